This is an optimization exercise on Yosys and OpenROAD, whose aim is small area, a short achievable clock period and few clock cycles per item, not a production implementation. At most, simulation tests tie the RTL to the original design; equivalence was not proved. Runs are listed by start time; runs that overlapped did not see each other's results, and the first one shown may already differ from the original design. Not every run is shown, and edits may drop behaviour that the tests do not exercise. The RTL of run 4 was laid out without a check of its function. No activity file was given, so power comes from the tool's default toggle rates.

===== flow/constraint.sdc =====
create_clock -name core_clock -period 10.0 [get_ports {clk}]
set_input_delay 2.0000 -clock core_clock [delete_from_list [all_inputs] [get_ports {clk}]]
set_output_delay 2.0000 -clock core_clock [all_outputs]
set_load 0.01 [all_outputs]

===== flow/run.sh =====
#!/bin/bash
# synth_recipe.tcl (not shown) runs the flow's synth.tcl, then flattens the netlist and writes it again
# the make line also repeats each setting of config.mk as NAME=value (left out here)
make -C /OpenROAD-flow-scripts/flow DESIGN_CONFIG=/design/flow/config.mk WORK_HOME=/design/flow/orfs CLKGATE_MAP_FILE= SYNTH_SCRIPT=/design/flow/synth_recipe.tcl finish

===== flow/config.mk =====
export PLATFORM = sky130hd
export DESIGN_NAME = core
export DESIGN_NICKNAME = core
export VERILOG_FILES = /design/flow/design.v
export SDC_FILE = /design/flow/constraint.sdc
export NUM_CORES = 4
export LEC_CHECK = 0
export CAP_MARGIN = 20
export CORE_MARGIN = 2
export CORE_UTILIZATION = 25
export PLACE_DENSITY = 0.45
export SLEW_MARGIN = 20

===== flow/design.v =====
module registers (
    input rst,
    input clk,
    input [4:0] r1_addr,
    input [4:0] r2_addr,
    input [4:0] rd1_addr,  
    input [4:0] rd2_addr,  
    input [31:0] rd1_data,
    input [31:0] rd2_data,
    output reg [31:0]  r1_data,
    output reg [31:0]  r2_data
);
reg [31:0] r [0:31];
always @ (*)
    if (r1_addr == 0) r1_data = 0;
    else if (r1_addr == rd2_addr) r1_data = rd2_data;
    else if (r1_addr == rd1_addr) r1_data = rd1_data;
    else r1_data = r[r1_addr];
always @ (*)
    if (r2_addr == 0) r2_data = 0;
    else if (r2_addr == rd2_addr) r2_data = rd2_data;
    else if (r2_addr == rd1_addr) r2_data = rd1_data;
    else r2_data = r[r2_addr];
integer i;
always @ (posedge clk, posedge rst)
if (rst)
    for (i = 0; i < 32; i = i + 1) r[i] <= 0;
else begin
    if (rd1_addr != 0) r[rd1_addr] <= rd1_data;
    if (rd2_addr != 0) r[rd2_addr] <= rd2_data;
end
endmodule
module instr_fetch(
    input rst,
    input clk,
    input en,
    input pc_set,
    input [31:0] pc_data,
    input [31:0] mem_data,
    output reg [31:0] mem_addr,
    output wire [31:0] ir,
    output reg [31:0] pc
);
assign ir = mem_data;
always @ (posedge clk, posedge rst)
begin
    if (rst) pc <= 0;
    else if (en)
    begin
        if (pc_set)
        begin
            mem_addr <= pc_data;
            pc <= pc_data + 4;
        end
        else
        begin
            mem_addr <= pc;
            pc <= pc + 4;
        end
    end
end
endmodule
module instr_decode(
    input rst,
    input clk,
    input en,
    input [31:0] ir_in,
    input [31:0] r1_data,
    input [31:0] r2_data,
    output reg [4:0] r1_addr,
    output reg [4:0] r2_addr,
    output wire [4:0] rd,
    output reg [31:0] op1,
    output reg [31:0] op2,
    output reg [12:0] offset,
    output wire [6:0] opcode,
    output wire [2:0] funct3,
    output wire [6:0] funct7
);
reg [31:0] ir;
wire [4:0] rs1, rs2;
assign opcode = ir[6:0];
assign rs1 = ir[19:15];
assign rs2 = ir[24:20];
assign rd = ir[11:7];
assign funct3 = ir[14:12];
assign funct7 = ir[31:25];
always @ (posedge clk, posedge rst)
if (rst) ir <= 0;
else if (en) ir <= ir_in;
always @ (*)
begin
    r1_addr = 0;
    r2_addr = 0;
    op1 = 0;
    op2 = 0;
    offset = 0;
    case (opcode)
    7'b0110011: begin
        r1_addr = rs1;
        op1 = r1_data;
        r2_addr = rs2;
        op2 = r2_data;
    end
    7'b0010011: begin
        r1_addr = rs1;
        op1 = r1_data;
        if (funct3 == 3'b001 || funct3 == 3'b101)
            op2 = ir[24:20];
        else
            op2 = { {20{ir[31]}}, ir[31:20] };
    end
    7'b1100011: begin
        r1_addr = rs1;
        op1 = r1_data;
        r2_addr = rs2;
        op2 = r2_data;
        offset = { ir[31], ir[7], ir[30:25], ir[11:8], 1'b0 };
    end
    default: ;
    endcase
end
endmodule
module instr_exec(
    input clk,
    input rst,
    input en,
    input [6:0] opcode,
    input [2:0] funct3,
    input [6:0] funct7,
    input [31:0] op1,
    input [31:0] op2,
    input [12:0] offset,
    input [31:0] pc,
    input [4:0] rd,
    output reg [4:0] reg_addr,
    output reg [31:0] reg_data,
    output reg [31:0] pc_data,
    output reg pc_set
);
wire alt = (opcode == 7'b0110011 || funct3 == 3'b101) && funct7 != 0;
always @ (posedge clk, posedge rst)
if (rst) begin
    reg_addr <= 0;
    pc_set <= 0;
end
else if (en) begin
    case (opcode)
    0: begin
        reg_addr <= 0;
        pc_set <= 0;
    end
    7'b0110011, 7'b0010011: begin
        reg_addr <= rd;
        pc_set <= 0;
        case (funct3)
        3'b000:
            if (!alt) reg_data <= op1 + op2;  
            else reg_data <= op1 + ~op2 + 1'b1;  
        3'b001: reg_data <= op1 << op2[4:0];
        3'b010: reg_data <= ($signed(op1) < $signed(op2)) ? 1 : 0;
        3'b011: reg_data <= (op1 < op2) ? 1 : 0;
        3'b100: reg_data <= op1 ^ op2;
        3'b101:
            if (!alt) reg_data <= op1 >> op2[4:0];  
            else reg_data <= $signed(op1) >>> op2[4:0];  
        3'b110: reg_data <= op1 | op2;
        3'b111: reg_data <= op1 & op2;
        endcase
    end
    7'b1100011: begin
        reg_addr <= 0;
        pc_data <= pc + { {19{offset[12]}}, offset[12:0] };
        case (funct3)
        3'b000: pc_set <= op1 == op2;
        3'b001: pc_set <= op1 != op2;
        3'b100: pc_set <= $signed(op1) < $signed(op2);
        3'b101: pc_set <= $signed(op1) >= $signed(op2);
        3'b110: pc_set <= op1 < op2;
        3'b111: pc_set <= op1 >= op2;
        default: pc_set <= 0;
        endcase
    end
    default: ;
    endcase
end
endmodule
module core (
    input [31:0] data_in,
    input rst,
    input clk,
    output wire [31:0] addr,
    output wire [31:0] data_out,
    output wire mem_ren,
    output wire mem_wen
);
wire fetch;
wire decode;
wire execute;
reg [2:0] state;
reg [2:0] next_state;
wire [31:0] fetch_ir, fetch_pc;
wire [4:0] r1_addr, r2_addr, rd1_addr, rd2_addr, decode_rd;
wire [31:0] r1_data, r2_data, rd1_data, rd2_data, decode_op1, decode_op2, exec_pc;
wire [12:0] decode_offset;
wire [6:0] decode_opcode, decode_funct7;
wire [2:0] decode_funct3;
wire exec_pc_set;
assign fetch = state == 3'b001;
assign decode = state == 3'b010;
assign execute = state == 3'b011;
assign mem_ren = fetch;
assign mem_wen = 1'b0;
assign data_out = 0;
always @ (posedge clk, posedge rst)
    if (rst) state <= 3'b000;
    else state <= next_state;
always @ (*)
    case (state)
    3'b001: next_state = 3'b010;
    3'b010: next_state = 3'b011;
    3'b011: next_state = 3'b001;
    default: next_state = 3'b001;
    endcase
registers registers (
    .rst(rst),
    .clk(clk),
    .r1_addr(r1_addr),
    .r2_addr(r2_addr),
    .rd1_addr(rd1_addr),
    .rd2_addr(5'd0),
    .rd1_data(rd1_data),
    .rd2_data(32'd0),
    .r1_data(r1_data),
    .r2_data(r2_data)
);
instr_fetch instr_fetch (
    .clk(clk),
    .rst(rst),
    .en(next_state == 3'b001),
    .pc_set(exec_pc_set),
    .pc_data(exec_pc),
    .mem_data(data_in),
    .mem_addr(addr),
    .ir(fetch_ir),
    .pc(fetch_pc)
);
instr_decode instr_decode (
    .clk(clk),
    .rst(rst),
    .en(fetch),
    .ir_in(fetch_ir),
    .r1_data(r1_data),
    .r2_data(r2_data),
    .r1_addr(r1_addr),
    .r2_addr(r2_addr),
    .rd(decode_rd),
    .op1(decode_op1),
    .op2(decode_op2),
    .offset(decode_offset),
    .opcode(decode_opcode),
    .funct3(decode_funct3),
    .funct7(decode_funct7)
);
instr_exec instr_exec (
    .clk(clk),
    .rst(rst),
    .en(decode),
    .opcode(decode_opcode),
    .funct3(decode_funct3),
    .funct7(decode_funct7),
    .op1(decode_op1),
    .op2(decode_op2),
    .offset(decode_offset),
    .pc(addr),
    .rd(decode_rd),
    .reg_addr(rd1_addr),
    .reg_data(rd1_data),
    .pc_data(exec_pc),
    .pc_set(exec_pc_set)
);
endmodule

==> impl_metrics.env, run 1 <==
export IMPL_status="timing/DRC/antenna clean"
export IMPL_start_util=0.251
export IMPL_slew_headroom=0.0329
export IMPL_worst_pin_slew_ns=1.44
export IMPL_antenna_found_initial=32
export IMPL_synthArstFlopShare=0.917
export IMPL_finalSetupViolations=0
export IMPL_post_cts_buffers=0
export IMPL_cts_hold_buf=0
export IMPL_power_internal_mw=10.3
export IMPL_fmaxAchievable_mhz=112
export IMPL_cp_slowest_cell="nand2b_4"
export IMPL_fin_crit_ns=8.89
export IMPL_vdd_drop_max_mv=0.125
export IMPL_min_path_type="register to register"
export IMPL_powerDensity_nw_per_um2=192
export IMPL_coreArea_um2=277000
export IMPL_die_area_um2=283000
export IMPL_synth_edf_count=96
export IMPL_cts_resized=0
export IMPL_rsz0062_at_grt="false"
export IMPL_crit_required_ns=10.54
export IMPL_clock_latency_ns=0.87
export IMPL_reg2reg_to="instr_exec.reg_data[31]"
export IMPL_grt_use_total=0.290
export IMPL_fin_nets=6615
export IMPL_final_cell_mix="1,081 x mux2_2, 1,053 x dfrtp_1, 470 x a22oi_1"
export IMPL_numCtsBuffers=144
export IMPL_clkPwrFrac=0.366
export IMPL_vias_per_cell=6.44
export IMPL_cp_start_kind="register"
export IMPL_place_hpwl_mm=278
export IMPL_cts_tree="yes"
export IMPL_path_cells="nand2b_4 -> buf_4 -> a2111oi_4 -> buf_4 -> a22oi_1 -> nand4_1 -> nor4_1 -> a21oi_2 -> ha_1 -> nand2b_1 -> a221oi_1 -> o21bai_1 -> o311a_1 -> o311a_1 -> o21ai_0 -> nand4_1 -> a31oi_1 -> a2111oi_0 -> a211oi_1 -> xor2_1 -> o211ai_1"
export IMPL_drtIter0Drc=12800
export IMPL_synth_seq_area_share=0.424
export IMPL_critical_path_class="register to register"
export IMPL_final_hold_violation_count=0
export IMPL_area_growth_pct=16.4
export IMPL_syn_inst=6490
export IMPL_hp_start="instr_fetch.mem_addr[0]"
export IMPL_regToRegSetupSlack_ns=1.11
export IMPL_cp_top_family="compound AO/OA/AOI/OAI gates"
export IMPL_vias=66300
export IMPL_drt_pass1_iter_count=11
export IMPL_grt_overflow=0
export IMPL_crit_start="instr_decode.ir[6]"
export IMPL_clk_pin_slew_ns=0.07
export IMPL_p_seq_frac=0.442
export IMPL_stdcell_count=10300
export IMPL_num_rows=193
export IMPL_synth_distinct_cells=112
export IMPL_period_share=0.889
export IMPL_final_util=0.293
export IMPL_synthFlopType="dfrtp_1"
export IMPL_holdPathEnd="instr_exec.pc_data[0]"
export IMPL_whs_path_depth=0
export IMPL_final_common_cell="mux2_2"
export IMPL_fillers=28600
export IMPL_die_w_um=532
export IMPL_clock_root_buffer="clkbuf_16"
export IMPL_grt_pass1_wl_mm=568
export IMPL_syn_area_per_cell_um2=10.7
export IMPL_grt_max_degree=162
export IMPL_cp_max_fo=50
export IMPL_p_switching_mw=5.19
export IMPL_ant_nets=0
export IMPL_routedWlPerCell_um=41.4
export IMPL_fin_skew_ns=0.0465
export IMPL_reg2regPathDepth=21
export IMPL_design_area_um2=81000
export IMPL_post_dp_cell_area_um2=75800
export IMPL_ys_ff_latch=1160
export IMPL_yosysWarnings=6
export IMPL_power_switching_fraction=0.335
export IMPL_end_kind="register"
export IMPL_routed_wl_mm=427
export IMPL_first_global_vias=62300
export IMPL_slowest_delay_ns=0.86
export IMPL_p_leak_nw=33.6
export IMPL_maxSlewViolCount=0
export IMPL_arrival_ns=9.43
export IMPL_pwr_share_comb=0.192
export IMPL_dp_cells=10000
export IMPL_crit_buf_inv=2
export IMPL_io_pins=100
export IMPL_drc=0
export IMPL_cts_max_level=4
export IMPL_synth_area_um2=69600
export IMPL_r2r_start="instr_decode.ir[6]"
export IMPL_maxCapViolCount=0
export IMPL_place_gp_congestion=1.02
export IMPL_io_buffers=66
export IMPL_clkSinkCount=1160
export IMPL_final_layout_size_suffix_gt1_frac=0.283
export IMPL_clockBufferDepth=3
export IMPL_chipHeight_um=532
## power groups by stage
stage / Sequential [mW] / Clock (mW) / Combinational, mW
final: 6.86 / 5.69 / 2.98
after global routing: 6.88 / 5.92 / 3.08
after CTS: 6.77 / 5.73 / 2.89
after detailed placement: 6.84 / 0 / 2.88
after global placement: 6.84 / 0 / 2.83
after floorplan: 6.30 / 0 / 1.85
## through the flow
stage / hold WS (ns) / TNS [ns] / setup slack [ns] / power, mW
after global routing: 0.494 / 0 / 1.23 / 15.9
after global placement: 0.446 / 0 / 1.60 / 9.67
final: 0.463 / 0 / 1.11 / 15.5
after floorplan: 0.446 / -7704.86 / -9.29 / 8.15
after detailed placement: 0.458 / 0 / 1.68 / 9.72
after CTS: 0.474 / 0 / 1.65 / 15.4
## worst max path at each step
stage,to,cells after the start
global route,instr_exec.reg_data[31],21
detailed placement,instr_exec.reg_data[31],21
global placement,instr_exec.reg_data[31],24
CTS,instr_exec.reg_data[31],21
finish,instr_exec.reg_data[31],21
floorplan,instr_exec.pc_data[0],3
## routing by layer
metal,routed length (um),global-route usage
met5,314,0.00422
met3,53000,0.0984
met1,168000,0.375
met2,171000,0.404
met4,33900,0.194
## state kept, by name (all words and copies together) (netlist names)
register	count
instr_decode.ir	32
instr_exec.pc_data	32
instr_exec.pc_set	1
instr_exec.reg_addr	5
instr_exec.reg_data	32
instr_fetch.mem_addr	32
instr_fetch.pc	32
registers.r	992
state	2
## cell usage after synthesis (all sizes together), types with 119 or more instances
master / n / area share
nand3: 202 / 0.015
ha: 131 / 0.024
a22o: 134 / 0.017
nand2: 339 / 0.018
inv: 133 / 0.0072
a22oi: 470 / 0.051
buf: 264 / 0.022
nor2: 243 / 0.013
mux2i: 127 / 0.018
mux2: 1081 / 0.17
nand4: 148 / 0.013
clkbuf: 356 / 0.019
a21oi: 169 / 0.013
dfrtp: 1064 / 0.38
nor3: 119 / 0.0087
o21ai: 229 / 0.017
## cell type report
cell class                      instances  area, um2  share of cell area
Antenna cell                           28       70.1            0.000865
Clock buffer                          210       4230              0.0522
Clock inverter                         50        806             0.00995
Inverter                              136        514             0.00635
Multi-Input combinational cell       4606      37700               0.466
Sequential cell                      1160      29500               0.364
Tap cell                             3705       4640              0.0572
Timing Repair Buffer                  399       3520              0.0435
## logic make-up (layout without fill, tap and decap cells)
group	count (synthesis)	in the layout	synth area share
other cells	1	61	0.0000539
compound gates	1725	1725	0.192
mux	1208	1208	0.193
fa+ha+maj	134	134	0.0244
buf+inv	756	795	0.0482
xor+xnor	87	87	0.0112
flops	1160	1160	0.424
simple gates	1419	1419	0.106
Testbench counts, summed over its fixed seeds: cycles 154,959, instrs 51,525.
==> run 2: changes to the inputs <==
==> flow/design.v (replaced) <==
module core (
    input [31:0] data_in,
    input rst,
    input clk,
    output wire [31:0] addr,
    output wire [31:0] data_out,
    output wire mem_ren,
    output wire mem_wen
);
assign data_out = 32'd0;
assign mem_wen = 1'b0;
reg run;
always @(posedge clk, posedge rst)
    if (rst) run <= 1'b0;
    else run <= 1'b1;
assign mem_ren = run;
reg [31:0] ea, eb;       
reg [2:0]  ef3;          
reg        ealt;         
reg [4:0]  erd;          
reg        ebr;          
reg [29:0] epc;          
reg [10:0] eoff;         
wire [31:0] sum = ealt ? ea - eb : ea + eb;
wire        ltu = ea < eb;
wire        lts = $signed(ea) < $signed(eb);
wire        eq  = ea == eb;
wire [31:0] sra = $signed(ea) >>> eb[4:0];
wire [31:0] srl = ea >> eb[4:0];
reg [31:0] res;
always @(*)
    case (ef3)
    3'b000: res = sum;
    3'b001: res = ea << eb[4:0];
    3'b010: res = {31'd0, lts};
    3'b011: res = {31'd0, ltu};
    3'b100: res = ea ^ eb;
    3'b101: res = ealt ? sra : srl;
    3'b110: res = ea | eb;
    default: res = ea & eb;
    endcase
wire cond  = ef3[2] ? (ef3[1] ? ltu : lts) : eq;
wire taken = ebr & (cond ^ ef3[0]);
wire [29:0] pc_seq = epc + 30'd1;
wire [29:0] pc_tgt = epc + {{19{eoff[10]}}, eoff};
wire [29:0] fpc = taken ? pc_tgt : pc_seq;
assign addr = {fpc, 2'b00};
reg [31:0] r [1:31];
reg [31:1] v;
integer i;
always @(posedge clk)
    for (i = 1; i < 32; i = i + 1)
        if (erd == i) r[i] <= res;
always @(posedge clk, posedge rst)
    if (rst) v <= 31'd0;
    else
        for (i = 1; i < 32; i = i + 1)
            if (erd == i) v[i] <= 1'b1;
wire [31:0] ins = data_in;
wire [4:0]  rs1 = ins[19:15];
wire [4:0]  rs2 = ins[24:20];
wire [2:0]  f3  = ins[14:12];
wire        is_br  = ins[6];         
wire        is_imm = ~ins[5];        
wire fwd1 = (rs1 == erd) && (erd != 5'd0);
wire fwd2 = (rs2 == erd) && (erd != 5'd0);
reg [31:0] rd1, rd2;
always @(*) begin
    rd1 = 32'd0;
    rd2 = 32'd0;
    for (i = 1; i < 32; i = i + 1) begin
        if (rs1 == i && v[i]) rd1 = rd1 | r[i];
        if (rs2 == i && v[i]) rd2 = rd2 | r[i];
    end
end
wire [31:0] opa = fwd1 ? res : rd1;
wire [31:0] opb = is_imm ? {{20{ins[31]}}, ins[31:20]} : (fwd2 ? res : rd2);
always @(posedge clk) begin
    ea   <= opa;
    eb   <= opb;
    ef3  <= f3;
    ealt <= ins[30] & (ins[5] | f3 == 3'b101);
    eoff <= {ins[31], ins[7], ins[30:25], ins[11:9]};
end
always @(posedge clk, posedge rst)
    if (rst) begin
        erd <= 5'd0;
        ebr <= 1'b0;
        epc <= 30'h3ffffffe;     
    end else begin
        erd <= (run && !is_br) ? ins[11:7] : 5'd0;
        ebr <= run && is_br;
        epc <= fpc;
    end
endmodule
==> run 2 against run 1 <==
Compared with the run above:
- still clean
- critical path depth is 4 higher
- design area is 19% lower
- count of clock-buffer cells in the layout is 43 lower
- maximum frequency is 6.6% lower
- combinational power is 29% lower
- largest power group unchanged
==> impl_metrics.env, run 2 <==
export IMPL_status="timing/DRC/antenna clean"
export IMPL_regToRegSetupSlack_ns=3.76
export IMPL_vias_per_cell=6.44
export IMPL_reg_largest_list="r (992), ea (32), eb (32)"
export IMPL_maxSlewViolCount=0
export IMPL_reg2regPathDepth=24
export IMPL_dr_wl_met2_mm=132
export IMPL_final_layout_size_suffix_gt1_frac=0.144
export IMPL_worst_pin_slew_ns=1.30
export IMPL_die_w_um=479
export IMPL_powerDensity_nw_per_um2=193
export IMPL_synth_area_um2=56300
export IMPL_fin_skew_ns=0.0353
export IMPL_reg2reg_to="epc[22]"
export IMPL_fmaxAchievable_mhz=105
export IMPL_arrival_ns=7.52
export IMPL_synth_most_common_cell="edfxtp_1"
export IMPL_final_cell_mix="992 x edfxtp_1, 308 x a221oi_1, 307 x a22oi_1"
export IMPL_ys_top_cells_by_area="edfxtp_1 53%, a221oi_1 4.8%, a22o_1 4.7%"
export IMPL_start_util=0.251
export IMPL_final_common_cell="edfxtp_1"
export IMPL_synthTopCellsByCount="992 x edfxtp_1, 308 x a221oi_1, 307 x a22oi_1, 304 x clkbuf_1, 302 x a22o_1"
export IMPL_end_kind="output port"
export IMPL_grt_use_total=0.256
export IMPL_vdd_drop_max_mv=0.136
export IMPL_finalSetupViolations=0
export IMPL_maxCapViolCount=0
export IMPL_place_hpwl_mm=172
export IMPL_io_buffers=59
export IMPL_synthFlopType="edfxtp_1"
export IMPL_critical_path_class="register to output port"
export IMPL_clock_latency_ns=0.80
export IMPL_fin_hold_ws_ns=0.482
export IMPL_hp_start="v[22]"
export IMPL_coreArea_um2=224000
export IMPL_num_rows=174
export IMPL_drc=0
export IMPL_routed_wl_mm=306
export IMPL_clock_root_buffer="clkbuf_16"
export IMPL_die_area_um2=229000
export IMPL_ys_ff_latch=1139
export IMPL_chipHeight_um=479
export IMPL_cp_start_kind="register"
export IMPL_synthArstFlopShare=0.0597
export IMPL_stdcell_count=7601
export IMPL_finalSetupTns_ns=0
export IMPL_largest_register="r"
export IMPL_dp_cells=7352
export IMPL_drtIter0Drc=9810
export IMPL_grt_overflow=0
export IMPL_top_layer="met5"
export IMPL_io_pins=100
export IMPL_drt_met1_wl_mm=113
export IMPL_design_area_um2=65300
export IMPL_clockBufferDepth=3
export IMPL_rsz0062_at_grt="false"
export IMPL_place_gp_congestion=0.919
export IMPL_synth_seq_area_share=0.588
export IMPL_wl_met3_mm=40.6
export IMPL_cp_max_fo=10
export IMPL_clk_pin_slew_ns=0.06
export IMPL_synth_edf_count=992
export IMPL_r2r_start="ea[16]"
export IMPL_p_leak_nw=21.8
export IMPL_fin_crit_ns=9.52
export IMPL_vias=48900
export IMPL_routedWlPerCell_um=40.3
export IMPL_drt_pass1_iter_count=11
export IMPL_final_util=0.291
export IMPL_synth_top_area_cell="edfxtp_1"
export IMPL_crit_required_ns=8.00
export IMPL_fin_nets=4656
export IMPL_antenna_found_initial=20
export IMPL_synth_distinct_cells=96
export IMPL_yosysWarnings=2
export IMPL_area_growth_pct=15.9
export IMPL_holdPathEnd="v[22]"
export IMPL_cts_tree="yes"
export IMPL_first_global_vias=45600
export IMPL_largest_register_ffs=992
export IMPL_numCtsBuffers=130
export IMPL_cts_hold_buf=0
export IMPL_synth_top_area_frac=0.529
export IMPL_ant_nets=0
export IMPL_grt_max_degree=76
export IMPL_final_hold_violation_count=0
export IMPL_whs_path_depth=1
export IMPL_period_share=0.952
export IMPL_slew_headroom=0.121
export IMPL_syn_area_per_cell_um2=12.5
export IMPL_min_path_type="register to register"
export IMPL_cts_max_level=4
export IMPL_syn_inst=4496
export IMPL_grt_pass1_wl_mm=406
export IMPL_clkSinkCount=1139
export IMPL_post_dp_cell_area_um2=60900
run 2: changes by cell type after synthesis, moves of 77 or more:
cell      delta
dfxtp_1     +79
a221oi_1   +200
o21ai_0    -107
a22oi_1    -163
buf_2       -77
mux2i_1     -90
dfrtp_1   -1025
nand3_1     -87
nand2_1    -239
edfxtp_1   +896
a22o_1     +168
mux2_2    -1072
run 2: stage by stage:
| stage | setup slack, ns | power [mW] |
|---|---|---|
| global route | 0.00309 | 13.0 |
| CTS | 0.0228 | 12.6 |
| detailed placement | 0.664 | 7.72 |
| finish | 0.483 | 12.6 |
| floorplan | 2.15 | 6.80 |
| global placement | 0.608 | 7.73 |
run 2: layout make-up:
type	count	area, um2
tap	2992	3740
clock buffer	167	3470
antenna	14	35.0
fill	22600	159000
timing repair buffer	250	2040
inverter	123	462
clock inverter	67	801
sequential	1139	33100
multi-input combinational	2849	21600
run 2: cells by family (layout without fill, tap and decap cells):
logic type | after synthesis | in the layout | synth area share
buffers and inverters | 542 | 607 | 0.0397
multiplexers | 100 | 100 | 0.0302
other | 2 | 50 | 0.000133
AO/OA/AOI/OAI | 1610 | 1610 | 0.221
flip-flops | 1139 | 1139 | 0.588
adder cells (fa/ha/maj) | 129 | 129 | 0.0291
AND/OR/NAND/NOR | 921 | 921 | 0.0834
XOR/XNOR | 53 | 53 | 0.00851
run 2: routing by layer:
| metal | up-vias | track usage |
|---|---|---|
| met5 | - | 0 |
| met4 | 10 | 0.146 |
| met3 | 1207 | 0.0842 |
| met2 | 4607 | 0.387 |
| met1 | 24700 | 0.320 |
| li1 | 18400 | - |
run 2: repair_timing:
action / in CTS / in global routing
gates resized for setup: 2 / 8
setup endpoints to repair: 2 / 6
buffers inserted: 0 / 0
run 2: worst max-delay path, cell delays in order, from the launching register on:
cell and delay, ns:
dfxtp_1 0.61, inv_1 0.18, ha_1 0.55, nor4_1 0.09, buf_4 0.19, and2_1 0.22
a211oi_4 0.39, a21oi_2 0.15, o311ai_4 0.56, xnor2_4 0.24, and2_1 0.19, nand2b_1 0.06
ha_1 0.21, inv_1 0.09, fa_1 0.21, nor2b_1 0.06, o21a_1 0.19, o21ai_0 0.23
a21oi_1 0.14, nor4_2 0.38, a311oi_2 0.21, o21bai_2 0.25, a211oi_2 0.13, o21a_1 0.22
o311ai_1 0.36, clkdlybuf4s50_1 0.64
run 2: worst max-delay path by stage:
stage          endpoint  slack, ns  startpoint
2_1_floorplan  addr[30]       2.15       eb[2]
3_3_place_gp   addr[30]       0.61      ea[27]
3_5_place_dp   addr[30]       0.66      ea[27]
4_1_cts        addr[30]       0.02      ea[11]
5_1_grt        addr[30]      0.003      ea[11]
6_report       addr[30]       0.48      ea[16]
run 2: power breakdown:
part           switching, mW  internal, mW
registers             0.0982          5.47
logic                   1.40         0.715
clock network           2.13          2.78
total                   3.63          8.97
Testbench counts for the RTL of run 2, summed over its fixed seeds: cycles 51,909, instrs 51,525.
==> run 3: changes to the inputs <==
--- a/flow/design.v
+++ b/flow/design.v
@@ -22,9 +22,17 @@
 reg [29:0] epc;          
 reg [10:0] eoff;         
 wire [31:0] sum = ealt ? ea - eb : ea + eb;
-wire        ltu = ea < eb;
-wire        lts = $signed(ea) < $signed(eb);
-wire        eq  = ea == eb;
+reg  [31:0] cp, cg;
+wire        eq = &cp;
+reg         lt;
+integer k;
+always @(*) begin
+    lt = 1'b0;
+    for (k = 0; k < 32; k = k + 1)
+        lt = cg[k] | (cp[k] & lt);
+end
+wire        altu = ea < eb;
+wire        alts = $signed(ea) < $signed(eb);
 wire [31:0] sra = $signed(ea) >>> eb[4:0];
 wire [31:0] srl = ea >> eb[4:0];
 reg [31:0] res;
@@ -32,18 +40,18 @@
     case (ef3)
     3'b000: res = sum;
     3'b001: res = ea << eb[4:0];
-    3'b010: res = {31'd0, lts};
-    3'b011: res = {31'd0, ltu};
+    3'b010: res = {31'd0, alts};
+    3'b011: res = {31'd0, altu};
     3'b100: res = ea ^ eb;
     3'b101: res = ealt ? sra : srl;
     3'b110: res = ea | eb;
     default: res = ea & eb;
     endcase
-wire cond  = ef3[2] ? (ef3[1] ? ltu : lts) : eq;
+wire cond  = ef3[2] ? lt : eq;
 wire taken = ebr & (cond ^ ef3[0]);
 wire [29:0] pc_seq = epc + 30'd1;
 wire [29:0] pc_tgt = epc + {{19{eoff[10]}}, eoff};
-wire [29:0] fpc = taken ? pc_tgt : pc_seq;
+wire [29:0] fpc = ({30{taken}} & pc_tgt) | ({30{~taken}} & pc_seq);
 assign addr = {fpc, 2'b00};
 reg [31:0] r [1:31];
 reg [31:1] v;
@@ -78,6 +86,8 @@
 always @(posedge clk) begin
     ea   <= opa;
     eb   <= opb;
+    cp   <= ~(opa ^ opb);
+    cg   <= {f3[1] ? ~opa[31] & opb[31] : opa[31] & ~opb[31], ~opa[30:0] & opb[30:0]};
     ef3  <= f3;
     ealt <= ins[30] & (ins[5] | f3 == 3'b101);
     eoff <= {ins[31], ins[7], ins[30:25], ins[11:9]};
==> flow/config.mk (replaced) <==
export PLATFORM = sky130hd
export DESIGN_NAME = core
export DESIGN_NICKNAME = core
export VERILOG_FILES = /design/flow/design.v
export SDC_FILE = /design/flow/constraint.sdc
export NUM_CORES = 4
export LEC_CHECK = 0
export ABC_CLOCK_PERIOD_IN_PS = 5000
export CAP_MARGIN = 20
export CORE_MARGIN = 2
export CORE_UTILIZATION = 40
export PLACE_DENSITY = 0.6
export SETUP_SLACK_MARGIN = 4.5
export SLEW_MARGIN = 20
==> run 3 against run 2 <==
Compared with the run above:
- critical path depth is 13 lower
- power is 5.7% higher
- largest power group unchanged
- via count is 5.2% higher
- design area is 3.5% higher
- global-route usage is 10 points higher
==> impl_metrics.env, run 3 <==
export IMPL_whs_path_depth=1
export IMPL_ant_nets=0
export IMPL_crit_required_ns=8.00
export IMPL_synth_area_um2=59000
export IMPL_place_gp_congestion=0.978
export IMPL_fillers=13000
export IMPL_cp_max_fo=4
export IMPL_final_common_cell="edfxtp_1"
export IMPL_largest_register_ffs=992
export IMPL_clock_latency_ns=0.81
export IMPL_final_cell_mix="992 x edfxtp_1, 392 x a22oi_1, 267 x a221oi_1"
export IMPL_io_pins=100
export IMPL_die_area_um2=151000
export IMPL_synthFlopType="edfxtp_1"
export IMPL_numCtsBuffers=117
export IMPL_fin_skew_ns=0.0817
export IMPL_num_rows=140
export IMPL_clockBufferDepth=3
export IMPL_fin_nets=4995
export IMPL_vias_per_cell=7.55
export IMPL_area_growth_pct=14.5
export IMPL_final_hold_violation_count=0
export IMPL_cts_tree="yes"
export IMPL_synth_distinct_cells=97
export IMPL_routedWlPerCell_um=41.3
export IMPL_fin_crit_ns=5.82
export IMPL_clock_root_buffer="clkbuf_16"
export IMPL_drt_pass1_iter_count=15
export IMPL_min_path_type="register to register"
export IMPL_power_total_mw=13.3
export IMPL_drtIter0Drc=12300
export IMPL_largest_register="r"
export IMPL_maxCapViolCount=0
export IMPL_ys_ff_latch=1203
export IMPL_finalSetupViolations=0
export IMPL_clkSinkCount=1203
export IMPL_yosysWarnings=2
export IMPL_syn_inst=4768
export IMPL_antenna_found_initial=17
export IMPL_arrival_ns=3.82
export IMPL_reg2regPathDepth=16
export IMPL_multi_input_area_um2=23600
export IMPL_synth_top_area_cell="edfxtp_1"
export IMPL_start_util=0.404
export IMPL_vias=51500
export IMPL_routed_wl_mm=282
export IMPL_cts_hold_buf=0
export IMPL_drc=0
export IMPL_worst_pin_slew_ns=1.25
export IMPL_first_global_vias=48300
export IMPL_io_buffers=59
export IMPL_period_share=0.582
export IMPL_cts_max_level=3
export IMPL_die_w_um=388
export IMPL_status="timing/DRC/antenna clean"
export IMPL_powerDensity_nw_per_um2=197
export IMPL_ys_top_cells_by_area="edfxtp_1 50%, a22oi_1 5.0%, dfxtp_1 4.9%"
export IMPL_clk_pin_slew_ns=0.06
export IMPL_seqCellArea_um2=34400
export IMPL_syn_area_per_cell_um2=12.4
export IMPL_chipHeight_um=388
export IMPL_synth_seq_area_share=0.583
export IMPL_grt_max_degree=69
export IMPL_vdd_drop_max_mv=0.167
export IMPL_grt_pass1_wl_mm=381
export IMPL_grt_overflow=0
export IMPL_slew_headroom=0.166
export IMPL_maxSlewViolCount=0
export IMPL_p_leak_nw=23.6
export IMPL_synth_most_common_cell="edfxtp_1"
export IMPL_synthArstFlopShare=0.0565
export IMPL_synth_top_area_frac=0.505
export IMPL_synth_edf_count=992
export IMPL_place_hpwl_mm=161
export IMPL_coreArea_um2=146000
export IMPL_finalSetupTns_ns=0
export IMPL_end_kind="output port"
export IMPL_cp_start_kind="register"
export IMPL_synthTopCellsByCount="992 x edfxtp_1, 393 x a22oi_1, 321 x clkbuf_1, 268 x a221oi_1, 261 x a22o_1"
export IMPL_fmaxAchievable_mhz=172
export IMPL_rsz0062_at_grt="true"
export IMPL_grt_use_total=0.360
export IMPL_critical_path_class="register to output port"
export IMPL_final_layout_size_suffix_gt1_frac=0.173
run 3: changes by cell type after synthesis, moves of 20 or more:
cell	previous run	this run
nand3_1	115	162
buf_2	34	13
a22oi_1	307	393
ha_1	126	160
nor4_1	32	12
o21ai_1	5	52
or4_1	19	54
nand2_1	98	153
a22o_1	302	261
dfxtp_1	79	143
a221oi_1	308	268
a21oi_1	205	181
run 3: worst max-delay path, cell delays in order, from the launching register on:
cell,delay [ns]
dfstp_2,0.57
ha_4,0.22
a211oi_4,0.27
o21ai_2,0.11
a211oi_2,0.26
o211ai_1,0.19
a22oi_2,0.34
o311a_1,0.28
o21ai_2,0.07
a311oi_2,0.28
mux2_4,0.20
xnor2_2,0.11
buf_4,0.17
run 3: kinds of logic (layout without fill, tap and decap cells):
group	Yosys count	after routing	synth area share
flops	1203	1203	0.583
mux	118	118	0.0327
simple gates	1010	1010	0.0875
compound gates	1635	1635	0.212
fa+ha+maj	163	163	0.0349
buf+inv	567	659	0.0393
other cells	2	45	0.000127
xor+xnor	70	70	0.0104
run 3: path summary, 6_finish.rpt:
path / start / endpoint / slack, ns
max: epc[1] / addr[31] / 4.18
min: v[14] / v[14] / 0.49
min in group asynchronous: rst / erd[0] / 1.75
max reg2reg: eb[3] / cg[31] / 4.72
min reg2reg: v[14] / v[14] / 0.49
max in group asynchronous: rst / v[22] / 7.75
run 3: layer usage:
metal | global-route usage | routed length [um] | vias to the layer above
met3 | 0.164 | 50000 | 1630
met2 | 0.508 | 114000 | 5515
met1 | 0.447 | 94400 | 24900
met4 | 0.215 | 22800 | 29
met5 | 0.0134 | 410 | -
li1 | - | - | 19400
run 3: where the power goes:
part           leakage, nW  internal [mW]  switching (mW)
Clock                 1.95           2.60            2.06
Sequential            11.1           5.77           0.210
Combinational         10.5           1.05            1.63
run 3: what timing repair did:
action,in CTS,in global routing
setup buffers,31,39
gates cloned,4,3
setup endpoints to repair,84,48
resized for setup,212,137
pin swaps,30,48
run 3: cell type report:
| cell class | instances | area share |
|---|---|---|
| Sequential cell | 1203 | 0.509 |
| Multi-Input combinational cell | 3032 | 0.349 |
| Clock buffer | 144 | 0.0461 |
| Timing Repair Buffer | 301 | 0.0387 |
| Tap cell | 1917 | 0.0355 |
| Clock inverter | 71 | 0.0129 |
| Inverter | 143 | 0.00800 |
| Antenna cell | 9 | 0.000333 |
run 3: metrics by stage:
| stage | utilization | setup WS (ns) | hold slack [ns] | area (um2) | std cells |
|---|---|---|---|---|---|
| floorplan | - | 4.81 | 0.446 | 59100 | 4802 |
| global placement | 0.424 | 3.13 | 0.457 | 62000 | 6517 |
| detailed placement | 0.424 | 3.09 | 0.463 | 62000 | 6517 |
| CTS | 0.456 | 4.17 | 0.479 | 66700 | 6767 |
| global route | 0.462 | 4.00 | 0.490 | 67500 | 6811 |
| finish | 0.462 | 4.18 | 0.485 | 67600 | 6820 |
Testbench counts for the RTL of run 3, summed over its fixed seeds: cycles 51,909, instrs 51,525.
==> run 4: changes to the inputs <==
==> flow/design.v (replaced) <==
module core (
    input [31:0] data_in,
    input rst,
    input clk,
    output wire [31:0] addr,
    output wire [31:0] data_out,
    output wire mem_ren,
    output wire mem_wen
);
assign data_out = 32'd0;
assign mem_wen = 1'b0;
reg run;
always @(posedge clk, posedge rst)
    if (rst) run <= 1'b0;
    else run <= 1'b1;
assign mem_ren = run;
reg [31:0] ea, eb;       
reg [2:0]  ef3;          
reg        ealt;         
reg [4:0]  erd;          
reg        ebr;          
reg [29:0] eseq;         
reg [29:0] etgt;         
wire [32:0] sum1 = {ea, 1'b1} + {eb, ealt};
wire [31:0] sum = sum1[32:1];
reg  [31:0] cp, cg;
integer k;
reg         ccin, cinv;
reg  [31:0] tg [0:5];
reg  [31:0] tp [0:5];
integer l, j;
always @(*) begin
    tg[0] = cg;
    tp[0] = cp;
    for (l = 0; l < 5; l = l + 1) begin
        tg[l+1] = 32'd0;
        tp[l+1] = 32'd0;
        for (j = 0; j < (16 >> l); j = j + 1) begin
            tg[l+1][j] = tg[l][2*j+1] | (tp[l][2*j+1] & tg[l][2*j]);
            tp[l+1][j] = tp[l][2*j+1] & tp[l][2*j];
        end
    end
end
wire cmp = tg[5][0] | (tp[5][0] & ccin);
reg  [32:0] sa;
reg  [4:0]  sh;
wire [32:0] sr = $signed(sa) >>> sh;
reg  [31:0] sl;
always @(*)
    for (k = 0; k < 32; k = k + 1)
        sl[k] = sr[31-k];
reg [31:0] res;
always @(*)
    case (ef3)
    3'b000: res = sum;
    3'b001: res = sl;
    3'b010: res = {31'd0, cmp};
    3'b011: res = {31'd0, cmp};
    3'b100: res = ea ^ eb;
    3'b101: res = sr[31:0];
    3'b110: res = ea | eb;
    default: res = ea & eb;
    endcase
wire taken = ebr & (cmp ^ cinv);
wire [29:0] fpc = ({30{taken}} & etgt) | ({30{~taken}} & eseq);
assign addr = {fpc, 2'b00};
reg [31:0] r [1:31];
reg [31:1] v;
integer i;
always @(posedge clk)
    for (i = 1; i < 32; i = i + 1)
        if (erd == i) r[i] <= res;
always @(posedge clk, posedge rst)
    if (rst) v <= 31'd0;
    else
        for (i = 1; i < 32; i = i + 1)
            if (erd == i) v[i] <= 1'b1;
wire [31:0] ins = data_in;
wire [4:0]  rs1 = ins[19:15];
wire [4:0]  rs2 = ins[24:20];
wire [2:0]  f3  = ins[14:12];
wire        is_br  = ins[6];         
wire        is_imm = ~ins[5];        
wire is_shift   = ~is_br & (f3[1:0] == 2'b01);        
wire is_sub     = ~is_br & ~is_imm & ins[30] & (f3 == 3'b000);    
wire cmp_eq     = is_br & ~f3[2];                   
wire cmp_signed = is_br ? ~f3[1] : ~f3[0];           
wire fwd1 = (rs1 == erd) && (erd != 5'd0);
wire fwd2 = (rs2 == erd) && (erd != 5'd0);
reg [31:0] rd1, rd2;
always @(*) begin
    rd1 = 32'd0;
    rd2 = 32'd0;
    for (i = 1; i < 32; i = i + 1) begin
        if (rs1 == i && v[i]) rd1 = rd1 | r[i];
        if (rs2 == i && v[i]) rd2 = rd2 | r[i];
    end
end
wire [31:0] opa = fwd1 ? res : rd1;
reg  [31:0] opa_rev;
always @(*)
    for (k = 0; k < 32; k = k + 1)
        opa_rev[k] = opa[31-k];
wire [31:0] opb = is_imm ? {{20{ins[31]}}, ins[31:20]} : (fwd2 ? res : rd2);
always @(posedge clk) begin
    ea   <= opa;
    eb   <= opb ^ {32{is_sub}};
    sa   <= {is_shift & f3[2] & ins[30] & opa[31], (f3[2] ? opa : opa_rev) & {32{is_shift}}};
    sh   <= opb[4:0] & {5{is_shift}};
    cp   <= ~(opa ^ opb);
    cg   <= {cmp_signed ? opa[31] & ~opb[31] : ~opa[31] & opb[31], ~opa[30:0] & opb[30:0]} & {32{~cmp_eq}};
    ccin <= cmp_eq;
    cinv <= is_br & f3[0];
    ef3  <= f3;
    ealt <= is_sub;
    etgt <= fpc + {{20{ins[31]}}, ins[7], ins[30:25], ins[11:9]};
end
always @(posedge clk, posedge rst)
    if (rst) begin
        erd <= 5'd0;
        ebr <= 1'b0;
        eseq <= 30'h3fffffff;    
    end else begin
        erd <= (run && !is_br) ? ins[11:7] : 5'd0;
        ebr <= run && is_br;
        eseq <= fpc + 30'd1;
    end
endmodule
==> flow/config.mk (replaced) <==
export PLATFORM = sky130hd
export DESIGN_NAME = core
export DESIGN_NICKNAME = core
export VERILOG_FILES = /design/flow/design.v
export SDC_FILE = /design/flow/constraint.sdc
export NUM_CORES = 4
export LEC_CHECK = 0
export CAP_MARGIN = 20
export CORE_MARGIN = 2
export CORE_UTILIZATION = 40
export CTS_BUF_LIST = sky130_fd_sc_hd__clkbuf_4 sky130_fd_sc_hd__clkbuf_8
export PLACE_DENSITY = 0.6
export SETUP_SLACK_MARGIN = 5
export SLEW_MARGIN = 20
==> run 4 against run 3 <==
Compared with the run above:
- synthesized cell count fell by 1.8%
- power is 2.8% higher
- highest routed layer unchanged
- global-route usage down 0.26 points
- design area increased by 0.93%
- hold slack better by 0.0011 ns
==> impl_metrics.env, run 4 <==
export IMPL_synth_top_area_frac=0.503
export IMPL_die_w_um=389
export IMPL_ys_top_cells_by_area="edfxtp_1 50%, dfxtp_1 6.8%, a22oi_1 4.5%"
export IMPL_clock_latency_ns=0.99
export IMPL_grt_use_total=0.357
export IMPL_antenna_found_initial=16
export IMPL_largest_register_ffs=992
export IMPL_syn_inst=4681
export IMPL_vdd_drop_max_mv=0.148
export IMPL_p_seq_frac=0.455
export IMPL_worst_pin_slew_ns=1.27
export IMPL_fmaxAchievable_mhz=184
export IMPL_synth_compound_area_share=0.200
export IMPL_rsz0062_at_grt="true"
export IMPL_status="timing/DRC/antenna clean"
export IMPL_fin_nets=4973
export IMPL_place_gp_congestion=0.980
export IMPL_wl_met3_mm=47.5
export IMPL_coreArea_um2=147000
export IMPL_numCtsBuffers=201
export IMPL_synth_edf_count=992
export IMPL_synth_top_family_by_area="compound AO/OA/AOI/OAI gates"
export IMPL_finalSetupViolations=0
export IMPL_clk_pin_slew_ns=0.07
export IMPL_powerDensity_nw_per_um2=201
export IMPL_routed_wl_mm=279
export IMPL_cp_start_kind="register"
export IMPL_clock_root_buffer="clkbuf_8"
export IMPL_drc=0
export IMPL_synth_simple_area_share=0.0858
export IMPL_fillers=13100
export IMPL_first_global_vias=47400
export IMPL_critical_path_class="register to output port"
export IMPL_synth_distinct_cells=101
export IMPL_synth_top_area_cell="edfxtp_1"
export IMPL_slew_headroom=0.155
export IMPL_grt_pass1_wl_mm=377
export IMPL_final_hold_violation_count=0
export IMPL_design_area_um2=68200
export IMPL_synthTopCellsByCount="992 x edfxtp_1, 358 x a22oi_1, 295 x clkbuf_1, 280 x a221oi_1, 272 x a22o_1"
export IMPL_end_kind="output port"
export IMPL_chipHeight_um=389
export IMPL_drt_pass1_iter_count=14
export IMPL_synth_area_um2=59200
export IMPL_drtIter0Drc=11700
export IMPL_clkPwrFrac=0.359
export IMPL_drt_met1_wl_mm=93.7
export IMPL_dr_wl_met2_mm=114
export IMPL_start_util=0.402
export IMPL_fin_crit_ns=5.44
export IMPL_routedWlPerCell_um=40.4
export IMPL_ys_ff_latch=1262
export IMPL_synthAdderAreaFrac=0.0275
export IMPL_fin_skew_ns=0.0689
export IMPL_synth_area_mux_share=0.0357
export IMPL_synth_seq_area_share=0.601
export IMPL_synthFlopType="edfxtp_1"
export IMPL_power_internal_mw=9.76
export IMPL_place_hpwl_mm=157
export IMPL_synth_xor_area_share=0.0110
export IMPL_vias_per_cell=7.38
export IMPL_ant_nets=0
export IMPL_power_switching_fraction=0.287
export IMPL_io_buffers=59
export IMPL_final_common_cell="edfxtp_1"
export IMPL_syn_area_per_cell_um2=12.6
export IMPL_synthArstFlopShare=0.0539
export IMPL_num_rows=141
export IMPL_top_layer="met5"
export IMPL_period_share=0.544
export IMPL_vias=51000
export IMPL_p_switching_mw=3.94
export IMPL_reg_largest_list="r (992), sa (33)"
export IMPL_cp_max_fo=8
export IMPL_io_pins=100
export IMPL_grt_max_degree=69
export IMPL_min_path_type="register to register"
export IMPL_crit_required_ns=8.00
export IMPL_cts_tree="yes"
export IMPL_finalSetupTns_ns=0
export IMPL_largest_register="r"
export IMPL_final_cell_mix="992 x edfxtp_1, 358 x a22oi_1, 278 x a221oi_1"
export IMPL_cts_hold_buf=0
export IMPL_maxCapViolCount=0
export IMPL_synth_most_common_cell="edfxtp_1"
export IMPL_yosysWarnings=4
export IMPL_post_dp_cell_area_um2=62100
export IMPL_grt_overflow=0
export IMPL_pwr_share_comb=0.186
export IMPL_die_area_um2=151000
export IMPL_arrival_ns=3.44
export IMPL_maxSlewViolCount=0
export IMPL_clkSinkCount=1262
export IMPL_final_layout_size_suffix_gt1_frac=0.199
export IMPL_p_leak_nw=24.3
export IMPL_cts_max_level=4
export IMPL_area_growth_pct=15.2
export IMPL_clockBufferDepth=3
## run 4: cell types whose count changed in the layout (fill, tap and decap cells not counted), moves of 45 or more
| cell | previous run | this run |
|---|---|---|
| clkbuf_8 | 2 | 215 |
| clkbuf_16 | 123 | 0 |
| nor2_1 | 219 | 120 |
| dfxtp_1 | 133 | 197 |
| clkbuf_4 | 2 | 57 |
| a21oi_1 | 162 | 117 |
## run 4: repair_timing
action                     4_1_cts  5_1_grt
buffers inserted                45       33
gates cloned                     5        2
pin swaps                       17       27
gates resized for setup        294       81
setup endpoints to repair      147      121
## run 4: cells by family (layout without fill, tap and decap cells)
kind of cell | count (synthesis) | in the layout
compound gates | 1534 | 1534
flops | 1262 | 1262
simple gates | 962 | 962
buf+inv | 563 | 830
mux | 155 | 155
fa+ha+maj | 129 | 129
xor+xnor | 74 | 74
other cells | 2 | 40
## run 4: cell type report
cell class	count	area (um2)	share of cell area
antenna	4	10.0	0.000147
clock buffer	272	3390	0.0497
clock inverter	103	1010	0.0149
inverter	152	581	0.00851
multi-input combinational	2890	22500	0.330
sequential	1262	35600	0.522
tap	1930	2410	0.0354
timing repair buffer	301	2660	0.0390
timing repair inverter	2	10.0	0.000147
## run 4: path summary, 6_finish.rpt
check	slack, ns	start	to	depth (start not counted)
max in group asynchronous	7.69	rst	ebr	3
worst min-delay path	0.49	v[8]	v[8]	1
worst max register to register	4.89	cg[10]	etgt[29]	21
min in group asynchronous	1.66	rst	v[20]	3
worst max-delay path	4.56	cg[10]	addr[6]	10
worst min register to register	0.49	v[8]	v[8]	1
## run 4: power by group through the flow
stage / combinational (mW) / clock, mW / sequential, mW
final: 2.55 / 4.91 / 6.23
after global routing: 2.69 / 5.12 / 6.26
after CTS: 2.32 / 4.89 / 6.22
after detailed placement: 2.01 / 0 / 6.30
after global placement: 2.00 / 0 / 6.30
after floorplan: 1.28 / 0 / 6.25
## run 4: through the flow
step                       util  setup slack (ns)  hold WS, ns  total power [mW]  std cells
after floorplan               -              5.09        0.390              7.53       4715
after global placement    0.422              3.01        0.415              8.30       6451
after detailed placement  0.422              2.95        0.406              8.31       6451
after CTS                 0.459              4.56        0.481              13.4       6876
after global routing      0.463              4.42        0.501              14.1       6914
final                     0.463              4.56        0.486              13.7       6916
## run 4: critical path, stage by stage (launching register included)
cell and delay, ns:
dfxtp_1 0.31, a21oi_2 0.14, a21oi_2 0.07, o31ai_1 0.23, o211ai_1 0.12, buf_4 0.19, or2_4 0.26, o311a_4 0.44
buf_16 0.22, mux2_4 0.33, buf_6 0.14
## run 4: metal layers
metal,up-vias,track usage
li1,19200,-
met1,24700,0.438
met2,5574,0.508
met3,1561,0.158
met4,24,0.231
met5,-,0.00191
==> run 5: changes to the inputs <==
--- a/flow/design.v
+++ b/flow/design.v
@@ -23,25 +23,25 @@
 reg [29:0] etgt;         
 wire [32:0] sum1 = {ea, 1'b1} + {eb, ealt};
 wire [31:0] sum = sum1[32:1];
-reg  [31:0] cp, cg;
+reg  [15:0] cp, cg;       
+reg         ccin, cinv;
 integer k;
-reg         ccin, cinv;
-reg  [31:0] tg [0:5];
-reg  [31:0] tp [0:5];
+reg  [15:0] tg [0:4];
+reg  [15:0] tp [0:4];
 integer l, j;
 always @(*) begin
     tg[0] = cg;
     tp[0] = cp;
-    for (l = 0; l < 5; l = l + 1) begin
-        tg[l+1] = 32'd0;
-        tp[l+1] = 32'd0;
-        for (j = 0; j < (16 >> l); j = j + 1) begin
+    for (l = 0; l < 4; l = l + 1) begin
+        tg[l+1] = 16'd0;
+        tp[l+1] = 16'd0;
+        for (j = 0; j < (8 >> l); j = j + 1) begin
             tg[l+1][j] = tg[l][2*j+1] | (tp[l][2*j+1] & tg[l][2*j]);
             tp[l+1][j] = tp[l][2*j+1] & tp[l][2*j];
         end
     end
 end
-wire cmp = tg[5][0] | (tp[5][0] & ccin);
+wire cmp = tg[4][0] | (tp[4][0] & ccin);
 reg  [32:0] sa;
 reg  [4:0]  sh;
 wire [32:0] sr = $signed(sa) >>> sh;
@@ -97,6 +97,8 @@
     end
 end
 wire [31:0] opa = fwd1 ? res : rd1;
+wire [31:0] bp = ~(opa ^ opb);
+wire [31:0] bg = {cmp_signed ? opa[31] & ~opb[31] : ~opa[31] & opb[31], ~opa[30:0] & opb[30:0]} & {32{~cmp_eq}};
 reg  [31:0] opa_rev;
 always @(*)
     for (k = 0; k < 32; k = k + 1)
@@ -107,8 +109,10 @@
     eb   <= opb ^ {32{is_sub}};
     sa   <= {is_shift & f3[2] & ins[30] & opa[31], (f3[2] ? opa : opa_rev) & {32{is_shift}}};
     sh   <= opb[4:0] & {5{is_shift}};
-    cp   <= ~(opa ^ opb);
-    cg   <= {cmp_signed ? opa[31] & ~opb[31] : ~opa[31] & opb[31], ~opa[30:0] & opb[30:0]} & {32{~cmp_eq}};
+    for (k = 0; k < 16; k = k + 1) begin
+        cp[k] <= bp[2*k+1] & bp[2*k];
+        cg[k] <= bg[2*k+1] | (bp[2*k+1] & bg[2*k]);
+    end
     ccin <= cmp_eq;
     cinv <= is_br & f3[0];
     ef3  <= f3;
--- a/flow/config.mk
+++ b/flow/config.mk
@@ -8,7 +8,6 @@
 export CAP_MARGIN = 20
 export CORE_MARGIN = 2
 export CORE_UTILIZATION = 40
-export CTS_BUF_LIST = sky130_fd_sc_hd__clkbuf_4 sky130_fd_sc_hd__clkbuf_8
 export PLACE_DENSITY = 0.6
 export SETUP_SLACK_MARGIN = 5
 export SLEW_MARGIN = 20
==> run 5 against run 4 <==
Compared with the run above:
- final cell count fell by 3.3%
- still clean
- clock skew grew 0.054 ns
- via count decreased by 3.5%
==> impl_metrics.env, run 5 <==
export IMPL_synthArstFlopShare=0.0553
export IMPL_num_rows=139
export IMPL_fin_crit_ns=5.26
export IMPL_min_path_type="register to register"
export IMPL_place_gp_congestion=0.997
export IMPL_yosysWarnings=4
export IMPL_vias=49200
export IMPL_final_common_cell="edfxtp_1"
export IMPL_fin_hold_ws_ns=0.461
export IMPL_ant_nets=0
export IMPL_synth_top_area_frac=0.513
export IMPL_grt_max_degree=69
export IMPL_grt_pass1_wl_mm=360
export IMPL_arrival_ns=3.26
export IMPL_vias_per_cell=7.36
export IMPL_slowest_delay_ns=0.32
export IMPL_io_pins=100
export IMPL_vdd_drop_max_mv=0.163
export IMPL_final_cell_mix="992 x edfxtp_1, 405 x a22oi_1, 248 x a22o_1"
export IMPL_critical_path_class="register to output port"
export IMPL_reg_largest_list="r (992), sa (33)"
export IMPL_maxSlewViolCount=0
export IMPL_die_w_um=385
export IMPL_period_share=0.526
export IMPL_post_dp_cell_area_um2=61200
export IMPL_drt_pass1_iter_count=12
export IMPL_synth_area_um2=58100
export IMPL_grt_use_total=0.347
export IMPL_cts_max_level=3
export IMPL_crit_required_ns=8.00
export IMPL_fmaxAchievable_mhz=190
export IMPL_grt_overflow=0
export IMPL_synthFlopType="edfxtp_1"
export IMPL_antenna_found_initial=17
export IMPL_chipHeight_um=385
export IMPL_cp_top_family="compound AO/OA/AOI/OAI gates"
export IMPL_slew_headroom=0.212
export IMPL_drtIter0Drc=11000
export IMPL_largest_register="r"
export IMPL_final_hold_violation_count=0
export IMPL_ys_ff_latch=1230
export IMPL_cts_hold_buf=0
export IMPL_cp_max_fo=6
export IMPL_clock_latency_ns=0.81
export IMPL_routedWlPerCell_um=39.7
export IMPL_clock_root_buffer="clkbuf_16"
export IMPL_cp_slowest_cell="dfxtp_2"
export IMPL_regToRegSetupSlack_ns=5.00
export IMPL_finalSetupViolations=0
export IMPL_end_kind="output port"
export IMPL_largest_register_ffs=992
export IMPL_clockBufferDepth=3
export IMPL_die_area_um2=148000
export IMPL_crit_buf_inv=5
export IMPL_coreArea_um2=144000
export IMPL_synthTopCellsByCount="992 x edfxtp_1, 405 x a22oi_1, 308 x clkbuf_1, 248 x a22o_1, 247 x a221oi_1"
export IMPL_rsz0062_at_grt="true"
export IMPL_synth_edf_count=992
export IMPL_design_area_um2=67000
export IMPL_first_global_vias=45600
export IMPL_fin_skew_ns=0.123
export IMPL_ys_top_cells_by_area="edfxtp_1 51%, dfxtp_1 5.9%, a22oi_1 5.2%"
export IMPL_start_util=0.404
export IMPL_fillers=12600
export IMPL_syn_area_per_cell_um2=12.6
export IMPL_p_leak_nw=23.6
export IMPL_cp_start_kind="register"
export IMPL_finalSetupTns_ns=0
export IMPL_final_layout_size_suffix_gt1_frac=0.180
export IMPL_synth_top_area_cell="edfxtp_1"
export IMPL_place_hpwl_mm=152
export IMPL_worst_pin_slew_ns=1.18
export IMPL_syn_inst=4616
export IMPL_drc=0
export IMPL_fin_nets=4834
export IMPL_routed_wl_mm=266
export IMPL_clk_pin_slew_ns=0.06
export IMPL_synth_distinct_cells=94
export IMPL_synth_seq_area_share=0.601
export IMPL_path_cells="a211oi_2 -> o21a_1 -> o211ai_1 -> a211oi_4 -> buf_6 -> nor3_2 -> nand3b_1 -> buf_4 -> buf_12 -> clkbuf_16 -> mux2_4 -> buf_6"
export IMPL_crit_path_frequent_cell="buf_6"
export IMPL_clkSinkCount=1230
export IMPL_synth_most_common_cell="edfxtp_1"
export IMPL_area_growth_pct=15.2
export IMPL_maxCapViolCount=0
export IMPL_power_total_mw=13.2
export IMPL_status="timing/DRC/antenna clean"
export IMPL_cts_tree="yes"
export IMPL_numCtsBuffers=121
export IMPL_powerDensity_nw_per_um2=197
export IMPL_io_buffers=59
==> run 5: cell count changes after synthesis, sizes merged, moves of 26 or more <==
cell / change
a221oi: -33
a22oi: +46
dfxtp: -32
nand2: -26
nor2: +52
o21ai: +33
==> run 5: timing repair <==
action / in CTS / in global routing
setup endpoints to repair: 160 / 80
gates cloned: 3 / 1
pin swaps: 20 / 31
setup buffers: 50 / 27
gates resized for setup: 375 / 57
==> run 5: where the power goes <==
group          total (mW)  switching [mW]  internal, mW
clock                4.68            2.10          2.59
sequential           6.09           0.180          5.91
combinational        2.42            1.39          1.02
total                13.2            3.67          9.52
==> run 5: kinds of logic (layout without fill, tap and decap cells) <==
family | Yosys count | count (layout) | share of synthesized area
AOI/OAI and AO/OA | 1517 | 1517 | 0.197
buffers and inverters | 539 | 662 | 0.0380
xor gates and xnor gates | 89 | 89 | 0.0134
muxes | 150 | 150 | 0.0364
other | 2 | 51 | 0.000129
DFF | 1230 | 1230 | 0.601
and+or+nand+nor | 960 | 960 | 0.0860
adders and majority gates | 129 | 129 | 0.0280
==> run 5: final timing paths <==
kind                       depth (start not counted)       end    start
setup / recovery                                  12  addr[18]     ccin
hold / removal                                     1   eseq[0]  etgt[0]
setup reg to reg                                  24  etgt[26]    cg[1]
hold reg to reg                                    1   eseq[0]  etgt[0]
max in group asynchronous                          3       ebr      rst
min in group asynchronous                          3     v[23]      rst
==> run 5: per-stage QoR <==
stage,utilization,cells,setup WS (ns)
6_report,0.465,6691,4.74
5_1_grt,0.465,6676,4.67
4_1_cts,0.462,6648,4.61
3_5_place_dp,0.425,6370,3.46
3_3_place_gp,0.425,6369,3.49
2_1_floorplan,-,4650,5.11
==> run 5: per-layer routing <==
layer,up-vias,wire length (um),GRT usage
met4,23,22600,0.211
li1,18700,-,-
met1,23700,91000,0.434
met5,-,472,0.00942
met2,5203,108000,0.495
met3,1538,44100,0.149
==> run 5: final cells by class <==
class	count	area (um2)	area share
inverters	135	507	0.00757
clock inverters	76	777	0.0116
repair buffers	302	2700	0.0403
multi-input cells	2881	22400	0.334
well taps	1903	2380	0.0356
diodes	15	37.5	0.000561
clock buffers	149	3230	0.0483
flip-flops and latches	1230	34900	0.522
Testbench counts for the RTL of run 5, summed over its fixed seeds: cycles 51,909, instrs 51,525.
==> run 6: changes to the inputs <==
--- a/flow/config.mk
+++ b/flow/config.mk
@@ -7,7 +7,10 @@
 export LEC_CHECK = 0
 export CAP_MARGIN = 20
 export CORE_MARGIN = 2
-export CORE_UTILIZATION = 40
-export PLACE_DENSITY = 0.6
+export CORE_UTILIZATION = 50
+export CTS_CLUSTER_DIAMETER = 150
+export CTS_CLUSTER_SIZE = 20
+export PLACE_DENSITY = 0.65
 export SETUP_SLACK_MARGIN = 5
 export SLEW_MARGIN = 20
+export TNS_END_PERCENT = 0
==> run 6 against run 5 <==
Compared with the run above:
- count of clock-buffer cells in the layout shrank 41
- global-route usage grew 7.3 points
- first-iteration DRC count grew 5.0%
- final cell count shrank 8.0%
- power shrank 14%
- die area shrank 20%
- clock skew shrank 0.089 ns
- flip-flop and latch count is the same
- hold slack gained 0.041 ns
- critical endpoint is now cg[13]
- largest cell class unchanged
==> impl_metrics.env, run 6 <==
export IMPL_start_util=0.502
export IMPL_fin_nets=4753
export IMPL_power_total_mw=11.4
export IMPL_final_hold_violation_count=0
export IMPL_rsz0062_at_grt="true"
export IMPL_min_path_type="register to register"
export IMPL_place_hpwl_mm=147
export IMPL_vias_per_cell=7.92
export IMPL_fin_ws_ns=4.52
export IMPL_routed_wl_mm=256
export IMPL_finalSetupViolations=0
export IMPL_end_kind="register"
export IMPL_stdcell_count=6157
export IMPL_syn_inst=4616
export IMPL_r2r_start="cp[7]"
export IMPL_cp_max_fo=18
export IMPL_numCtsBuffers=71
export IMPL_p_leak_nw=22.4
export IMPL_drc=0
export IMPL_grt_max_degree=69
export IMPL_ant_nets=0
export IMPL_fin_crit_ns=5.48
export IMPL_grt_pass1_wl_mm=347
export IMPL_final_layout_size_suffix_gt1_frac=0.148
export IMPL_io_pins=100
export IMPL_reg2reg_to="etgt[28]"
export IMPL_synthArstFlopShare=0.0553
export IMPL_drtIter0Drc=11600
export IMPL_fin_skew_ns=0.0343
export IMPL_synth_top_area_frac=0.513
export IMPL_final_common_cell="edfxtp_1"
export IMPL_grt_overflow=0
export IMPL_synth_edf_count=992
export IMPL_chipHeight_um=345
export IMPL_cts_max_level=3
export IMPL_worst_pin_slew_ns=1.26
export IMPL_crit_start="data_in[16]"
export IMPL_die_area_um2=119000
export IMPL_synthTopCellsByCount="992 x edfxtp_1, 405 x a22oi_1, 308 x clkbuf_1, 248 x a22o_1, 247 x a221oi_1"
export IMPL_dp_cells=5993
export IMPL_ys_ff_latch=1230
export IMPL_num_rows=125
export IMPL_vdd_drop_max_mv=0.166
export IMPL_largest_register_ffs=992
export IMPL_preCtsSetupSlack_ns=3.50
export IMPL_clock_root_buffer="clkbuf_16"
export IMPL_synth_distinct_cells=94
export IMPL_reg2regPathDepth=25
export IMPL_cp_start_kind="primary input"
export IMPL_whs_path_depth=1
export IMPL_clkSinkCount=1230
export IMPL_wl_met3_mm=46.1
export IMPL_crit_required_ns=10.59
export IMPL_clock_latency_ns=0.72
export IMPL_critical_path_class="primary input to register"
export IMPL_fin_hold_ws_ns=0.502
export IMPL_vias=48800
export IMPL_design_area_um2=64000
export IMPL_syn_area_per_cell_um2=12.6
export IMPL_top_layer="met5"
export IMPL_final_util=0.553
export IMPL_routedWlPerCell_um=41.7
export IMPL_place_gp_congestion=0.989
export IMPL_antenna_found_initial=3
export IMPL_finalSetupTns_ns=0
export IMPL_synthFlopType="edfxtp_1"
export IMPL_slew_headroom=0.162
export IMPL_reg_largest_list="r (992), sa (33)"
export IMPL_area_growth_pct=10.1
export IMPL_final_cell_mix="992 x edfxtp_1, 405 x a22oi_1, 248 x a22o_1"
export IMPL_ys_top_cells_by_area="edfxtp_1 51%, dfxtp_1 5.9%, a22oi_1 5.2%"
export IMPL_coreArea_um2=116000
export IMPL_synth_top_area_cell="edfxtp_1"
export IMPL_clk_pin_slew_ns=0.09
export IMPL_synth_area_um2=58100
export IMPL_die_w_um=345
export IMPL_cts_tree="yes"
export IMPL_grt_use_total=0.421
export IMPL_holdPathEnd="v[23]"
export IMPL_maxSlewViolCount=0
export IMPL_cts_hold_buf=0
export IMPL_status="timing/DRC/antenna clean"
export IMPL_powerDensity_nw_per_um2=178
export IMPL_maxCapViolCount=0
export IMPL_post_dp_cell_area_um2=60700
export IMPL_synth_most_common_cell="edfxtp_1"
export IMPL_first_global_vias=44500
export IMPL_fmaxAchievable_mhz=182
export IMPL_synth_seq_area_share=0.601
export IMPL_largest_register="r"
export IMPL_yosysWarnings=4
export IMPL_arrival_ns=6.08
export IMPL_hp_start="v[23]"
export IMPL_drt_pass1_iter_count=14
export IMPL_regToRegSetupSlack_ns=4.78
export IMPL_io_buffers=59
export IMPL_drt_met1_wl_mm=84.8
export IMPL_dr_wl_met2_mm=103
export IMPL_period_share=0.548
export IMPL_clockBufferDepth=3
==> run 6: cell counts after synthesis <==
Identical to the previous run, type by type.
==> run 6: power breakdown <==
| group | total, mW | internal [mW] | switching (mW) |
|---|---|---|---|
| clock network | 3.11 | 1.41 | 1.70 |
| registers | 6.08 | 5.90 | 0.179 |
| logic | 2.21 | 0.880 | 1.33 |
==> run 6: how the worst max path moves through the flow <==
stage                to  slack, ns
5_1_grt           cp[7]       4.64
3_5_place_dp      cp[1]       3.50
2_1_floorplan  etgt[28]       5.11
4_1_cts        addr[22]       4.69
3_3_place_gp      cg[8]       3.54
6_report         cg[13]       4.52
==> run 6: cell type report <==
class	instances	area [um2]
Tap cell	1524	1910
Clock buffer	108	2020
Clock inverter	3	36.3
Antenna cell	5	12.5
Multi-Input combinational cell	2881	22100
Inverter	135	507
Fill cell	9492	51800
Sequential cell	1230	34900
Timing Repair Buffer	271	2390
==> run 6: routing by layer <==
| layer | vias up | track usage |
|---|---|---|
| met5 | - | 0.0172 |
| met4 | 20 | 0.263 |
| met3 | 1579 | 0.200 |
| met2 | 5400 | 0.589 |
| met1 | 23300 | 0.522 |
| li1 | 18400 | - |
==> run 6: what timing repair did <==
item / 4_1_cts / 5_1_grt
cloned: 4 / 0
setup endpoints to repair: 160 / 143
gates resized for setup: 252 / 60
buffers inserted: 34 / 7
pin swaps: 11 / 15
==> run 6: critical path, stage by stage <==
cell and delay, ns:
clkdlybuf4s50_1 0.67, nor3b_1 0.61, and3_2 0.28, buf_4 0.50, buf_4 0.52, a22oi_1 0.16, nand3_1 0.15, nor3_1 0.07
nand2_1 0.07, o21a_1 0.39, inv_1 0.09, ha_1 0.31, a21oi_1 0.15, nor2_1 0.05
==> run 6: kinds of logic (layout without fill, tap and decap cells) <==
logic type                 count (synthesis)  count (layout)  share of synthesized area
AOI/OAI and AO/OA                       1517            1517                      0.197
DFF                                     1230            1230                      0.601
and+or+nand+nor                          960             960                     0.0860
buffers and inverters                    539             517                     0.0380
muxes                                    150             150                     0.0364
adders and majority gates                129             129                     0.0280
xor gates and xnor gates                  89              89                     0.0134
other                                      2              41                   0.000129
==> run 7: changes to the inputs <==
--- a/flow/design.v
+++ b/flow/design.v
@@ -23,25 +23,25 @@
 reg [29:0] etgt;         
 wire [32:0] sum1 = {ea, 1'b1} + {eb, ealt};
 wire [31:0] sum = sum1[32:1];
-reg  [15:0] cp, cg;       
-reg         ccin, cinv;
+reg  [7:0]  cp, cg;
+reg         ccin;
 integer k;
-reg  [15:0] tg [0:4];
-reg  [15:0] tp [0:4];
+reg  [7:0]  tg [0:3];
+reg  [7:0]  tp [0:3];
 integer l, j;
 always @(*) begin
     tg[0] = cg;
     tp[0] = cp;
-    for (l = 0; l < 4; l = l + 1) begin
-        tg[l+1] = 16'd0;
-        tp[l+1] = 16'd0;
-        for (j = 0; j < (8 >> l); j = j + 1) begin
+    for (l = 0; l < 3; l = l + 1) begin
+        tg[l+1] = 8'd0;
+        tp[l+1] = 8'd0;
+        for (j = 0; j < (4 >> l); j = j + 1) begin
             tg[l+1][j] = tg[l][2*j+1] | (tp[l][2*j+1] & tg[l][2*j]);
             tp[l+1][j] = tp[l][2*j+1] & tp[l][2*j];
         end
     end
 end
-wire cmp = tg[4][0] | (tp[4][0] & ccin);
+wire cmp = tg[3][0] | (tp[3][0] & ccin);
 reg  [32:0] sa;
 reg  [4:0]  sh;
 wire [32:0] sr = $signed(sa) >>> sh;
@@ -61,7 +61,7 @@
     3'b110: res = ea | eb;
     default: res = ea & eb;
     endcase
-wire taken = ebr & (cmp ^ cinv);
+wire taken = ebr & cmp;
 wire [29:0] fpc = ({30{taken}} & etgt) | ({30{~taken}} & eseq);
 assign addr = {fpc, 2'b00};
 reg [31:0] r [1:31];
@@ -83,7 +83,11 @@
 wire        is_imm = ~ins[5];        
 wire is_shift   = ~is_br & (f3[1:0] == 2'b01);        
 wire is_sub     = ~is_br & ~is_imm & ins[30] & (f3 == 3'b000);    
-wire cmp_eq     = is_br & ~f3[2];                   
+wire cmp_ne     = is_br & (f3 == 3'b001);
+wire cmp_ge     = is_br & f3[2] & f3[0];
+wire cmp_x      = cmp_ge | cmp_ne;
+wire cmp_y      = ~is_br | (f3[2] & ~f3[0]) | cmp_ne;
+wire cmp_cin    = is_br & ((f3 == 3'b000) | (f3[2] & f3[0]));
 wire cmp_signed = is_br ? ~f3[1] : ~f3[0];           
 wire fwd1 = (rs1 == erd) && (erd != 5'd0);
 wire fwd2 = (rs2 == erd) && (erd != 5'd0);
@@ -98,7 +102,12 @@
 end
 wire [31:0] opa = fwd1 ? res : rd1;
 wire [31:0] bp = ~(opa ^ opb);
-wire [31:0] bg = {cmp_signed ? opa[31] & ~opb[31] : ~opa[31] & opb[31], ~opa[30:0] & opb[30:0]} & {32{~cmp_eq}};
+wire [30:0] ab = opa[30:0] & ~opb[30:0];         
+wire [30:0] ba = ~opa[30:0] & opb[30:0];         
+wire        ab31 = opa[31] & ~opb[31];
+wire        ba31 = ~opa[31] & opb[31];
+wire [31:0] bg = {cmp_signed ? (ab31 & cmp_y) | (ba31 & cmp_x) : (ab31 & cmp_x) | (ba31 & cmp_y),
+                  (ab & {31{cmp_x}}) | (ba & {31{cmp_y}})};
 reg  [31:0] opa_rev;
 always @(*)
     for (k = 0; k < 32; k = k + 1)
@@ -109,12 +118,12 @@
     eb   <= opb ^ {32{is_sub}};
     sa   <= {is_shift & f3[2] & ins[30] & opa[31], (f3[2] ? opa : opa_rev) & {32{is_shift}}};
     sh   <= opb[4:0] & {5{is_shift}};
-    for (k = 0; k < 16; k = k + 1) begin
-        cp[k] <= bp[2*k+1] & bp[2*k];
-        cg[k] <= bg[2*k+1] | (bp[2*k+1] & bg[2*k]);
+    for (k = 0; k < 8; k = k + 1) begin
+        cp[k] <= &bp[4*k +: 4];
+        cg[k] <= bg[4*k+3] | (bp[4*k+3] & bg[4*k+2]) | (&bp[4*k+2 +: 2] & bg[4*k+1])
+               | (&bp[4*k+1 +: 3] & bg[4*k]);
     end
-    ccin <= cmp_eq;
-    cinv <= is_br & f3[0];
+    ccin <= cmp_cin;
     ef3  <= f3;
     ealt <= is_sub;
     etgt <= fpc + {{20{ins[31]}}, ins[7], ins[30:25], ins[11:9]};
==> flow/flow/run.sh (new file) <==
#!/bin/bash
set -o pipefail
export BUFFER_PORTS_ARGS="-buffer_cell sky130_fd_sc_hd__buf_4"
bash standard.sh finish > standard.log 2>&1
==> flow/standard.sh (new file) <==
#!/bin/bash
# synth_recipe.tcl (not shown) runs the flow's synth.tcl, then flattens the netlist and writes it again
# the make line also repeats each setting of config.mk as NAME=value (left out here)
make -C /OpenROAD-flow-scripts/flow DESIGN_CONFIG=/design/flow/config.mk WORK_HOME=/design/flow/orfs CLKGATE_MAP_FILE= SYNTH_SCRIPT=/design/flow/synth_recipe.tcl "${@:-finish}"
--- a/flow/config.mk
+++ b/flow/config.mk
@@ -13,4 +13,3 @@
 export PLACE_DENSITY = 0.65
 export SETUP_SLACK_MARGIN = 5
 export SLEW_MARGIN = 20
-export TNS_END_PERCENT = 0
removed: flow/run.sh
==> run 7 against run 6 <==
Compared with the run above:
- still clean
- clock skew rose by 0.0060 ns
- worst setup slack gained 0.33 ns
- synthesized cell count is 1.3% higher
- maximum frequency grew 6.3%
- non-clock buffer count rose by 20
- first-iteration DRC count grew 16%
- register-to-register slack better by 0.31 ns
- critical path depth increased by 2
- critical path type unchanged
==> impl_metrics.env, run 7 <==
export IMPL_min_path_type="register to register"
export IMPL_drt_pass1_iter_count=14
export IMPL_seqCellArea_um2=34600
export IMPL_power_switching_fraction=0.285
export IMPL_p_switching_mw=3.16
export IMPL_grt_max_degree=69
export IMPL_rsz0062_at_grt="true"
export IMPL_synth_top_area_frac=0.510
export IMPL_fin_nets=4862
export IMPL_synth_top_area_cell="edfxtp_1"
export IMPL_routedWlPerCell_um=42.4
export IMPL_synthFlopType="edfxtp_1"
export IMPL_coreArea_um2=116000
export IMPL_syn_area_per_cell_um2=12.5
export IMPL_synth_area_um2=58400
export IMPL_vdd_drop_max_mv=0.165
export IMPL_die_w_um=346
export IMPL_place_hpwl_mm=151
export IMPL_finalSetupTns_ns=0
export IMPL_yosysWarnings=4
export IMPL_powerDensity_nw_per_um2=172
export IMPL_largest_register="r"
export IMPL_first_global_vias=45200
export IMPL_dp_cells=6059
export IMPL_clkPwrFrac=0.272
export IMPL_arrival_ns=5.73
export IMPL_grt_use_total=0.422
export IMPL_cp_slowest_cell="and3_4"
export IMPL_clock_latency_ns=0.69
export IMPL_r2r_start="ea[11]"
export IMPL_final_util=0.555
export IMPL_synth_most_common_cell="edfxtp_1"
export IMPL_path_cells="buf_4 -> nor3_1 -> and3_4 -> buf_6 -> a22o_1 -> a221oi_1 -> nand4_1 -> or4_1 -> o21ai_1 -> o21ai_1 -> inv_1 -> ha_1 -> a21o_1 -> a21o_1 -> a21oi_1 -> o22ai_1"
export IMPL_final_hold_violation_count=0
export IMPL_fmaxAchievable_mhz=194
export IMPL_p_seq_frac=0.538
export IMPL_synth_distinct_cells=94
export IMPL_area_growth_pct=10.4
export IMPL_numCtsBuffers=70
export IMPL_finalSetupViolations=0
export IMPL_reg_largest_list="r (992), sa (33)"
export IMPL_syn_inst=4674
export IMPL_crit_required_ns=10.57
export IMPL_clock_root_buffer="clkbuf_16"
export IMPL_num_rows=125
export IMPL_fin_crit_ns=5.16
export IMPL_vias_per_cell=8.07
export IMPL_slowest_delay_ns=0.55
export IMPL_hp_start="v[10]"
export IMPL_chipHeight_um=346
export IMPL_status="timing/DRC/antenna clean"
export IMPL_grt_overflow=0
export IMPL_grt_pass1_wl_mm=354
export IMPL_drc=0
export IMPL_end_kind="register"
export IMPL_io_pins=100
export IMPL_clockBufferDepth=3
export IMPL_final_cell_mix="992 x edfxtp_1, 387 x a22oi_1, 259 x a22o_1"
export IMPL_synthArstFlopShare=0.0561
export IMPL_cts_hold_buf=0
export IMPL_power_internal_mw=7.94
export IMPL_synthTopCellsByCount="992 x edfxtp_1, 387 x a22oi_1, 307 x clkbuf_1, 261 x a221oi_1, 259 x a22o_1"
export IMPL_vias=50200
export IMPL_drtIter0Drc=13400
export IMPL_critical_path_class="primary input to register"
export IMPL_antenna_found_initial=15
export IMPL_fillers=9565
export IMPL_final_common_cell="edfxtp_1"
export IMPL_p_leak_nw=22.6
export IMPL_ys_top_cells_by_area="edfxtp_1 51%, dfxtp_1 5.2%, a22oi_1 5.0%"
export IMPL_crit_start="data_in[22]"
export IMPL_place_gp_congestion=1.00
export IMPL_cts_tree="yes"
export IMPL_cts_max_level=3
export IMPL_routed_wl_mm=264
export IMPL_clkSinkCount=1213
export IMPL_die_area_um2=120000
export IMPL_power_total_mw=11.1
export IMPL_ant_nets=0
export IMPL_cp_max_fo=20
export IMPL_period_share=0.516
export IMPL_io_buffers=59
export IMPL_cp_start_kind="primary input"
export IMPL_fin_skew_ns=0.0403
export IMPL_pwr_share_comb=0.190
export IMPL_synth_edf_count=992
export IMPL_slew_headroom=0.125
export IMPL_start_util=0.503
export IMPL_largest_register_ffs=992
export IMPL_stdcell_count=6226
export IMPL_maxCapViolCount=0
export IMPL_ys_ff_latch=1213
export IMPL_multi_input_area_um2=22700
export IMPL_synth_seq_area_share=0.592
export IMPL_final_layout_size_suffix_gt1_frac=0.159
export IMPL_worst_pin_slew_ns=1.31
export IMPL_maxSlewViolCount=0
export IMPL_clk_pin_slew_ns=0.09
[run 7: cell count changes after synthesis, moves of 13 or more]
cell	change
o21ai_1	+14
mux2_2	-15
a21o_1	+24
nand2_1	+23
o21ai_0	-42
nor2_1	-28
nand3_1	-22
inv_1	+20
a221oi_1	+14
ha_1	+31
a22oi_1	-18
o31ai_1	+13
dfxtp_1	-17
[run 7: power by group through the flow]
stage,sequential (mW),combinational (mW),clock [mW]
final,5.98,2.11,3.02
after global routing,6.00,2.24,3.17
after CTS,5.97,2.01,2.99
after detailed placement,6.07,1.97,0
after global placement,6.07,1.94,0
after floorplan,6.02,1.31,0
[run 7: layer usage]
| metal | global-route usage | up-vias | share of wire |
|---|---|---|---|
| met3 | 0.214 | 1732 | 0.19 |
| met4 | 0.261 | 26 | 0.088 |
| met5 | 0.00600 | - | 0.0017 |
| met1 | 0.521 | 23700 | 0.33 |
| met2 | 0.586 | 5942 | 0.39 |
| li1 | - | 18800 | - |
[run 7: metrics by stage]
step	hold WS, ns	area, um2	setup slack (ns)
2_1_floorplan	0.408	58700	4.99
3_3_place_gp	0.460	60900	3.58
3_5_place_dp	0.464	60900	3.59
4_1_cts	0.489	63500	4.94
5_1_grt	0.511	64400	4.96
6_report	0.502	64400	4.84
[run 7: logic make-up after synthesis]
logic type,share of synthesized area
AOI/OAI and AO/OA,0.205
xor gates and xnor gates,0.0121
adders and majority gates,0.0345
buffers and inverters,0.0399
DFF,0.592
muxes,0.0314
other,0.000129
and+or+nand+nor,0.0841
[run 7: area by class of cell]
cell class / count / area share
Clock inverter: 5 / 0.000816
Timing Repair inverter: 1 / 0.0000777
Sequential cell: 1213 / 0.537
Tap cell: 1524 / 0.0296
Multi-Input combinational cell: 2927 / 0.353
Antenna cell: 9 / 0.000350
Inverter: 164 / 0.00963
Timing Repair Buffer: 291 / 0.0405
Clock buffer: 92 / 0.0295
[run 7: path summary, 6_finish.rpt]
check | end | slack [ns] | cells after the start
worst min register to register | v[10] | 0.50 | 1
worst min-delay path | v[10] | 0.50 | 1
worst max-delay path | cg[0] | 4.84 | 16
max in group asynchronous | v[13] | 7.73 | 3
worst max register to register | cg[6] | 5.09 | 15
min in group asynchronous | run | 1.64 | 3
[run 7: critical path, delay by kind of cell]
kind	cells	cell delay [ns]
simple gates	4	1.41
compound gates	8	1.29
buf+inv	3	0.73
fa+ha+maj	1	0.21
[run 7: what timing repair did]
action | CTS | global route
cloned | 4 | 2
buffers inserted | 7 | 48
pin swaps | 6 | 27
gates resized for setup | 119 | 125
setup endpoints to repair | 53 | 34
Testbench counts for the RTL of run 7, summed over its fixed seeds: cycles 51,909, instrs 51,525.
==> run 8: changes to the inputs <==
==> flow/run.sh (new file) <==
#!/bin/bash
# synth_recipe.tcl (not shown) runs the flow's synth.tcl, then flattens the netlist and writes it again
# the make line also repeats each setting of config.mk as NAME=value (left out here)
make -C /OpenROAD-flow-scripts/flow DESIGN_CONFIG=/design/flow/config.mk WORK_HOME=/design/flow/orfs CLKGATE_MAP_FILE= SYNTH_SCRIPT=/design/flow/synth_recipe.tcl finish
removed: flow/flow/run.sh
removed: flow/standard.sh
==> run 8 against run 7 <==
Compared with the run above:
- wire length is 0.48% higher
- synthesized cell count unchanged
- die area is the same
- non-clock buffer count grew 13
- synthesized area is the same
- clock power is essentially flat
- combinational power up 4%
- utilization is 0.32 points higher
- final cell count increased by 0.42%
- hold slack got worse by 0.0039 ns
- count of clock-buffer cells in the layout did not move
- critical path depth up 2
- largest cell class unchanged
==> impl_metrics.env, run 8 <==
export IMPL_status="timing/DRC/antenna clean"
export IMPL_grt_max_degree=69
export IMPL_area_growth_pct=11.0
export IMPL_synth_edf_count=992
export IMPL_drc=0
export IMPL_synth_distinct_cells=94
export IMPL_min_path_type="register to register"
export IMPL_final_cell_mix="992 x edfxtp_1, 387 x a22oi_1, 259 x a22o_1"
export IMPL_cp_start_kind="primary input"
export IMPL_synth_top_area_cell="edfxtp_1"
export IMPL_final_layout_size_suffix_gt1_frac=0.160
export IMPL_p_leak_nw=22.7
export IMPL_fin_nets=4878
export IMPL_io_buffers=59
export IMPL_power_internal_mw=7.98
export IMPL_die_w_um=346
export IMPL_stdcell_count=6252
export IMPL_fin_skew_ns=0.0375
export IMPL_antenna_found_initial=21
export IMPL_finalSetupTns_ns=0
export IMPL_p_seq_frac=0.534
export IMPL_pwr_share_comb=0.195
export IMPL_cts_hold_buf=0
export IMPL_maxSlewViolCount=0
export IMPL_syn_inst=4674
export IMPL_endpoint="cg[7]"
export IMPL_slew_headroom=0.228
export IMPL_die_area_um2=120000
export IMPL_ys_ff_latch=1213
export IMPL_finalSetupViolations=0
export IMPL_cts_max_level=3
export IMPL_period_share=0.517
export IMPL_largest_register="r"
export IMPL_fin_ws_ns=4.83
export IMPL_reg2reg_to="cg[2]"
export IMPL_first_global_vias=45900
export IMPL_crit_required_ns=10.59
export IMPL_regToRegSetupSlack_ns=4.96
export IMPL_drtIter0Drc=13400
export IMPL_numCtsBuffers=70
export IMPL_clock_latency_ns=0.72
export IMPL_num_rows=125
export IMPL_place_hpwl_mm=150
export IMPL_drt_pass1_iter_count=13
export IMPL_routedWlPerCell_um=42.4
export IMPL_synthFlopType="edfxtp_1"
export IMPL_vdd_drop_max_mv=0.195
export IMPL_maxCapViolCount=0
export IMPL_clkPwrFrac=0.271
export IMPL_worst_pin_slew_ns=1.16
export IMPL_coreArea_um2=116000
export IMPL_routed_wl_mm=265
export IMPL_power_switching_fraction=0.289
export IMPL_fmaxAchievable_mhz=193
export IMPL_preCtsSetupSlack_ns=3.09
export IMPL_clock_root_buffer="clkbuf_16"
export IMPL_cp_max_fo=20
export IMPL_synthTopCellsByCount="992 x edfxtp_1, 387 x a22oi_1, 307 x clkbuf_1, 261 x a221oi_1, 259 x a22o_1"
export IMPL_syn_area_per_cell_um2=12.5
export IMPL_synth_most_common_cell="edfxtp_1"
export IMPL_start_util=0.503
export IMPL_vias=50400
export IMPL_arrival_ns=5.76
export IMPL_fin_crit_ns=5.17
export IMPL_crit_start="data_in[19]"
export IMPL_whs_path_depth=1
export IMPL_dp_cells=6055
export IMPL_p_switching_mw=3.24
export IMPL_synth_seq_area_share=0.592
export IMPL_vias_per_cell=8.07
export IMPL_io_pins=100
export IMPL_clk_pin_slew_ns=0.11
export IMPL_ys_top_cells_by_area="edfxtp_1 51%, dfxtp_1 5.2%, a22oi_1 5.0%"
export IMPL_grt_use_total=0.427
export IMPL_ant_nets=0
export IMPL_synth_top_area_frac=0.510
export IMPL_end_kind="register"
export IMPL_clkSinkCount=1213
export IMPL_reg_largest_list="r (992), sa (33)"
export IMPL_critical_path_class="primary input to register"
export IMPL_cts_tree="yes"
export IMPL_place_gp_congestion=0.992
export IMPL_final_common_cell="edfxtp_1"
export IMPL_rsz0062_at_grt="true"
export IMPL_final_hold_violation_count=0
export IMPL_synth_area_um2=58400
export IMPL_reg2regPathDepth=14
export IMPL_grt_overflow=0
export IMPL_powerDensity_nw_per_um2=173
export IMPL_largest_register_ffs=992
export IMPL_clockBufferDepth=3
export IMPL_grt_pass1_wl_mm=358
export IMPL_chipHeight_um=346
export IMPL_r2r_start="sh[1]"
export IMPL_yosysWarnings=4
export IMPL_synthArstFlopShare=0.0561
export IMPL_fillers=9457
-- run 8: cell types whose count changed in the layout (fill, tap and decap cells not counted), moves of 7 or more --
| cell | before | now |
|---|---|---|
| clkdlybuf4s50_1 | 0 | 23 |
| nor3_1 | 48 | 41 |
| clkbuf_2 | 0 | 14 |
| buf_2 | 0 | 9 |
| buf_4 | 239 | 192 |
| diode_2 | 9 | 18 |
| mux2_4 | 0 | 15 |
| mux2_2 | 36 | 21 |
-- run 8: how the worst min path moves through the flow --
stage,startpoint,end,slack [ns]
floorplan,etgt[0],eseq[0],0.41
global placement,v[24],v[24],0.46
detailed placement,v[20],v[20],0.46
CTS,v[15],v[15],0.49
global route,v[20],v[20],0.52
finish,v[15],v[15],0.50
-- run 8: power by group through the flow --
stage	logic, mW	clock network (mW)	registers [mW]
after detailed placement	1.99	0	6.07
after floorplan	1.31	0	6.02
after global placement	1.97	0	6.07
after CTS	2.05	3.00	5.97
final	2.19	3.04	5.99
after global routing	2.33	3.17	6.01
-- run 8: what timing repair did --
item	4_1_cts	5_1_grt
gates resized for setup	264	121
cloned	6	2
pin swaps	26	13
setup buffers	32	41
setup endpoints to repair	139	44
-- run 8: critical path, cell delays in order --
cell and delay (ns):
clkdlybuf4s18_2 0.30, and3_4 0.29, and3_4 0.27, buf_6 0.26
buf_4 0.29, a22o_1 0.21, a221oi_1 0.21, nand4_1 0.17
nor3_1 0.24, nand2_1 0.20, o21ai_2 0.23, inv_1 0.13
ha_1 0.23, a21oi_1 0.12, nor2b_1 0.06, o21ai_0 0.14
a21oi_1 0.08, or2_2 0.26
-- run 8: kinds of logic after synthesis --
group                    Yosys count  synth area share
AO/OA/AOI/OAI                   1584             0.205
flip-flops                      1213             0.592
AND/OR/NAND/NOR                  934            0.0841
buffers and inverters            569            0.0399
adder cells (fa/ha/maj)          160            0.0345
multiplexers                     131            0.0314
XOR/XNOR                          81            0.0121
other                              2          0.000129
-- run 8: layout make-up --
cell class / count / area (um2) / area share
multi-input cells: 2930 / 22900 / 0.354
well taps: 1524 / 1910 / 0.0294
inverters: 164 / 627 / 0.00967
clock buffers: 92 / 1860 / 0.0286
repair buffers: 304 / 2740 / 0.0423
flip-flops and latches: 1213 / 34600 / 0.534
clock inverters: 6 / 104 / 0.00160
diodes: 18 / 45.0 / 0.000695
repair inverters: 1 / 5.00 / 0.0000772
-- run 8: metrics by stage --
stage	total power [mW]	util	instance area [um2]	hold slack, ns
6_report	11.2	0.558	64800	0.498
5_1_grt	11.5	0.558	64800	0.518
4_1_cts	11.0	0.552	64100	0.493
3_5_place_dp	8.06	0.526	61100	0.464
3_3_place_gp	8.03	0.526	61100	0.458
2_1_floorplan	7.33	-	58700	0.408
-- run 8: per-layer routing --
layer	wire, um	vias up	global-route usage
met2	104000	5909	0.591
li1	-	18800	-
met4	26600	23	0.296
met1	84600	23800	0.512
met3	49400	1889	0.217
met5	621	-	0.0376
==> run 9: changes to the inputs <==
==> flow/flow/run.sh (new file) <==
#!/bin/bash
set -o pipefail
export BUFFER_PORTS_ARGS="-buffer_cell sky130_fd_sc_hd__buf_4"
bash standard.sh finish > standard.log 2>&1
==> flow/standard.sh (new file) <==
#!/bin/bash
# synth_recipe.tcl (not shown) runs the flow's synth.tcl, then flattens the netlist and writes it again
# the make line also repeats each setting of config.mk as NAME=value (left out here)
make -C /OpenROAD-flow-scripts/flow DESIGN_CONFIG=/design/flow/config.mk WORK_HOME=/design/flow/orfs CLKGATE_MAP_FILE= SYNTH_SCRIPT=/design/flow/synth_recipe.tcl "${@:-finish}"
--- a/flow/config.mk
+++ b/flow/config.mk
@@ -7,9 +7,9 @@
 export LEC_CHECK = 0
 export CAP_MARGIN = 20
 export CORE_MARGIN = 2
-export CORE_UTILIZATION = 50
+export CORE_UTILIZATION = 40
 export CTS_CLUSTER_DIAMETER = 150
 export CTS_CLUSTER_SIZE = 20
-export PLACE_DENSITY = 0.65
+export PLACE_DENSITY = 0.6
 export SETUP_SLACK_MARGIN = 5
 export SLEW_MARGIN = 20
removed: flow/run.sh
==> run 9 against run 8 <==
Compared with the run above:
- still clean
- critical path depth fell by 3
- maximum frequency rose by 1.0%
- utilization fell by 11 points
- via count fell by 0.90%
- global-route usage fell by 7.8 points
- sequential share of layout area fell by 0.54 points
- wire length rose by 1.6%
- flip-flop and latch count did not move
- critical path type unchanged
- critical endpoint is now cg[2]
- largest cell class unchanged
==> impl_metrics.env, run 9 <==
export IMPL_period_share=0.512
export IMPL_syn_area_per_cell_um2=12.5
export IMPL_final_common_cell="edfxtp_1"
export IMPL_maxCapViolCount=0
export IMPL_dp_cells=6441
export IMPL_grt_max_degree=69
export IMPL_synthTopCellsByCount="992 x edfxtp_1, 387 x a22oi_1, 307 x clkbuf_1, 261 x a221oi_1, 259 x a22o_1"
export IMPL_p_leak_nw=22.8
export IMPL_crit_path_frequent_cell="buf_4"
export IMPL_top_layer="met5"
export IMPL_finalSetupViolations=0
export IMPL_io_buffers=59
export IMPL_synth_area_um2=58400
export IMPL_wl_met3_mm=46.1
export IMPL_io_pins=100
export IMPL_cp_slowest_cell="o21ai_1"
export IMPL_ys_ff_latch=1213
export IMPL_coreArea_um2=145000
export IMPL_power_switching_fraction=0.291
export IMPL_place_hpwl_mm=154
export IMPL_clock_latency_ns=0.75
export IMPL_finalSetupTns_ns=0
export IMPL_arrival_ns=5.73
export IMPL_synth_most_common_cell="edfxtp_1"
export IMPL_stdcell_count=6641
export IMPL_dr_wl_met2_mm=109
export IMPL_clockBufferDepth=3
export IMPL_final_hold_violation_count=0
export IMPL_synthFlopType="edfxtp_1"
export IMPL_vias=50000
export IMPL_maxSlewViolCount=0
export IMPL_fillers=12900
export IMPL_drc=0
export IMPL_grt_pass1_wl_mm=364
export IMPL_design_area_um2=65500
export IMPL_post_dp_cell_area_um2=61400
export IMPL_synth_distinct_cells=94
export IMPL_chipHeight_um=386
export IMPL_final_util=0.451
export IMPL_area_growth_pct=12.1
export IMPL_final_layout_size_suffix_gt1_frac=0.168
export IMPL_grt_overflow=0
export IMPL_synth_top_area_cell="edfxtp_1"
export IMPL_numCtsBuffers=70
export IMPL_ant_nets=0
export IMPL_power_total_mw=11.4
export IMPL_die_w_um=386
export IMPL_clkSinkCount=1213
export IMPL_routedWlPerCell_um=40.6
export IMPL_end_kind="register"
export IMPL_clock_root_buffer="clkbuf_16"
export IMPL_clk_pin_slew_ns=0.09
export IMPL_cts_max_level=3
export IMPL_place_gp_congestion=0.966
export IMPL_cp_start_kind="primary input"
export IMPL_cp_max_fo=18
export IMPL_synth_top_area_frac=0.510
export IMPL_num_rows=140
export IMPL_die_area_um2=149000
export IMPL_synth_edf_count=992
export IMPL_syn_inst=4674
export IMPL_antenna_found_initial=9
export IMPL_fin_skew_ns=0.0486
export IMPL_worst_pin_slew_ns=1.24
export IMPL_min_path_type="register to register"
export IMPL_vias_per_cell=7.53
export IMPL_synthArstFlopShare=0.0561
export IMPL_clkPwrFrac=0.269
export IMPL_status="timing/DRC/antenna clean"
export IMPL_routed_wl_mm=269
export IMPL_rsz0062_at_grt="true"
export IMPL_grt_use_total=0.349
export IMPL_powerDensity_nw_per_um2=174
export IMPL_drt_pass1_iter_count=15
export IMPL_cts_tree="yes"
export IMPL_fin_nets=4887
export IMPL_final_cell_mix="992 x edfxtp_1, 387 x a22oi_1, 259 x a22o_1"
export IMPL_crit_buf_inv=3
export IMPL_power_internal_mw=8.08
export IMPL_yosysWarnings=4
export IMPL_fin_crit_ns=5.12
export IMPL_cp_top_family="compound AO/OA/AOI/OAI gates"
export IMPL_vdd_drop_max_mv=0.130
export IMPL_largest_register_ffs=992
export IMPL_drt_met1_wl_mm=91.0
export IMPL_p_seq_frac=0.526
export IMPL_path_cells="buf_4 -> and2_1 -> and3_4 -> buf_4 -> a22o_1 -> a221oi_1 -> nand4_1 -> nor3_1 -> nand2_1 -> o21ai_1 -> inv_1 -> ha_1 -> a21o_1 -> a21oi_1 -> o22ai_1"
export IMPL_slew_headroom=0.166
export IMPL_start_util=0.402
export IMPL_pwr_share_comb=0.205
export IMPL_ys_top_cells_by_area="edfxtp_1 51%, dfxtp_1 5.2%, a22oi_1 5.0%"
export IMPL_first_global_vias=45600
export IMPL_critical_path_class="primary input to register"
export IMPL_reg_largest_list="r (992), sa (33)"
export IMPL_synth_seq_area_share=0.592
export IMPL_largest_register="r"
export IMPL_fmaxAchievable_mhz=195
export IMPL_crit_required_ns=10.61
export IMPL_slowest_delay_ns=0.57
export IMPL_p_switching_mw=3.31
export IMPL_drtIter0Drc=10900
run 9: area by class of cell:
| class | instances | area, um2 | share of cell area |
|---|---|---|---|
| inverters | 164 | 619 | 0.00946 |
| repair buffers | 316 | 2860 | 0.0437 |
| multi-input cells | 2927 | 23000 | 0.351 |
| repair inverters | 1 | 5.00 | 0.0000764 |
| well taps | 1917 | 2400 | 0.0366 |
| diodes | 5 | 12.5 | 0.000191 |
| clock buffers | 92 | 1870 | 0.0285 |
| clock inverters | 6 | 105 | 0.00161 |
| flip-flops and latches | 1213 | 34600 | 0.528 |
run 9: stage by stage:
step | worst slack (ns) | hold WS, ns
final | 4.88 | 0.486
after detailed placement | 3.50 | 0.448
after floorplan | 4.99 | 0.408
after global placement | 3.52 | 0.434
after global routing | 4.91 | 0.508
after CTS | 4.88 | 0.489
run 9: timing repair:
item	in CTS	in global routing
pin swaps	11	30
hold buffers	0	0
endpoints found under the setup margin	63	48
setup buffers	39	51
hold endpoints to repair	0	0
resized for setup	175	133
cloned	4	3
run 9: final timing paths:
path,start,to,slack [ns],cells after the start
max,data_in[17],cg[2],4.88,15
min,etgt[0],eseq[0],0.49,1
max reg2reg,sh[1],cg[2],5.18,14
min reg2reg,etgt[0],eseq[0],0.49,1
max in group asynchronous,rst,v[14],7.83,3
min in group asynchronous,rst,erd[2],1.58,3
run 9: metal layers:
layer,vias to the layer above,GRT usage
li1,18800,-
met1,24200,0.434
met2,5361,0.498
met3,1627,0.157
met4,22,0.207
met5,-,0.0146
run 9: logic make-up after synthesis:
kind of cell / count (synthesis) / share of synthesized area
other: 2 / 0.000129
DFF: 1213 / 0.592
muxes: 131 / 0.0314
AOI/OAI and AO/OA: 1584 / 0.205
xor gates and xnor gates: 81 / 0.0121
buffers and inverters: 569 / 0.0399
adders and majority gates: 160 / 0.0345
and+or+nand+nor: 934 / 0.0841
run 9: worst register-to-register path: stages, from the launching register on:
cell      delay [ns]
dfxtp_2         0.33
buf_6           0.38
mux4_2          0.70
mux2_2          0.31
o211ai_1        0.35
a21oi_1         0.14
a211oi_2        0.63
nand2_4         0.43
o21ai_2         0.55
inv_1           0.11
ha_1            0.21
a21o_1          0.16
a21o_1          0.17
a21oi_1         0.14
o22ai_1         0.09
run 9: power groups by stage:
| stage | clock network, mW | logic, mW | registers (mW) |
|---|---|---|---|
| 4_1_cts | 3.05 | 2.22 | 5.98 |
| 3_3_place_gp | 0 | 1.97 | 6.07 |
| 2_1_floorplan | 0 | 1.31 | 6.02 |
| 3_5_place_dp | 0 | 1.99 | 6.07 |
| 5_1_grt | 3.22 | 2.49 | 6.02 |
| 6_report | 3.06 | 2.34 | 6.00 |

-- port drivers added, routing unchanged --
In the flow no input, the clock included, has a driving cell. The finished layouts below were timed again as built, in two steps.
Step 1: set_driving_cell puts a clkbuf_16 on clk and a buf_2 on each other input, an assumption about the parent block.
Step 2 adds t to the input delays and takes it off the output delays; t is the mean of the earliest and latest rising clock arrival at the registers after step 1. Input paths then give back, and output paths get back, about the clock's delay inside the block.
a / b / c = ideal ports / drivers / drivers and shift; a / b = the first two.
run	t, ns	slack for setup (ns)	pins driven straight from the clock port
run 1	0.928	1.109 / 1.109 / 1.109	1
run 2	0.872	0.483 / 0.389 / 1.261	1
run 3	0.851	4.179 / 4.096 / 3.501	1
run 4	1.030	4.562 / 4.487 / 3.871	1
run 5	0.828	4.741 / 4.665 / 4.139	1
run 6	0.765	4.515 / 4.560 / 3.795	1
run 7	0.746	4.841 / 4.873 / 4.127	1
run 8	0.776	4.828 / 4.781 / 4.103	1
run 9	0.797	4.880 / 4.919 / 4.138	1
After both steps setup and hold are still met in every run listed. For run 9, which loses most, drivers alone change the setup slack by +0.039 ns; drivers and shift together by -0.742 ns.
